Source: an optimization exercise on an open RTL-to-GDS flow (aim: small area, a short achievable clock period and few clock cycles). Production flows keep margins and buffers that such runs may drop.
Only simulation tests tie the RTL to the original design; equivalence was not proved.
Runs are listed by start time; runs that overlapped did not see each other's results, and the first one shown may already differ from the original design.
Some runs may be left out. An edit can pass the tests and still lose a function that they never use.
Power figures rest on the tool's default switching activity, not on a simulated workload.

$ cat run.sh
#!/bin/bash
# synth_recipe.tcl (not shown) runs the flow's synth.tcl, then flattens the netlist and writes it again
# the make line also repeats each setting of config.mk as NAME=value (left out here)
make -C /OpenROAD-flow-scripts/flow DESIGN_CONFIG=/design/flow/config.mk WORK_HOME=/design/flow/orfs CLKGATE_MAP_FILE= SYNTH_SCRIPT=/design/flow/synth_recipe.tcl finish
$ cat constraint.sdc
create_clock -name core_clock -period 10.0 [get_ports {clk}]
set_input_delay 2.0000 -clock core_clock [delete_from_list [all_inputs] [get_ports {clk}]]
set_output_delay 2.0000 -clock core_clock [all_outputs]
set_load 0.01 [all_outputs]
$ cat config.mk
export PLATFORM = sky130hd
export DESIGN_NAME = CHIP
export DESIGN_NICKNAME = CHIP
export VERILOG_FILES = /design/flow/design.v
export SDC_FILE = /design/flow/constraint.sdc
export NUM_CORES = 8
export LEC_CHECK = 0
export CAP_MARGIN = 20
export CORE_MARGIN = 2
export CORE_UTILIZATION = 40
export PLACE_DENSITY = 0.6
export SLEW_MARGIN = 20
$ cat design.v
module CHIP(
    clk,
    rst_n,
    mem_wen_D,
    mem_addr_D,
    mem_wdata_D,
    mem_rdata_D,
    mem_addr_I,
    mem_rdata_I);
    input         clk, rst_n ;
    output        mem_wen_D  ;
    output [31:0] mem_addr_D ;
    output [31:0] mem_wdata_D;
    input  [31:0] mem_rdata_D;
    output [31:0] mem_addr_I ;
    input  [31:0] mem_rdata_I;
    reg    [31:0] PC          ;              
    reg    [31:0] PC_nxt      ;              
    wire          regWrite    ;              
    wire   [ 4:0] rs1, rs2, rd;              
    wire   [31:0] rs1_data    ;              
    wire   [31:0] rs2_data    ;              
    wire   [31:0] rd_data     ;              
    reg   [1:0]state, state_nxt;
    reg   [2:0]  itype, itype_nxt;  
    reg   [2:0]  func, func_nxt; 
    reg   [31:0] imm           ;
    reg   [31:0] alu_out       ;
    reg   [31:0] alu_out_nxt   ;
    reg   check_branch         ;
    reg   [31:0] write_rd      ;
    reg   [31:0] write_rd_nxt  ;
    reg   write, write_nxt     ;
    reg   ctrl, ctrl_nxt       ;  
    reg   [14:0] addr_I        ;
    reg   [14:0] addr_I_nxt    ;
    wire  valid                ;  
    wire  ready                ;  
    wire  [63:0] out           ;  
    parameter ID = 2'b00;
    parameter EX = 2'b01;
    parameter MW = 2'b10;   
    parameter R = 3'b000;
    parameter I = 3'b001;
    parameter S = 3'b010;
    parameter B = 3'b011;
    parameter U = 3'b100;
    parameter J = 3'b101;
    reg_file reg0(                           
        .clk(clk),                           
        .rst_n(rst_n),                       
        .wen(regWrite),                      
        .a1(rs1),                            
        .a2(rs2),                            
        .aw(rd),                             
        .d(rd_data),                         
        .q1(rs1_data),                       
        .q2(rs2_data));                      
    mulDiv mul0(
        .clk(clk),
        .rst_n(rst_n),
        .valid(valid),
        .ready(ready),
        .mode(1'b0),
        .in_A(rs1_data),
        .in_B(rs2_data),
        .out(out));
    assign  mem_wen_D  = ctrl;
    assign  mem_addr_D = alu_out;
    assign  mem_wdata_D = rs2_data;
    assign  mem_addr_I = PC;
    assign  regWrite = write;   
    assign  rs1 = addr_I[9:5];
    assign  rs2 = addr_I[14:10];
    assign  rd  = addr_I[4:0];
    assign  rd_data = (write && rd != 0) ? write_rd : 0;
    assign  valid = (itype == R && func == 3'b010 && state == EX) ? 1'b1 : 1'b0; 
    always @(*) begin
        case(state)
            ID : begin
                state_nxt = EX;
            end
            EX : begin
                state_nxt = ((itype == I && func == 3'b001)||(itype == S && func == 3'b000)) ? MW : ((itype == R && func == 3'b010 && !ready) ? EX : ID);
            end
            MW : begin
                state_nxt = ID;
            end
            default : state_nxt = ID;
        endcase
    end
    always @(*) begin   
        case(state)
            EX: begin
                case(itype)
                    R:begin
                        imm[31:0] = {32{1'b0}};
                    end
                    I:begin
                        imm[11:0]  = mem_rdata_I[31:20];
                        imm[31:12] = {20{imm[11]}};
                    end
                    S:begin
                        imm[11:5]  = mem_rdata_I[31:25];
                        imm[4:0]   = mem_rdata_I[11:7];
                        imm[31:12] = {20{imm[11]}};
                    end
                    B:begin
                        imm[12] = mem_rdata_I[31];
                        imm[11] = mem_rdata_I[7];
                        imm[10:5]  = mem_rdata_I[30:25];
                        imm[4:1]   = mem_rdata_I[11:8];
                        imm[0]  = 1'b0;
                        imm[31:13] = {19{imm[12]}};
                    end
                    U:begin
                        imm[31:12] = mem_rdata_I[31:12];
                        imm[11:0]  = {12{1'b0}};
                    end
                    J:begin
                        imm[20] = mem_rdata_I[31];
                        imm[19:12] =  mem_rdata_I[19:12];
                        imm[11] = mem_rdata_I[20];
                        imm[10:1]  = mem_rdata_I[30:21];
                        imm[0]  = 1'b0;
                        imm[31:21] = {11{imm[20]}};
                    end
                    default : imm = 0;
                endcase
            end
            default : imm = 0; 
        endcase
    end
    always @(*) begin  
        case(state)
            ID:begin
                case(mem_rdata_I[6:0])
                    7'b0110111:begin
                        itype_nxt = U;    
                        addr_I_nxt[4:0] = mem_rdata_I[11:7];
                        addr_I_nxt[9:5] = 5'b0;
                        addr_I_nxt[14:10] = 5'b0;
                        func_nxt = 3'b000;    
                    end
                    7'b0010111:begin
                        itype_nxt = U;    
                        addr_I_nxt[4:0] = mem_rdata_I[11:7];
                        addr_I_nxt[9:5] = 5'b0;
                        addr_I_nxt[14:10] = 5'b0;
                        func_nxt = 3'b001;    
                    end
                    7'b1101111:begin
                        itype_nxt = J;    
                        addr_I_nxt[4:0] = mem_rdata_I[11:7];
                        addr_I_nxt[9:5] = 5'b0;
                        addr_I_nxt[14:10] = 5'b0;
                        func_nxt = 3'b000;    
                    end
                    7'b1100111:begin
                        itype_nxt = I;    
                        addr_I_nxt[4:0] = mem_rdata_I[11:7];
                        addr_I_nxt[9:5] = mem_rdata_I[19:15];
                        addr_I_nxt[14:10] = 5'b0;
                        func_nxt = 3'b000;    
                    end
                    7'b1100011:begin
                        itype_nxt = B;    
                        addr_I_nxt[4:0] = 5'b0;
                        addr_I_nxt[9:5] = mem_rdata_I[19:15];
                        addr_I_nxt[14:10] = mem_rdata_I[24:20];
                        case(mem_rdata_I[14:12])
                            3'b000:begin
                                func_nxt = 3'b000;    
                            end
                            3'b001:begin
                                func_nxt = 3'b001;    
                            end
                            3'b100:begin
                                func_nxt = 3'b010;    
                            end
                            3'b101:begin
                                func_nxt = 3'b011;    
                            end
                        default : func_nxt = func;
                        endcase
                    end
                    7'b0000011:begin
                        itype_nxt = I;    
                        addr_I_nxt[4:0] = mem_rdata_I[11:7];
                        addr_I_nxt[9:5] = mem_rdata_I[19:15];
                        addr_I_nxt[14:10] = 5'b0;
                        func_nxt = 3'b001;    
                    end
                    7'b0100011:begin
                        itype_nxt = S;    
                        addr_I_nxt[4:0] = 5'b0;
                        addr_I_nxt[9:5] = mem_rdata_I[19:15];
                        addr_I_nxt[14:10] = mem_rdata_I[24:20];
                        func_nxt = 3'b000;    
                    end
                    7'b0010011:begin
                        itype_nxt = I;    
                        addr_I_nxt[4:0] = mem_rdata_I[11:7];
                        addr_I_nxt[9:5] = mem_rdata_I[19:15];
                        addr_I_nxt[14:10] = 5'b0;
                        case(mem_rdata_I[14:12])
                            3'b000:begin
                                func_nxt = 3'b010;    
                            end
                            3'b010:begin
                                func_nxt = 3'b011;    
                            end
                            3'b001:begin
                                func_nxt = 3'b100;    
                            end
                            3'b101:begin
                                func_nxt = 3'b101;    
                            end
                            default : func_nxt = func;
                        endcase
                    end
                    7'b0110011:begin
                        itype_nxt = R;    
                        addr_I_nxt[4:0] = mem_rdata_I[11:7];
                        addr_I_nxt[9:5] = mem_rdata_I[19:15];
                        addr_I_nxt[14:10] = mem_rdata_I[24:20];
                        case(mem_rdata_I[31:25])
                            7'b0000000:begin
                                func_nxt = 3'b000;    
                            end
                            7'b0100000:begin
                                func_nxt = 3'b001;    
                            end
                            7'b0000001:begin
                                func_nxt = 3'b010;    
                            end
                            default:begin
                                func_nxt = func;
                            end
                        endcase
                    end
                    default: begin
                        itype_nxt = itype;
                        func_nxt = func;
                        addr_I_nxt = addr_I;
                    end
                endcase
            end
            default: begin
                itype_nxt = itype;
                func_nxt = func;
                addr_I_nxt = addr_I;
            end
        endcase
    end
    always @(*) begin   
        check_branch = 1'b0;
        case(state)
            EX: begin
                case(itype)
                    R:begin         
                        case(func)
                            3'b000:begin     
                                alu_out_nxt = 0;
                                write_rd_nxt = rs1_data + rs2_data;
                                ctrl_nxt = 0;
                                PC_nxt = PC + 4;
                                write_nxt = 1;
                            end
                            3'b001:begin     
                                alu_out_nxt = 0;
                                write_rd_nxt = rs1_data - rs2_data;
                                ctrl_nxt = 0;
                                PC_nxt = PC + 4;
                                write_nxt = 1;
                            end
                            3'b010:begin     
                                if(ready) begin
                                    alu_out_nxt = alu_out;
                                    write_rd_nxt = out[31:0];
                                    ctrl_nxt = 0;
                                    PC_nxt = PC + 4;
                                    write_nxt = 1;
                                end
                                else begin
                                    alu_out_nxt = 0;
                                    write_rd_nxt = write_rd;
                                    ctrl_nxt = 0;
                                    PC_nxt = PC;
                                    write_nxt = 0;
                                end
                            end
                            default:begin
                                alu_out_nxt = alu_out;
                                write_rd_nxt = write_rd;
                                ctrl_nxt = 0;
                                PC_nxt = PC;
                                write_nxt = write;
                            end
                        endcase
                    end
                    I:begin         
                        case(func)
                            3'b000:begin     
                                alu_out_nxt = 0;
                                write_rd_nxt = PC + 4;
                                ctrl_nxt = 0;
                                PC_nxt = rs1_data + imm;
                                write_nxt = 1;
                            end
                            3'b001:begin     
                                alu_out_nxt = rs1_data + imm;
                                write_rd_nxt = write_rd;
                                ctrl_nxt = 0;
                                PC_nxt = PC;
                                write_nxt = 0;
                            end
                            3'b010:begin     
                                alu_out_nxt = 0;
                                write_rd_nxt = rs1_data + imm;
                                ctrl_nxt = 0;
                                PC_nxt = PC + 4;
                                write_nxt = 1;
                            end
                            3'b011:begin     
                                alu_out_nxt = 0;
                                write_rd_nxt = ($signed(rs1_data)<$signed(imm)) ? 1'b1 : 1'b0;
                                ctrl_nxt = 0;
                                PC_nxt = PC + 4;
                                write_nxt = 1;
                            end
                            3'b100:begin     
                                alu_out_nxt = 0;
                                write_rd_nxt = rs1_data <<< imm[4:0];
                                ctrl_nxt = 0;
                                PC_nxt = PC + 4;
                                write_nxt = 1;
                            end
                            3'b101:begin     
                                alu_out_nxt = 0;
                                write_rd_nxt = rs1_data >>> imm[4:0];
                                ctrl_nxt = 0;
                                PC_nxt = PC + 4;
                                write_nxt = 1;
                            end
                            default:begin
                                alu_out_nxt = alu_out;
                                write_rd_nxt = write_rd;
                                ctrl_nxt = 0;
                                PC_nxt = PC;
                                write_nxt = write;
                            end
                        endcase
                    end
                    S:begin         
                        case(func)
                            3'b000:begin     
                                alu_out_nxt = rs1_data + imm;
                                write_rd_nxt = 0;
                                ctrl_nxt = 1;
                                PC_nxt = PC;
                                write_nxt = 0;
                            end
                            default:begin
                                alu_out_nxt = alu_out;
                                write_rd_nxt = write_rd;
                                ctrl_nxt = 0;
                                PC_nxt = PC;
                                write_nxt = write;
                            end
                        endcase
                    end
                    B:begin         
                        case(func)
                            3'b000:begin     
                                check_branch = (rs1_data==rs2_data) ? 1'b1 : 1'b0;
                                alu_out_nxt = 0;
                                write_rd_nxt = 0;
                                ctrl_nxt = 0;
                                PC_nxt = (check_branch) ? (PC+imm) : (PC+4);
                                write_nxt = 0;
                            end
                            3'b001:begin     
                                check_branch = (rs1_data!=rs2_data) ? 1'b1 : 1'b0;
                                alu_out_nxt = 0;
                                write_rd_nxt = 0;
                                ctrl_nxt = 0;
                                PC_nxt = (check_branch) ? (PC+imm) : (PC+4);
                                write_nxt = 0;
                            end
                            3'b010:begin     
                                check_branch = ($signed(rs1_data)<$signed(rs2_data)) ? 1'b1 : 1'b0;
                                alu_out_nxt = 0;
                                write_rd_nxt = 0;
                                ctrl_nxt = 0;
                                PC_nxt = (check_branch) ? (PC+imm) : (PC+4);
                                write_nxt = 0;
                            end
                            3'b011:begin     
                                check_branch = ($signed(rs1_data)>=$signed(rs2_data)) ? 1'b1 : 1'b0;
                                alu_out_nxt = 0;
                                write_rd_nxt = 0;
                                ctrl_nxt = 0;
                                PC_nxt = (check_branch) ? (PC+imm) : (PC+4);
                                write_nxt = 0;
                            end
                            default:begin
                                alu_out_nxt = alu_out;
                                write_rd_nxt = write_rd;
                                ctrl_nxt = 0;
                                PC_nxt = PC;
                                write_nxt = write;
                            end
                        endcase
                    end
                    U:begin         
                        case(func)
                            3'b000:begin     
                                alu_out_nxt = 0;
                                write_rd_nxt = imm;
                                ctrl_nxt = 0;
                                PC_nxt = PC + 4;
                                write_nxt = 1;
                            end
                            3'b001:begin     
                                alu_out_nxt = 0;
                                write_rd_nxt = PC + imm;
                                ctrl_nxt = 0;
                                PC_nxt = PC + 4;
                                write_nxt = 1;
                            end
                            default:begin
                                alu_out_nxt = alu_out;
                                write_rd_nxt = write_rd;
                                ctrl_nxt = 0;
                                PC_nxt = PC;
                                write_nxt = write;
                            end
                        endcase
                    end
                    J:begin         
                        case(func)
                            3'b000:begin     
                                alu_out_nxt = 0;
                                write_rd_nxt = PC + 4;
                                ctrl_nxt = 0;
                                PC_nxt = PC + imm;
                                write_nxt = 1;
                            end
                            default:begin
                                alu_out_nxt = alu_out;
                                write_rd_nxt = write_rd;
                                ctrl_nxt = 0;
                                PC_nxt = PC;
                                write_nxt = write;
                            end
                        endcase
                    end
                    default:begin
                        alu_out_nxt = alu_out;
                        write_rd_nxt = write_rd;
                        ctrl_nxt = 0;
                        PC_nxt = PC;
                        write_nxt = write;
                    end
                endcase
            end
            MW: begin
                write_rd_nxt = (itype == I && func == 3'b001) ? mem_rdata_D : write_rd;
                ctrl_nxt = ctrl;
                alu_out_nxt = alu_out;
                PC_nxt = PC + 4;
                write_nxt = (itype == I && func == 3'b001) ? 1 : 0;
            end
            default:begin
                alu_out_nxt = alu_out;
                write_rd_nxt = write_rd;
                ctrl_nxt = 0;
                PC_nxt = PC;
                write_nxt = 0;
            end
        endcase
    end
    always @(posedge clk or negedge rst_n) begin
        if (!rst_n) begin
            PC <= 32'h00010000;  
            state <= ID;
            itype <= R;    
            func <= 3'b000;    
            write_rd <= 0;
            alu_out <= 0;
            write <= 0;
            ctrl <= 0;
            addr_I <= 0;
        end
        else begin
            PC <= PC_nxt;
            state <= state_nxt;
            itype <= itype_nxt;
            func <= func_nxt;
            write_rd <= write_rd_nxt;
            alu_out <= alu_out_nxt;
            write <= write_nxt;
            ctrl <= ctrl_nxt;
            addr_I <= addr_I_nxt;
        end 
    end
endmodule
module reg_file(clk, rst_n, wen, a1, a2, aw, d, q1, q2);
    parameter BITS = 32;
    parameter word_depth = 32;
    parameter addr_width = 5;  
    input clk, rst_n, wen;  
    input [BITS-1:0] d;
    input [addr_width-1:0] a1, a2, aw;
    output [BITS-1:0] q1, q2;
    reg [BITS-1:0] mem [0:word_depth-1];
    reg [BITS-1:0] mem_nxt [0:word_depth-1];
    integer i;
    assign q1 = mem[a1];
    assign q2 = mem[a2];
    always @(*) begin
        for (i=0; i<word_depth; i=i+1)
            mem_nxt[i] = (wen && (aw == i)) ? d : mem[i];
    end
    always @(posedge clk or negedge rst_n) begin
        if (!rst_n) begin
            mem[0] <= 0;
            for (i=1; i<word_depth; i=i+1) begin
                case(i)
                    32'd2: mem[i] <= 32'hbffffff0;
                    32'd3: mem[i] <= 32'h10008000;
                    default: mem[i] <= 32'h0;
                endcase
            end
        end
        else begin
            mem[0] <= 0;
            for (i=1; i<word_depth; i=i+1)
                mem[i] <= mem_nxt[i];
        end       
    end
endmodule
module mulDiv(clk, rst_n, valid, ready, mode, in_A, in_B, out);
    input         clk, rst_n;
    input         valid, mode;  
    output        ready;
    input  [31:0] in_A, in_B;
    output [63:0] out;
    parameter IDLE = 2'b00;
    parameter MUL  = 2'b01;
    parameter DIV  = 2'b10;
    parameter OUT  = 2'b11;
    reg  [ 1:0] state, state_nxt;
    reg  [ 4:0] counter, counter_nxt;
    reg  [63:0] shreg, shreg_nxt;
    reg  [31:0] alu_in, alu_in_nxt;
    reg  [32:0] alu_out;
    assign  ready = (state==OUT);
    assign  out = shreg;
    always @(*) begin
        case(state)
            IDLE: begin
                if (valid)
                    state_nxt = (mode==1) ? DIV : MUL;
                else
                    state_nxt = IDLE;
            end
            MUL : state_nxt = (counter==5'b11111) ? OUT : MUL;
            DIV : state_nxt = (counter==5'b11111) ? OUT : DIV;
            OUT : state_nxt = IDLE;       
        endcase
    end
    always @(*) begin
        case(state)
            MUL : counter_nxt = counter + 1'b1;
            DIV : counter_nxt = counter + 1'b1;
            default : counter_nxt = 0;
        endcase
    end
    always @(*) begin
        case(state)
            IDLE: begin
                if (valid) alu_in_nxt = in_B;
                else       alu_in_nxt = 0;
            end
            OUT : alu_in_nxt = 0;
            default: alu_in_nxt = alu_in;
        endcase
    end
    always @(*) begin
        case(state)
            MUL: begin 
                if (shreg[0]==1'b1) alu_out = shreg[63:32] + alu_in;
                else                alu_out = shreg[63:32];
            end
            DIV:begin
                if (shreg[62:31] >= alu_in) alu_out = shreg[62:31] - alu_in;
                else                        alu_out = shreg[62:31];
            end
            default: alu_out = 0;
        endcase
    end
    always @( *) begin
        case(state)
            IDLE: begin
                if (valid)begin
                    shreg_nxt[63:32] = 32'b0;
                    shreg_nxt[31:0] = in_A[31:0];
                end                  
                else
                    shreg_nxt = 0;
            end
            MUL: begin
                shreg_nxt[63:31] = alu_out[32:0];
                shreg_nxt[30:0] = shreg[31:1];
            end
            DIV: begin
                if (shreg[62:31] >= alu_in)begin
                    shreg_nxt[63:32] = alu_out[31:0];
                    shreg_nxt[31:1] = shreg[30:0];
                    shreg_nxt[0] = 1;
                end 
                else begin
                    shreg_nxt[63:32] = alu_out[31:0];
                    shreg_nxt[31:1] = shreg[30:0];
                    shreg_nxt[0] = 0;
                end                        
            end
            default: shreg_nxt = shreg;
        endcase
    end
    always @(posedge clk or negedge rst_n) begin
        if (!rst_n) begin
            state <= IDLE;
            counter <= 0;
            shreg <= 0;
            alu_in <= 0;
        end
        else begin
            state <= state_nxt;
            counter <= counter_nxt;
            shreg <= shreg_nxt;
            alu_in <= alu_in_nxt;
        end
    end
endmodule
==> results of run 1 <==
final timing paths:
path                       slack (ns)  depth (start not counted)                    endpoint
hold reg to reg                  0.46                          1   mul0.counter[0]$_DFF_PN0_
max in group asynchronous        6.60                          3       addr_I[8]$_DFFE_PN0P_
setup / recovery                 0.77                         16    write_rd[29]$_DFFE_PN0P_
min in group asynchronous        1.07                          1  mul0.shreg[61]$_DFFE_PN0P_
hold / removal                   0.46                          1   mul0.counter[0]$_DFF_PN0_
setup reg to reg                 0.77                         16    write_rd[29]$_DFFE_PN0P_
where the power goes:
group	leakage (uW)	total [uW]	switching, uW	internal, uW
Clock	0.00236	5530	2400	3120
Sequential	0.0167	6530	964	5560
Combinational	0.0203	10500	7670	2830
Total	0.0394	22500	11000	11500
cells by family after synthesis:
group / synth area share [%]
simple gates: 16.8
mux: 9.39
xor+xnor: 1.58
flops: 39.0
buf+inv: 4.59
fa+ha+maj: 3.93
compound gates: 24.7
routing by layer:
layer,track usage [%],routed length (um)
met3,18.8,64700
met1,52.8,161000
met5,0.757,609
met2,61.8,180000
met4,34.7,46100
flip-flops by register name, indices dropped and copies added, names as in the netlist, named ones only:
| name | flops |
|---|---|
| mul0.alu_in | 32 |
| mul0.state | 1 |
| func | 3 |
| mul0.shreg | 64 |
| itype | 3 |
| addr_I | 15 |
| reg0.mem | 992 |
| mul0.counter | 5 |
| state | 2 |
| write | 1 |
| PC | 32 |
| write_rd | 32 |
| alu_out | 32 |
| ctrl | 1 |
metrics by stage:
stage	power, uW	util (%)	std cells	instance area (um^2)	setup WS [ns]
floorplan	11600	-	8630	78200	3.62
global placement	16400	42.8	10900	83300	0.924
detailed placement	16400	42.8	10900	83300	1.20
CTS	21900	45.3	11200	88200	1.15
global route	22900	45.4	11200	88300	0.717
finish	22500	45.4	11200	88400	0.769
cells in the mapped netlist, types with 35 or more instances:
cell / n
o221ai_1: 41
or3_1: 36
clkbuf_1: 582
a211oi_1: 57
nor2_1: 430
o211ai_1: 55
nand3_1: 262
o22ai_1: 50
a21oi_1: 395
nor2b_1: 47
a22oi_1: 451
o31ai_1: 36
mux2_2: 537
nor3_1: 95
o21ai_0: 814
nand4_1: 124
a2111oi_0: 95
ha_1: 236
nand2b_1: 52
and3_1: 393
a221o_1: 42
xnor2_1: 100
dfrtp_1: 1186
o21bai_1: 40
inv_1: 194
nand2_1: 940
a221oi_1: 179
a22o_1: 201
and4_1: 47
a21o_1: 53
buf_1: 43
mux2i_1: 107
xor2_1: 41
buf_2: 60
or4_1: 35
area by class of cell:
cell class / count / area [um^2] / area share, %
antenna: 23 / 57.6 / 0.0651
inverter: 201 / 754 / 0.854
sequential: 1216 / 30500 / 34.5
multi-input combinational: 6505 / 44800 / 50.7
clock buffer: 208 / 4130 / 4.68
tap: 2542 / 3180 / 3.60
clock inverter: 52 / 743 / 0.841
timing repair buffer: 472 / 4220 / 4.78
==> metrics.yaml, run 1 <==
status: "complete, no violations"
layout.cells.most_common: "dfrtp_1"
fin_crit_sh_pct: 92.3
core-area_um2: 195000
drv_slew: 0
cpMaxStageDelayCell: "nor4_2"
slowest_delay_ns: 0.96
yosysSeqAreaShare_pct: 39.0
routed_wl_um: 452000
routed-via-count: 82300
final_hold_viol_count: 0
p_leak_uw: 0.0394
crit_start: "addr_I[9]$_DFFE_PN0P_"
final_cell_mix: "dfrtp_1 (1,181), nand2_1 (925), o21ai_0 (813), mux2_2 (537), a22oi_1 (451)"
crit_top_cell: "nor2_1"
tns_ns: 0
grt_pass1_vias: 77000
critPathTopFamily: "simple AND/OR/NAND/NOR gates"
yosys_warnings: 5
pwr_density_cell_nw_per_um2: 255
synth_cells: 8630
cts-resized-gates: 0
fmax_ghz: 0.108
clk_pin_slew_worst_paths_ns: 0.06
portBuffers: 162
path_max_fanout: 26
hp-start: "mul0.counter[0]$_DFF_PN0_"
rsz0062_at_grt: "false"
grt_pass1_wl_um: 622000
worstPathRequired_ns: 10.70
synth-main-ff-cell: "dfrtp_1"
max_slew_margin_pct: 6.29
clock_latency_ns: 0.86
r2r-start: "addr_I[9]$_DFFE_PN0P_"
antenna_found_initial: 39
rows: 162
drt-vias-per-instance: 7.34
critPathCaptureType: "flop"
syn_nets: 8938
async_flop_share_pct: 100
setup.worst_path.class: "reg -> reg"
postCtsSetupBuffers: 0
critPathBufInv: 0
antenna_left: 0
dp_hpwl_um: 305000
ir_drop_uv: 241
clock_tree.root_cell: "clkbuf_16"
drive_above_1_share_pct: 15.3
synth_edf_count: 0
nNetsFinal: 8847
fillers: 18700
setup_viol: 0
synth_area_um2: 78200
holdBufCountCts: 0
gp_congestion: 1.08
clockBufferDepth: 3
cts.sinks: 1216
drt_iter0_drc: 14600
worstMarginPinSlew_ns: 1.41
yosysTopAreaCell: "dfrtp_1"
cts_tree: "yes"
fin_worst_skew_ns: 0.0854
fin_crit_ns: 9.23
holdWs_ns: 0.459
worstSetupStartpointType: "flop"
crit_arrival_ns: 9.93
die_w_um: 446
synth.area.top_cells: "dfrtp_1 (38%), mux2_2 (7.7%), o21ai_0 (5.2%), nand2_1 (4.5%), a22oi_1 (4.3%)"
drc: 0
synth.avg_cell_area_um2: 9.06
area_delta_synth_final_pct: 13.1
drv_cap: 0
numCtsBuffers: 143
initial_core_util_pct: 40.2
ys_types: 120
h-tree-depth: 4
grt_max_degree: 176
hold_class: "reg -> reg"
path_cells: "nand2b_1 > nor2_1 > a2111o_1 > nor4_2 > nand2_1 > ha_1 > or3_1 > or4_1 > nor3_1 > a221o_1 > a2111oi_0 > a311oi_1 > nor2_1 > a2111oi_1 > o21ai_0 > and3_1"
grt.total_usage_pct: 44.1
die_h_um: 446
drtPass1Iterations: 14
io_pins: 163
overflow: 0
wire_per_inst_um: 40.3
dieArea_um2: 199000
synth_top_area_share_pct: 38.0
ys_seq_elements: 1216
Testbench counts, summed over its fixed seeds: cycles 63,243.
==> run 2: changes to the inputs <==
==> design.v (replaced) <==
module CHIP(
    clk,
    rst_n,
    mem_wen_D,
    mem_addr_D,
    mem_wdata_D,
    mem_rdata_D,
    mem_addr_I,
    mem_rdata_I);
    input         clk, rst_n ;
    output        mem_wen_D  ;
    output [31:0] mem_addr_D ;
    output [31:0] mem_wdata_D;
    input  [31:0] mem_rdata_D;
    output [31:0] mem_addr_I ;
    input  [31:0] mem_rdata_I;
    genvar gi;
    integer i;
    reg  [31:0] pc;              
    reg  [31:0] ea, eb;          
    reg  [31:0] ec;              
    reg  [ 4:0] e_rd;
    reg         e_we, e_ld, e_st, e_br, e_pred, e_jalr, e_mul;
    reg         e_sub, e_slt, e_sll, e_srl, e_selc;
    reg  [ 1:0] e_bf;            
    reg  [ 2:0] mcnt;            
    reg  [31:0] acc_s, acc_c;    
    reg  [31:0] m_res, m_sd;
    reg  [ 4:0] m_rd;
    reg         m_we, m_ld, m_st;
    reg  [31:0] rf [1:31];
    reg  [31:1] vld;
    wire [31:0] m_wb = m_ld ? mem_rdata_D : m_res;
    assign mem_wen_D   = m_st;
    assign mem_addr_D  = m_res;
    assign mem_wdata_D = m_sd;
    assign mem_addr_I  = pc;
    generate
        for (gi = 1; gi < 32; gi = gi + 1) begin : g_rf
            always @(posedge clk) begin
                if (m_we && m_rd == gi) rf[gi] <= m_wb;
            end
            always @(posedge clk or negedge rst_n) begin
                if (!rst_n) vld[gi] <= 1'b0;
                else if (m_we && m_rd == gi) vld[gi] <= 1'b1;
            end
        end
    endgenerate
    wire [31:0] ebx  = e_sub ? ~eb : eb;
    wire [31:0] sum  = ea + ebx + {31'd0, e_sub};
    wire        lt   = (ea[31] ^ eb[31]) ? ea[31] : sum[31];
    wire        eq   = (ea == eb);
    reg         taken;
    always @(*) begin
        case (e_bf)
            2'b00: taken = eq;
            2'b01: taken = ~eq;
            2'b10: taken = lt;
            default: taken = ~lt;
        endcase
    end
    wire        redir_br = e_br & (taken ^ e_pred);
    wire        redir    = redir_br | e_jalr;
    wire [31:0] redir_pc = e_jalr ? sum : ec;
    wire [31:0] ear, shr, shr_r;
    generate
        for (gi = 0; gi < 32; gi = gi + 1) begin : g_rev
            assign ear[gi]   = ea[31-gi];
            assign shr_r[gi] = shr[31-gi];
        end
    endgenerate
    assign shr = (e_sll ? ear : ea) >> eb[4:0];
    wire [7:0]  dig    = eb[31:24];
    wire        mfirst = (mcnt == 3'd0);
    wire        mcpa   = mcnt[2];
    reg  [31:0] row [0:9];
    always @(*) begin
        for (i = 0; i < 8; i = i + 1)
            row[i] = dig[i] ? (ea << i) : 32'd0;
        row[8] = mfirst ? 32'd0 : {acc_s[23:0], 8'd0};
        row[9] = mfirst ? 32'd0 : {acc_c[23:0], 8'd0};
    end
    function [63:0] csa;         
        input [31:0] x, y, z;
        begin
            csa[31:0]  = x ^ y ^ z;
            csa[63:32] = {((x[30:0] & y[30:0]) | (x[30:0] & z[30:0]) | (y[30:0] & z[30:0])), 1'b0};
        end
    endfunction
    wire [63:0] l1a = csa(row[0], row[1], row[2]);
    wire [63:0] l1b = csa(row[3], row[4], row[5]);
    wire [63:0] l1c = csa(row[6], row[7], row[8]);
    wire [63:0] l2a = csa(l1a[31:0], l1a[63:32], l1b[31:0]);
    wire [63:0] l2b = csa(l1b[63:32], l1c[31:0], l1c[63:32]);
    wire [63:0] l3a = csa(l2a[31:0], l2a[63:32], l2b[31:0]);
    wire [63:0] l4a = csa(l3a[31:0], l3a[63:32], l2b[63:32]);
    wire [63:0] l5a = csa(l4a[31:0], l4a[63:32], row[9]);
    wire [31:0] mprod = acc_s + acc_c;
    wire        mbusy = e_mul & ~mcpa;       
    reg  [31:0] e_res;
    always @(*) begin
        if (e_selc)      e_res = ec;
        else if (e_slt)  e_res = {31'd0, lt};
        else if (e_sll)  e_res = shr_r;
        else if (e_srl)  e_res = shr;
        else if (e_mul)  e_res = mprod;
        else             e_res = sum;
    end
    wire [31:0] ins = mem_rdata_I;
    wire [4:0]  op  = ins[6:2];
    wire [2:0]  f3  = ins[14:12];
    wire [4:0]  rs1 = ins[19:15];
    wire [4:0]  rs2 = ins[24:20];
    wire [4:0]  rd  = ins[11:7];
    wire is_lui   = (op == 5'b01101);
    wire is_auipc = (op == 5'b00101);
    wire is_jal   = (op == 5'b11011);
    wire is_jalr  = (op == 5'b11001);
    wire is_br    = (op == 5'b11000);
    wire is_ld    = (op == 5'b00000);
    wire is_st    = (op == 5'b01000);
    wire is_opi   = (op == 5'b00100);
    wire is_op    = (op == 5'b01100);
    wire is_mul   = is_op & ins[25];
    wire is_sub   = is_op & ins[30];
    wire is_slti  = is_opi & (f3 == 3'b010);
    wire is_slli  = is_opi & (f3 == 3'b001);
    wire is_srli  = is_opi & (f3 == 3'b101);
    wire use1 = ~(is_lui | is_auipc | is_jal);
    wire use2 = is_op | is_br | is_st;
    wire [31:0] imm_i = {{20{ins[31]}}, ins[31:20]};
    wire [31:0] imm_s = {{20{ins[31]}}, ins[31:25], ins[11:7]};
    wire [31:0] imm_b = {{19{ins[31]}}, ins[31], ins[7], ins[30:25], ins[11:8], 1'b0};
    wire [31:0] imm_u = {ins[31:12], 12'd0};
    wire [31:0] imm_j = {{11{ins[31]}}, ins[31], ins[19:12], ins[20], ins[30:21], 1'b0};
    wire efw  = e_we & ~e_ld;
    wire e1   = efw  && (e_rd == rs1) && use1;
    wire e2   = efw  && (e_rd == rs2);
    wire m1   = m_we && (m_rd == rs1) && use1 && !e1;
    wire m2   = m_we && (m_rd == rs2) && !e2;
    wire f1   = e1 | m1 | ~use1;
    wire f2   = e2 | m2;
    reg  [31:0] rv1, rv2;
    always @(*) begin
        rv1 = (e1 ? e_res : 32'd0) | (m1 ? m_wb : 32'd0);
        rv2 = (e2 ? e_res : 32'd0) | (m2 ? m_wb : 32'd0);
        for (i = 1; i < 32; i = i + 1) begin
            rv1 = rv1 | (((rs1 == i) && vld[i] && !f1) ? rf[i] : 32'd0);
            rv2 = rv2 | (((rs2 == i) && vld[i] && !f2) ? rf[i] : 32'd0);
        end
        rv1 = rv1 | (((rs1 == 5'd2) && !vld[2] && !f1) ? 32'hBFFFFFF0 : 32'd0)
                  | (((rs1 == 5'd3) && !vld[3] && !f1) ? 32'h10008000 : 32'd0);
        rv2 = rv2 | (((rs2 == 5'd2) && !vld[2] && !f2) ? 32'hBFFFFFF0 : 32'd0)
                  | (((rs2 == 5'd3) && !vld[3] && !f2) ? 32'h10008000 : 32'd0);
    end
    wire luse = e_ld && e_we && ((use1 && e_rd == rs1) || (use2 && e_rd == rs2));
    wire [31:0] pc4  = pc + 32'd4;
    wire [31:0] tgt  = pc + (is_jal ? imm_j : is_br ? imm_b : imm_u);
    wire        pred = is_jal | (is_br & ins[31]);
    wire [31:0] npc  = pred ? tgt : pc4;
    wire [31:0] alt  = ((is_br & ~ins[31]) | is_auipc) ? tgt : pc4;
    wire [31:0] ea_n = rv1;
    wire [31:0] eb_n = (is_op | is_br) ? rv2 : is_st ? imm_s : is_lui ? imm_u : imm_i;
    wire [31:0] ec_n = is_st ? rv2 : alt;
    wire hold_d = mbusy | luse;      
    always @(posedge clk or negedge rst_n) begin
        if (!rst_n) begin
            pc <= 32'h00010000;
        end else if (redir) begin
            pc <= redir_pc;
        end else if (!hold_d) begin
            pc <= npc;
        end
    end
    always @(posedge clk or negedge rst_n) begin
        if (!rst_n) begin
            e_we <= 1'b0; e_ld <= 1'b0; e_st <= 1'b0; e_br <= 1'b0;
            e_jalr <= 1'b0; e_mul <= 1'b0; mcnt <= 3'd0;
            e_rd <= 5'd0; e_pred <= 1'b0; e_sub <= 1'b0; e_slt <= 1'b0;
            e_sll <= 1'b0; e_srl <= 1'b0; e_selc <= 1'b0; e_bf <= 2'b00;
        end else if (mbusy) begin
            mcnt <= mcnt + 3'd1;
        end else if (redir | luse) begin
            e_we <= 1'b0; e_ld <= 1'b0; e_st <= 1'b0; e_br <= 1'b0;
            e_jalr <= 1'b0; e_mul <= 1'b0; mcnt <= 3'd0;
            e_selc <= 1'b0; e_slt <= 1'b0; e_sll <= 1'b0; e_srl <= 1'b0;
        end else begin
            e_we   <= (rd != 5'd0) & ~(is_br | is_st);
            e_ld   <= is_ld;
            e_st   <= is_st;
            e_br   <= is_br;
            e_jalr <= is_jalr;
            e_mul  <= is_mul;
            mcnt   <= 3'd0;
            e_rd   <= rd;
            e_pred <= ins[31];
            e_sub  <= is_sub | is_slti | is_br;
            e_slt  <= is_slti;
            e_sll  <= is_slli;
            e_srl  <= is_srli;
            e_selc <= is_jal | is_jalr | is_auipc;
            e_bf   <= {f3[2], f3[0]};
        end
    end
    always @(posedge clk) begin
        if (mbusy) begin
            eb    <= {eb[23:0], 8'd0};
            acc_s <= l5a[31:0];
            acc_c <= l5a[63:32];
        end else begin
            ea <= ea_n;
            eb <= eb_n;
            ec <= ec_n;
        end
    end
    always @(posedge clk or negedge rst_n) begin
        if (!rst_n) begin
            m_we <= 1'b0; m_ld <= 1'b0; m_st <= 1'b0; m_rd <= 5'd0;
        end else begin
            m_we <= e_we & ~mbusy;
            m_ld <= e_ld;
            m_st <= e_st;
            m_rd <= e_rd;
        end
    end
    always @(posedge clk) begin
        m_res <= e_res;
        m_sd  <= ec;
    end
endmodule
--- a/config.mk
+++ b/config.mk
@@ -10,3 +10,4 @@
 export CORE_UTILIZATION = 40
 export PLACE_DENSITY = 0.6
+export SETUP_SLACK_MARGIN = 5
 export SLEW_MARGIN = 20
==> run 2 against run 1 <==
The layout now fails its checks (max-capacitance violations, max-slew violations). Cell count is 21% lower. Critical path depth is 4 lower. Area after synthesis is 8.4% lower. Final area is 3.4% lower. Sequential share of layout area is 9.7 points higher. Clock power is 2% higher. Core utilization is 2.5 points higher. Worst hold slack worse by 0.071 ns. Non-clock buffer count is 111 higher. Critical endpoint is now ec[7]$_DFFE_PN_. Wire length is 7.1% lower. Combinational power is 75% higher. Fmax is 73% higher. Critical path type is now in -> reg.
==> metrics.yaml, run 2 <==
status: "complete, but fails checks"
violations: "max-capacitance violations, max-slew violations"
synth_edf_count: 1114  # +1,114
portBuffers: 160  # -1.2%
fin_crit_ns: 5.33  # -3.90 ns
holdWs_ns: 0.388  # -0.0709 ns
h-tree-depth: 4  # unchanged
synth_top_area_share_pct: 46.7  # +8.8 points
rows: 155  # -4.3%
fin_worst_skew_ns: 0.0864  # +0.00105 ns
syn_nets: 6461  # -28%
ir_drop_uv: 252  # +4.6%
p_leak_uw: 0.0303  # -23%
pwr-share-clk_pct: 16.8  # -7.7 points
rsz0062_at_grt: "true"
clk_pin_slew_worst_paths_ns: 0.06  # about the same
routed-via-count: 68200  # -17%
synth_cells: 6084  # -30%
dp_hpwl_um: 259000  # -15%
path_max_fanout: 9  # -65%
gp_congestion: 1.05  # -3.0%
grt.total_usage_pct: 44.4  # +0.27 points
worstPathRequired_ns: 10.70  # about the same
clockBufferDepth: 3  # unchanged
layout.cells.most_common: "edfxtp_1"
final_cell_mix: "edfxtp_1 (1,114), nand2_1 (458), a22oi_1 (403), buf_4 (311), a21oi_1 (226)"
setup_viol: 0  # unchanged
yosys_warnings: 3  # -2
netlist_top_cells_count: "edfxtp_1 (1,114), nand2_1 (461), a22oi_1 (406)"
critPathTopFamily: "simple AND/OR/NAND/NOR gates"
async_flop_share_pct: 7.14  # -93 points
regMostFlops: "rf"
synth_xor_area_share_pct: 2.29  # +0.71 points
switching_share_pct: 47.3  # -1.6 points
drive_above_1_share_pct: 16.6  # +1.3 points
initial_core_util_pct: 40.2  # about the same
pwr-share-seq_pct: 28.4  # -0.5 points
drtPass1Iterations: 13  # -1
ys_types: 109  # -9.2%
wire_per_inst_um: 47.2  # +17%
dieArea_um2: 182000  # -8.3%
fin_crit_sh_pct: 53.3  # -39 points
synth_top_family_by_area: "compound AO/OA/AOI/OAI gates"
clock_latency_ns: 0.86  # about the same
crit_top_cell: "buf_12"
antenna_found_initial: 60  # +54%
cts.sinks: 1303  # +7.2%
ys_seq_elements: 1303  # +7.2%
setup.worst_path.class: "in -> reg"
largest_register_ffs: 992  # unchanged
synth_area_um2: 71600  # -8.4%
fillers: 16100  # -14%
cts_tree: "yes"
worstSetupStartpointType: "primary input"
holdBufCountCts: 0  # unchanged
numCtsBuffers: 142  # -0.70%
clock_tree.root_cell: "clkbuf_16"
grt_max_degree: 73  # -59%
drc: 0  # unchanged
muxShareOfSynthArea_pct: 3.24  # -6.2 points
overflow: 0  # unchanged
routed_wl_um: 420000  # -7.1%
drv_cap: 1  # +1
critPathCaptureType: "flop"
yosysMostFrequentCell: "edfxtp_1"
internal-power_uw: 17700  # +54%
synth.avg_cell_area_um2: 11.8  # +30%
drv_slew: 12  # +12
cpMaxStageDelayCell: "or3b_2"
path_cells: "clkbuf_4 > buf_12 > buf_12 > or3b_2 > or4_1 > nand2_1 > a221oi_1 > a21oi_1 > a31oi_1 > o21ai_0 > a211o_1 > a21o_1"
yosysTopAreaCell: "edfxtp_1"
core-area_um2: 178000  # -8.4%
nNetsFinal: 6740  # -24%
synthAdderAreaFrac_pct: 7.52  # +3.6 points
drt-vias-per-instance: 7.68  # +4.7%
synth_compound_area_share_pct: 18.9  # -5.8 points
fin_util_pct: 47.9  # +2.5 points
pwr_density_cell_nw_per_um2: 393  # +54%
fmax_ghz: 0.188  # +73%
p_comb_share_pct: 54.9  # +8.4 points
antenna_left: 0  # unchanged
hold_class: "reg -> reg"
critPathBufInv: 3  # +3
area_delta_synth_final_pct: 19.3
tns_ns: 0  # unchanged
drt_iter0_drc: 16900  # +15%
grt_pass1_vias: 62100  # -19%
yosysSeqAreaShare_pct: 52.7  # +14 points
synth_simple_gate_area_share_pct: 11.6  # -5.2 points
crit_arrival_ns: 6.03  # -3.90 ns
p_switching_uw: 15900  # +44%
synth.area.top_cells: "edfxtp_1 (47%), fa_1 (5.6%), a22oi_1 (4.3%), dfrtp_1 (3.2%), dfxtp_1 (2.7%)"
grt_pass1_wl_um: 547000  # -12%
synth-main-ff-cell: "edfxtp_1"
max_slew_margin_pct: -0.620  # -6.9 points
die_w_um: 427  # -4.3%
worstMarginPinSlew_ns: 1.51  # +0.104 ns
io_pins: 163  # unchanged
die_h_um: 427  # -4.3%
slowest_delay_ns: 0.74  # -0.22 ns
final_hold_viol_count: 0  # unchanged
==> run 2: cell count changes in the layout (fill, tap and decap cells not counted), sizes merged, moves of 116 or more <==
cell | before | now
a21oi | 399 | 233
and2 | 22 | 220
and3 | 395 | 44
dfrtp | 1186 | 92
edfxtp | 0 | 1114
fa | 6 | 199
ha | 236 | 112
mux2 | 537 | 55
nand2 | 941 | 462
nand3 | 262 | 146
nor2 | 441 | 270
o21ai | 833 | 202
==> run 2: power by group through the flow <==
| stage | Combinational, uW | Sequential [uW] | Clock [uW] |
|---|---|---|---|
| 6_report | 18400 | 9530 | 5630 |
| 5_1_grt | 19500 | 9500 | 5800 |
| 4_1_cts | 17700 | 9430 | 5590 |
| 3_5_place_dp | 17000 | 9530 | 0 |
| 3_3_place_gp | 16800 | 9520 | 0 |
| 2_1_floorplan | 9970 | 8780 | 0 |
==> run 2: cell families (layout without fill, tap and decap cells) <==
family | Yosys count | in the layout
compound gates | 1813 | 1813
xor+xnor | 187 | 187
fa+ha+maj | 311 | 311
buf+inv | 680 | 1076
flops | 1303 | 1303
mux | 161 | 161
other cells | 0 | 50
simple gates | 1629 | 1632
==> run 2: cell type report <==
class                      instances  area (um^2)  area share, %
sequential                      1303        37700           44.2
antenna                           50          125          0.147
clock buffer                     182         3850           4.51
tap                             2355         2950           3.45
clock inverter                    82         1070           1.26
multi-input combinational       4104        33000           38.6
inverter                         229          861           1.01
timing repair buffer             583         5870           6.88
==> run 2: worst paths after layout <==
path | to | startpoint | depth (start not counted) | slack, ns
setup / recovery | ec[7]$_DFFE_PN_ | mem_rdata_I[24] | 12 | 4.67
hold / removal | m_st$_DFF_PN0_ | e_st$_DFFE_PN0N_ | 0 | 0.39
max in group asynchronous | e_sll$_DFFE_PN0N_ | rst_n | 2 | 7.30
hold reg to reg | m_st$_DFF_PN0_ | e_st$_DFFE_PN0N_ | 0 | 0.39
min in group asynchronous | pc[18]$_DFFE_PN0P_ | rst_n | 1 | 1.27
setup reg to reg | ea[13]$_DFFE_PN_ | e_sub$_DFFE_PN0P_ | 14 | 4.76
==> run 2: per-layer routing <==
metal  global-route usage (%)  up-vias  share of wire, %
li1                         -    24400                 -
met1                     51.2    33500                33
met2                     60.8     7622                39
met3                     23.5     2608                17
met4                     34.9       68                11
met5                     4.37        -              0.29
==> run 2: timing repair <==
action,4_1_cts,5_1_grt
gates resized for setup,275,133
setup endpoints to repair,151,127
endpoints found under the hold margin,0,0
pin swaps,50,43
buffers inserted,90,47
cloned,8,6
==> run 2: per-stage QoR <==
step                worst slack, ns  cells  area [um^2]  power (uW)
detailed placement             2.28   8422        77300       26600
CTS                            4.94   8784        84300       32700
global route                   4.95   8856        85300       34800
finish                         4.67   8888        85400       33600
global placement               2.30   8421        77300       26400
floorplan                      4.85   6084        71800       18700
==> run 2: worst reg2reg max path, stage by stage, from the launching register on <==
cell	delay, ns
dfrtp_2	0.44
buf_12	0.26
xor2_1	0.31
ha_1	0.32
a21o_1	0.21
a2111o_1	0.45
o32ai_4	0.46
o2bb2ai_2	0.22
xor2_2	0.22
nor2_1	0.13
a21oi_1	0.09
o21ai_0	0.26
buf_4	0.25
nand2_1	0.20
o211ai_1	1.02
Testbench counts for the RTL of run 2, summed over its fixed seeds: cycles 23,660.
==> run 3: changes to the inputs <==
==> design.v (replaced) <==
module CHIP(
    clk,
    rst_n,
    mem_wen_D,
    mem_addr_D,
    mem_wdata_D,
    mem_rdata_D,
    mem_addr_I,
    mem_rdata_I);
    input         clk, rst_n ;
    output        mem_wen_D  ;
    output [31:0] mem_addr_D ;
    output [31:0] mem_wdata_D;
    input  [31:0] mem_rdata_D;
    output [31:0] mem_addr_I ;
    input  [31:0] mem_rdata_I;
    genvar gi;
    integer i;
    reg  [31:0] pc;              
    reg  [31:0] ea, eb;          
    reg  [31:0] ec;              
    reg  [ 4:0] e_rd;
    reg         e_we, e_ld, e_st, e_br, e_pred, e_jalr, e_mul;
    reg         e_kill;          
    wire        E_WE = e_we & ~e_kill, E_LD = e_ld & ~e_kill, E_ST = e_st & ~e_kill;
    wire        E_BR = e_br & ~e_kill, E_JALR = e_jalr & ~e_kill, E_MUL = e_mul & ~e_kill;
    reg         e_sub, e_slt, e_sll, e_srl, e_selc;
    reg  [ 1:0] e_bf;            
    reg         fa, fb, fc;      
    reg  [31:0] m_res, m_sd;
    reg  [31:0] m_x;             
    reg         m_mul;
    reg  [ 4:0] m_rd;
    reg         m_we, m_ld, m_st;
    reg  [31:0] rf [1:31];
    reg  [31:1] vld;
    wire [31:0] m_prod = m_res + m_sd + m_x;
    wire [31:0] m_wb = m_ld ? mem_rdata_D : m_mul ? m_prod : m_res;
    assign mem_wen_D   = m_st;
    assign mem_addr_D  = m_res;
    assign mem_wdata_D = m_sd;
    assign mem_addr_I  = pc;
    generate
        for (gi = 1; gi < 32; gi = gi + 1) begin : g_rf
            always @(posedge clk) begin
                if (m_we && m_rd == gi) rf[gi] <= m_wb;
            end
            always @(posedge clk or negedge rst_n) begin
                if (!rst_n) vld[gi] <= 1'b0;
                else if (m_we && m_rd == gi) vld[gi] <= 1'b1;
            end
        end
    endgenerate
    wire [31:0] A    = fa ? mem_rdata_D : ea;
    wire [31:0] B    = fb ? mem_rdata_D : eb;
    wire [31:0] C    = fc ? mem_rdata_D : ec;
    wire [31:0] ebx  = e_sub ? ~B : B;
    wire [31:0] sum  = A + ebx + {31'd0, e_sub};
    wire        lt   = (A[31] ^ B[31]) ? A[31] : sum[31];
    wire        eq   = (A == B);
    reg         taken;
    always @(*) begin
        case (e_bf)
            2'b00: taken = eq;
            2'b01: taken = ~eq;
            2'b10: taken = lt;
            default: taken = ~lt;
        endcase
    end
    wire        redir_br = E_BR & (taken ^ e_pred);
    wire        redir    = redir_br | E_JALR;
    wire [31:0] redir_pc = e_jalr ? sum : C;
    wire [31:0] ear, shr, shr_r;
    generate
        for (gi = 0; gi < 32; gi = gi + 1) begin : g_rev
            assign ear[gi]   = A[31-gi];
            assign shr_r[gi] = shr[31-gi];
        end
    endgenerate
    assign shr = (e_sll ? ear : A) >> B[4:0];
    reg  [31:0] row [0:16];
    reg  [2:0]  bd;
    reg         b1, b2, bn;
    always @(*) begin
        row[16] = 32'd0;                     
        for (i = 0; i < 16; i = i + 1) begin
            bd = {eb[2*i+1], eb[2*i], (i == 0) ? 1'b0 : eb[2*i-1]};
            b1 = bd[1] ^ bd[0];                                  
            b2 = (bd == 3'b011) | (bd == 3'b100);                
            bn = bd[2] & ~(bd[1] & bd[0]);                       
            row[i] = ((({32{b1}} & ea) | ({32{b2}} & {ea[30:0], 1'b0})) ^ {32{bn}}) << (2*i);
            row[16][2*i] = bn;
        end
    end
    function [63:0] csa;         
        input [31:0] x, y, z;
        begin
            csa[31:0]  = x ^ y ^ z;
            csa[63:32] = {((x[30:0] & y[30:0]) | (x[30:0] & z[30:0]) | (y[30:0] & z[30:0])), 1'b0};
        end
    endfunction
    wire [63:0] t1a = csa(row[0],  row[1],  row[2]);
    wire [63:0] t1b = csa(row[3],  row[4],  row[5]);
    wire [63:0] t1c = csa(row[6],  row[7],  row[8]);
    wire [63:0] t1d = csa(row[9],  row[10], row[11]);
    wire [63:0] t1e = csa(row[12], row[13], row[14]);
    wire [63:0] t2a = csa(t1a[31:0], t1a[63:32], t1b[31:0]);
    wire [63:0] t2b = csa(t1b[63:32], t1c[31:0], t1c[63:32]);
    wire [63:0] t2c = csa(t1d[31:0], t1d[63:32], t1e[31:0]);
    wire [63:0] t2d = csa(t1e[63:32], row[15], row[16]);
    wire [63:0] t3a = csa(t2a[31:0], t2a[63:32], t2b[31:0]);
    wire [63:0] t3b = csa(t2b[63:32], t2c[31:0], t2c[63:32]);
    wire [63:0] t4a = csa(t3a[31:0], t3a[63:32], t3b[31:0]);
    wire [63:0] t4b = csa(t3b[63:32], t2d[31:0], t2d[63:32]);
    wire [63:0] t5a = csa(t4a[31:0], t4a[63:32], t4b[31:0]);
    reg  [31:0] e_res;
    always @(*) begin
        if (e_selc)      e_res = C;
        else if (e_slt)  e_res = {31'd0, lt};
        else if (e_sll)  e_res = shr_r;
        else if (e_srl)  e_res = shr;
        else             e_res = sum;
    end
    wire [31:0] ins = mem_rdata_I;
    wire [4:0]  op  = ins[6:2];
    wire [2:0]  f3  = ins[14:12];
    wire [4:0]  rs1 = ins[19:15];
    wire [4:0]  rs2 = ins[24:20];
    wire [4:0]  rd  = ins[11:7];
    wire is_lui   = (op == 5'b01101);
    wire is_auipc = (op == 5'b00101);
    wire is_jal   = (op == 5'b11011);
    wire is_jalr  = (op == 5'b11001);
    wire is_br    = (op == 5'b11000);
    wire is_ld    = (op == 5'b00000);
    wire is_st    = (op == 5'b01000);
    wire is_opi   = (op == 5'b00100);
    wire is_op    = (op == 5'b01100);
    wire is_mul   = is_op & ins[25];
    wire is_sub   = is_op & ins[30];
    wire is_slti  = is_opi & (f3 == 3'b010);
    wire is_slli  = is_opi & (f3 == 3'b001);
    wire is_srli  = is_opi & (f3 == 3'b101);
    wire use1 = ~(is_lui | is_auipc | is_jal);
    wire use2 = is_op | is_br | is_st;
    wire [31:0] imm_i = {{20{ins[31]}}, ins[31:20]};
    wire [31:0] imm_s = {{20{ins[31]}}, ins[31:25], ins[11:7]};
    wire [31:0] imm_b = {{19{ins[31]}}, ins[31], ins[7], ins[30:25], ins[11:8], 1'b0};
    wire [31:0] imm_u = {ins[31:12], 12'd0};
    wire [31:0] imm_j = {{11{ins[31]}}, ins[31], ins[19:12], ins[20], ins[30:21], 1'b0};
    wire efw  = E_WE & ~E_LD & ~E_MUL;
    wire e1   = efw  && (e_rd == rs1) && use1;
    wire e2   = efw  && (e_rd == rs2);
    wire m1   = m_we && (m_rd == rs1) && use1 && !e1;
    wire m2   = m_we && (m_rd == rs2) && !e2;
    wire f1   = e1 | m1 | ~use1;
    wire f2   = e2 | m2;
    reg  [31:0] rv1, rv2;
    always @(*) begin
        rv1 = (e1 ? e_res : 32'd0) | (m1 ? m_wb : 32'd0);
        rv2 = (e2 ? e_res : 32'd0) | (m2 ? m_wb : 32'd0);
        for (i = 1; i < 32; i = i + 1) begin
            rv1 = rv1 | (((rs1 == i) && vld[i] && !f1) ? rf[i] : 32'd0);
            rv2 = rv2 | (((rs2 == i) && vld[i] && !f2) ? rf[i] : 32'd0);
        end
        rv1 = rv1 | (((rs1 == 5'd2) && !vld[2] && !f1) ? 32'hBFFFFFF0 : 32'd0)
                  | (((rs1 == 5'd3) && !vld[3] && !f1) ? 32'h10008000 : 32'd0);
        rv2 = rv2 | (((rs2 == 5'd2) && !vld[2] && !f2) ? 32'hBFFFFFF0 : 32'd0)
                  | (((rs2 == 5'd3) && !vld[3] && !f2) ? 32'h10008000 : 32'd0);
    end
    wire eld  = E_LD & E_WE;
    wire fa_n = eld && use1 && (e_rd == rs1);
    wire fb_n = eld && (is_op | is_br) && (e_rd == rs2);
    wire lmul = eld && is_mul && ((e_rd == rs1) || (e_rd == rs2));
    wire fc_n = eld && is_st && (e_rd == rs2);
    wire luse = (E_MUL && E_WE && ((use1 && e_rd == rs1) || (use2 && e_rd == rs2))) || lmul;
    wire [31:0] pc4  = pc + 32'd4;
    wire [31:0] tgt  = pc + (is_jal ? imm_j : is_br ? imm_b : imm_u);
    wire        pred = is_jal | (is_br & ins[31]);
    wire [31:0] npc  = pred ? tgt : pc4;
    wire [31:0] alt  = ((is_br & ~ins[31]) | is_auipc) ? tgt : pc4;
    wire [31:0] ea_n = rv1;
    wire [31:0] eb_n = (is_op | is_br) ? rv2 : is_st ? imm_s : is_lui ? imm_u : imm_i;
    wire [31:0] ec_n = is_st ? rv2 : alt;
    wire hold_d = luse;              
    always @(posedge clk or negedge rst_n) begin
        if (!rst_n) begin
            pc <= 32'h00010000;
        end else if (redir) begin
            pc <= redir_pc;
        end else if (!hold_d) begin
            pc <= npc;
        end
    end
    always @(posedge clk or negedge rst_n) begin
        if (!rst_n) e_kill <= 1'b1;
        else        e_kill <= redir | luse;
    end
    always @(posedge clk) begin
        e_we   <= (rd != 5'd0) & ~(is_br | is_st);
        e_ld   <= is_ld;
        e_st   <= is_st;
        e_br   <= is_br;
        e_jalr <= is_jalr;
        e_mul  <= is_mul;
        e_rd   <= rd;
        e_pred <= ins[31];
        e_sub  <= is_sub | is_slti | is_br;
        e_slt  <= is_slti;
        e_sll  <= is_slli;
        e_srl  <= is_srli;
        e_selc <= is_jal | is_jalr | is_auipc;
        e_bf   <= {f3[2], f3[0]};
    end
    always @(posedge clk or negedge rst_n) begin
        if (!rst_n) begin
            fa <= 1'b0; fb <= 1'b0; fc <= 1'b0;
        end else begin
            fa <= fa_n; fb <= fb_n; fc <= fc_n;
        end
    end
    always @(posedge clk) begin
        ea <= ea_n;
        eb <= eb_n;
        ec <= ec_n;
    end
    always @(posedge clk or negedge rst_n) begin
        if (!rst_n) begin
            m_we <= 1'b0; m_ld <= 1'b0; m_st <= 1'b0; m_mul <= 1'b0; m_rd <= 5'd0;
        end else begin
            m_we  <= E_WE;
            m_ld  <= E_LD;
            m_st  <= E_ST;
            m_mul <= E_MUL;
            m_rd  <= e_rd;
        end
    end
    always @(posedge clk) begin
        m_res <= e_mul ? t5a[31:0] : e_res;
        m_sd  <= e_mul ? t5a[63:32] : C;
        m_x   <= t4b[63:32];
    end
endmodule
--- a/config.mk
+++ b/config.mk
@@ -6,8 +6,8 @@
 export NUM_CORES = 8
 export LEC_CHECK = 0
-export CAP_MARGIN = 20
+export CAP_MARGIN = 30
 export CORE_MARGIN = 2
-export CORE_UTILIZATION = 40
-export PLACE_DENSITY = 0.6
+export CORE_UTILIZATION = 50
+export PLACE_DENSITY = 0.7
 export SETUP_SLACK_MARGIN = 5
-export SLEW_MARGIN = 20
+export SLEW_MARGIN = 30
==> run 3 against run 2 <==
The run now finishes clean. Wire length grew 8.3%. Sequential power shrank 22%. Core utilization rose by 13 points. Cell count grew 9.0%. First-iteration DRC count grew 12%. Area after synthesis up 8.8%. Clock skew fell by 0.016 ns. Die area down 13%. Worst hold slack better by 0.0079 ns. Critical path depth increased by 1. Global-route usage grew 11 points. Sequential share of layout area shrank 6.3 points.
==> metrics.yaml, run 3 <==
status: "complete, no violations"
core-area_um2: 154000  # -13%
cpMaxStageDelayCell: "nand3_1"
drc: 0  # unchanged
rrSetupSlack_ns: 4.91  # +0.15 ns
max_slew_margin_pct: 15.9  # +16 points
synth-main-ff-cell: "edfxtp_1"
reg2reg_to: "m_res[31]$_DFF_P_"
p_leak_uw: 0.0334  # +10%
crit_start: "mem_rdata_I[16]"
h-tree-depth: 4  # unchanged
drt-vias-per-instance: 8.12  # +5.8%
grt_pass1_vias: 70800  # +14%
antenna_left: 0  # unchanged
die_h_um: 399  # -6.7%
final_cell_mix: "edfxtp_1 (992), a22oi_1 (548), buf_4 (459), nand2_1 (418), a21oi_1 (339)"
initial_core_util_pct: 50.4  # +10 points
netlist_top_cells_count: "edfxtp_1 (992), a22oi_1 (567), clkbuf_1 (429), nand2_1 (429), a21oi_1 (374)"
drv_cap: 0  # -1
synth_cells: 7179  # +18%
worstSetupStartpointType: "primary input"
regMostFlops: "rf"
final.setup.worst_slack_ns: 4.64  # -0.0325 ns
r2r-start: "eb[10]$_DFF_P_"
fin_crit_sh_pct: 53.6  # +0.33 points
ys_types: 106  # -2.8%
fmax_ghz: 0.186  # -0.61%
yosys_warnings: 3  # unchanged
rows: 144  # -7.1%
cts.sinks: 1255  # -3.7%
async_flop_share_pct: 6.06  # -1.1 points
crit_arrival_ns: 6.06  # +0.03 ns
syn_nets: 7644  # +18%
area_delta_synth_final_pct: 20.7
layout.cells.most_common: "edfxtp_1"
dieArea_um2: 159000  # -13%
synth_edf_count: 992  # -11%
yosysMostFrequentCell: "edfxtp_1"
yosysTopAreaCell: "edfxtp_1"
tns_ns: 0  # unchanged
synth_area_um2: 77900  # +8.8%
worstPathRequired_ns: 10.69  # about the same
die_w_um: 399  # -6.7%
holdWs_ns: 0.396  # +0.00786 ns
fin_util_pct: 60.9  # +13 points
path_cells: "clkbuf_4 > xor2_1 > nor4_2 > and3_4 > buf_4 > nor3_1 > nand3_1 > o211ai_1 > a221oi_1 > nand4_1 > nor2_1 > nand4_1 > a221o_1"
cts_tree: "yes"
clk_pin_slew_worst_paths_ns: 0.07  # about the same
fillers: 12500  # -22%
hold_class: "reg -> reg"
clock_latency_ns: 0.85  # about the same
dp_hpwl_um: 286000  # +11%
routed-via-count: 78700  # +15%
drv_slew: 0  # -12
final_hold_viol_count: 0  # unchanged
ys_seq_elements: 1255  # -3.7%
yosysSeqAreaShare_pct: 45.5  # -7.2 points
drtPass1Iterations: 17  # +4
drive_above_1_share_pct: 21.9  # +5.3 points
worstMarginPinSlew_ns: 1.23  # -0.282 ns
clock_tree.root_cell: "clkbuf_16"
reg2regPathDepth: 19  # +5
portBuffers: 160  # unchanged
grt_pass1_wl_um: 596000  # +9.1%
endpoint: "ea[16]$_DFF_P_"
critPathCaptureType: "flop"
grt.total_usage_pct: 55.0  # +11 points
numCtsBuffers: 137  # -3.5%
crit_top_cell: "nand4_1"
synth_top_area_share_pct: 38.3  # -8.5 points
nNetsFinal: 7956  # +18%
fin_worst_skew_ns: 0.0701  # -0.0163 ns
grt_max_degree: 66  # -9.6%
slowest_delay_ns: 0.71  # -0.03 ns
path_max_fanout: 12  # +3
largest_register_ffs: 992  # unchanged
routed_wl_um: 455000  # +8.3%
wire_per_inst_um: 46.9  # -0.67%
overflow: 0  # unchanged
clockBufferDepth: 3  # unchanged
holdBufCountCts: 0  # unchanged
synth.area.top_cells: "edfxtp_1 (38%), a22oi_1 (5.5%), fa_1 (5.2%), dfxtp_1 (4.8%), xnor2_1 (3.7%)"
stdcell_area_um2: 94000  # +10%
synth.avg_cell_area_um2: 10.8  # -7.8%
pre_cts_ws_ns: 2.36  # +0.0833 ns
fin_crit_ns: 5.36  # +0.0325 ns
antenna_found_initial: 49  # -18%
ir_drop_uv: 659  # +160%
gp_congestion: 1.08  # +3.5%
drt_iter0_drc: 18900  # +12%
pwr_density_cell_nw_per_um2: 313  # -20%
hp-start: "e_rd[3]$_DFF_P_"
setup_viol: 0  # unchanged
dpl_cell_area_um2: 83100  # +7.5%
io_pins: 163  # unchanged
setup.worst_path.class: "in -> reg"
rsz0062_at_grt: "true"
==> run 3: changes by cell type in the layout (fill, tap and decap cells not counted), moves of 38 or more <==
cell | before | now
a21oi_1 | 226 | 339
a221oi_1 | 195 | 252
a22o_1 | 163 | 201
a22oi_1 | 403 | 548
and2_1 | 214 | 46
buf_4 | 311 | 459
dfxtp_1 | 89 | 152
edfxtp_1 | 1114 | 992
inv_1 | 224 | 321
mux2_2 | 47 | 111
mux2i_1 | 57 | 109
nand2_1 | 458 | 418
xnor2_1 | 100 | 309
xor2_1 | 76 | 121
==> run 3: power by group <==
part	switching (uW)	total, uW	internal [uW]
sequential	694	7420	6730
combinational	10500	16700	6120
clock	2370	5330	2960
==> run 3: kinds of logic after synthesis <==
family | Yosys count | synth area share [%]
DFF | 1255 | 45.5
adders and majority gates | 399 | 8.35
AOI/OAI and AO/OA | 2325 | 22.0
muxes | 295 | 4.52
xor gates and xnor gates | 455 | 5.13
buffers and inverters | 953 | 4.93
and+or+nand+nor | 1497 | 9.60
==> run 3: per-layer routing <==
metal  track usage [%]  part of all wire [%]  vias up  wire (um)
met2              74.8                    39     9197     175000
met1              62.4                    31    37700     142000
met5              3.72                  0.29        -       1330
met4              47.0                    12       61      55600
met3              29.7                    18     3224      80700
li1                  -                     -    28500          -
==> run 3: stage by stage <==
step	std cells	total power [uW]
finish	9688	29400
global route	9651	30300
CTS	9455	28000
detailed placement	9072	22400
global placement	9065	22300
floorplan	7179	16000
==> run 3: layout make-up <==
class | instances | area [um^2] | share of cell area (%)
Sequential cell | 1255 | 35500 | 37.8
Antenna cell | 42 | 105 | 0.112
Clock buffer | 174 | 3670 | 3.91
Inverter | 332 | 1270 | 1.35
Multi-Input combinational cell | 4981 | 42200 | 44.9
Timing Repair inverter | 1 | 5.00 | 0.00532
Clock inverter | 76 | 922 | 0.981
Tap cell | 2044 | 2560 | 2.72
Timing Repair Buffer | 783 | 7680 | 8.17
==> run 3: worst min-delay path by stage <==
stage               cells after the start           endpoint  slack, ns
floorplan                               0  m_rd[0]$_DFF_PN0_       0.37
global placement                        0  m_rd[1]$_DFF_PN0_       0.38
detailed placement                      0  m_rd[1]$_DFF_PN0_       0.38
CTS                                     0  m_rd[4]$_DFF_PN0_       0.39
global route                            0  m_rd[3]$_DFF_PN0_       0.40
finish                                  0  m_rd[3]$_DFF_PN0_       0.40
==> run 3: timing repair <==
action / in CTS / in global routing
endpoints found under the hold margin: 0 / 0
endpoints found under the setup margin: 247 / 193
gates cloned: 14 / 11
resized for setup: 557 / 385
setup buffers: 119 / 175
pin swaps: 71 / 98
==> run 3: critical path, delay by kind of cell <==
| kind | cells | cell delay [ns] |
|---|---|---|
| buffers and inverters | 2 | 0.38 |
| and+or+nand+nor | 7 | 2.12 |
| xor gates and xnor gates | 1 | 0.22 |
| AOI/OAI and AO/OA | 3 | 1.29 |
Testbench counts for the RTL of run 3, summed over its fixed seeds: cycles 20,907.
==> run 4: changes to the inputs <==
--- a/config.mk
+++ b/config.mk
@@ -8,6 +8,6 @@
 export CAP_MARGIN = 30
 export CORE_MARGIN = 2
-export CORE_UTILIZATION = 50
-export PLACE_DENSITY = 0.7
+export CORE_UTILIZATION = 40
+export PLACE_DENSITY = 0.6
 export SETUP_SLACK_MARGIN = 5
 export SLEW_MARGIN = 30
==> run 4 against run 3 <==
Still clean. Clock power down 2%. Cell count up 4.4%. Power up 3.2%. Combinational power up 7%. Clock-buffer cell count down 5. Wire length up 1.2%. Fmax up 3.1%. Die area up 25%.
==> metrics.yaml, run 4 <==
status: "complete, no violations"
routed-via-count: 76400  # -3.0%
overflow: 0  # unchanged
nNetsFinal: 7904  # -0.65%
clock_latency_ns: 0.83  # -0.02 ns
cts.sinks: 1255  # unchanged
ys_seq_elements: 1255  # unchanged
final_cell_mix: "edfxtp_1 (992), a22oi_1 (551), nand2_1 (419), buf_4 (408), a21oi_1 (335)"
setup.worst_path.class: "in -> reg"
h-tree-depth: 4  # unchanged
wire_per_inst_um: 45.5  # -3.0%
rsz0062_at_grt: "true"
async_flop_share_pct: 6.06  # unchanged
synth-main-ff-cell: "edfxtp_1"
drive_above_1_share_pct: 21.5  # -0.44 points
ir_drop_uv: 669  # +1.6%
ys_types: 106  # unchanged
synth.area.top_cells: "edfxtp_1 (38%), a22oi_1 (5.5%), fa_1 (5.2%), dfxtp_1 (4.8%), xnor2_1 (3.7%)"
drt_iter0_drc: 16300  # -13%
drv_slew: 0  # unchanged
setup_viol: 0  # unchanged
final_hold_viol_count: 0  # unchanged
drt-vias-per-instance: 7.55  # -7.0%
largest_register_ffs: 992  # unchanged
drc: 0  # unchanged
multi_input_area_um2: 42100  # -0.24%
syn_nets: 7644  # unchanged
max_slew_margin_pct: 21.5  # +5.6 points
pwr_density_cell_nw_per_um2: 323  # +3.2%
fin_worst_skew_ns: 0.0566  # -0.0135 ns
antenna_found_initial: 35  # -29%
area_delta_synth_final_pct: 20.7  # about the same
grt.total_usage_pct: 44.2  # -11 points
worstPathRequired_ns: 10.64  # -0.05 ns
synth_top_area_share_pct: 38.3  # unchanged
path_max_fanout: 8  # -4
grt_max_degree: 66  # unchanged
yosysTopAreaCell: "edfxtp_1"
p_total_uw: 30400  # +3.2%
grt_pass1_vias: 70200  # -0.82%
numCtsBuffers: 136  # -0.73%
fillers: 17300  # +38%
core-area_um2: 193000  # +25%
crit_arrival_ns: 5.84  # -0.22 ns
synth_edf_count: 992  # unchanged
clock_tree.root_cell: "clkbuf_16"
worstMarginPinSlew_ns: 1.18  # -0.0491 ns
tns_ns: 0  # unchanged
cts_tree: "yes"
seq_area_um2: 35500  # about the same
fin_util_pct: 48.7  # -12 points
io_pins: 163  # unchanged
netlist_top_cells_count: "edfxtp_1 (992), a22oi_1 (567), clkbuf_1 (429), nand2_1 (429), a21oi_1 (374)"
die_w_um: 445  # +12%
layout.cells.most_common: "edfxtp_1"
clockBufferDepth: 3  # unchanged
synth_area_um2: 77900  # unchanged
fmax_ghz: 0.192  # +3.1%
yosysSeqAreaShare_pct: 45.5  # unchanged
worstSetupStartpointType: "primary input"
drtPass1Iterations: 17  # unchanged
fin_crit_ns: 5.20  # -0.159 ns
antenna_left: 0  # unchanged
gp_congestion: 1.07  # -1.4%
dp_hpwl_um: 290000  # +1.6%
clk_pin_slew_worst_paths_ns: 0.06  # about the same
rows: 161  # +12%
reg2regPathDepth: 19  # unchanged
grt_pass1_wl_um: 602000  # +0.88%
routed_wl_um: 460000  # +1.2%
p_leak_uw: 0.0330  # -1.1%
regMostFlops: "rf"
yosys_warnings: 3  # unchanged
synth.avg_cell_area_um2: 10.8  # unchanged
synth_cells: 7179  # unchanged
hold_depth: 0  # unchanged
initial_core_util_pct: 40.3  # -10 points
dieArea_um2: 198000  # +25%
fin_crit_sh_pct: 52.0  # -1.6 points
critPathCaptureType: "flop"
yosysMostFrequentCell: "edfxtp_1"
portBuffers: 160  # unchanged
hold_class: "reg -> reg"
drv_cap: 0  # unchanged
die_h_um: 445  # +12%
==> run 4: cell families after synthesis <==
kind of cell,Yosys count,synth area share [%]
mux,295,4.52
compound gates,2325,22.0
flops,1255,45.5
buf+inv,953,4.93
simple gates,1497,9.60
fa+ha+maj,399,8.35
xor+xnor,455,5.13
==> run 4: layer usage <==
metal / wire length [um] / global-route usage [%] / up-vias
li1: - / - / 28400
met4: 52400 / 36.5 / 33
met1: 150000 / 50.9 / 37200
met5: 951 / 1.17 / -
met3: 74700 / 20.9 / 2715
met2: 182000 / 61.9 / 8027
==> run 4: worst max-delay path, cell delays in order <==
cell and delay [ns]:
clkdlybuf4s15_2 0.39, mux2i_2 0.32, xnor2_1 0.12, ha_2 0.48, nand2_1 0.13, nor4_4 0.34
nor2_1 0.20, o221ai_4 0.33, a31oi_2 0.18, xnor2_2 0.32, o221a_2 0.38, a22oi_1 0.17
o21ai_1 0.46
==> run 4: area by class of cell <==
type                    instances  share of cell area [%]
clock buffers                 169                    3.91
multi-input cells            4977                    44.8
repair buffers                737                    7.77
inverters                     332                    1.36
well taps                    2526                    3.36
flip-flops and latches       1255                    37.8
clock inverters                77                   0.856
diodes                         37                  0.0985
==> run 4: metrics by stage <==
step           cells  hold WS, ns  area [um^2]  worst slack (ns)
6_report       10100        0.396        94000              4.80
5_1_grt        10100        0.410        93900              4.80
3_5_place_dp    9541        0.380        83500              2.37
4_1_cts         9938        0.394        91400              4.91
2_1_floorplan   7179        0.370        78300              4.67
3_3_place_gp    9537        0.382        83400              2.30
==> run 4: what timing repair did <==
item                       4_1_cts  5_1_grt
gates cloned                     8       13
buffers inserted               143      120
gates resized for setup        609      313
hold buffers                     0        0
pin swaps                       73      110
setup endpoints to repair      210      182
==> run 4: worst paths after layout <==
kind | from | to | slack, ns
setup reg to reg | eb[7]$_DFF_P_ | m_res[31]$_DFF_P_ | 4.89
max in group asynchronous | rst_n | fa$_DFF_PN0_ | 7.56
min in group asynchronous | rst_n | pc[15]$_DFFE_PN0P_ | 1.06
hold reg to reg | e_rd[3]$_DFF_P_ | m_rd[3]$_DFF_PN0_ | 0.40
hold / removal | e_rd[3]$_DFF_P_ | m_rd[3]$_DFF_PN0_ | 0.40
setup / recovery | mem_rdata_D[13] | m_res[27]$_DFF_P_ | 4.80
==> run 4: power by group <==
group / internal [uW] / switching, uW / total [uW]
logic: 6300 / 11500 / 17800
clock network: 2850 / 2350 / 5200
registers: 6730 / 672 / 7400
==> run 5: changes to the inputs <==
--- a/design.v
+++ b/design.v
@@ -29,5 +29,5 @@
     reg         fa, fb, fc;      
     reg  [31:0] m_res, m_sd;
-    reg  [31:0] m_x;             
+    reg  [31:0] m_x, m_y;        
     reg         m_mul;
     reg  [ 4:0] m_rd;
@@ -35,5 +35,5 @@
     reg  [31:0] rf [1:31];
     reg  [31:1] vld;
-    wire [31:0] m_prod = m_res + m_sd + m_x;
+    wire [31:0] m_prod = m_res + m_sd + m_x + m_y;
     wire [31:0] m_wb = m_ld ? mem_rdata_D : m_mul ? m_prod : m_res;
     assign mem_wen_D   = m_st;
@@ -113,5 +113,4 @@
     wire [63:0] t4a = csa(t3a[31:0], t3a[63:32], t3b[31:0]);
     wire [63:0] t4b = csa(t3b[63:32], t2d[31:0], t2d[63:32]);
-    wire [63:0] t5a = csa(t4a[31:0], t4a[63:32], t4b[31:0]);
     reg  [31:0] e_res;
     always @(*) begin
@@ -237,7 +236,8 @@
     end
     always @(posedge clk) begin
-        m_res <= e_mul ? t5a[31:0] : e_res;
-        m_sd  <= e_mul ? t5a[63:32] : C;
-        m_x   <= t4b[63:32];
+        m_res <= e_mul ? t4a[31:0] : e_res;
+        m_sd  <= e_mul ? t4a[63:32] : C;
+        m_x   <= t4b[31:0];
+        m_y   <= t4b[63:32];
     end
 endmodule
==> run 5 against run 4 <==
Still clean. Non-clock buffer count down 179. Synthesized cell count down 2.8%. Fmax down 0.73%. Sequential share of layout area up 1.9 points. Global-route usage down 2.9 points. Clock skew down 0.0011 ns. Critical path type unchanged.
==> metrics.yaml, run 5 <==
status: "complete, no violations"
yosysMostFrequentCell: "edfxtp_1"
drtPass1Iterations: 13  # -4
r2r-start: "m_res[21]$_DFF_P_"
final_cell_mix: "edfxtp_1 (992), a22oi_1 (528), nand2_1 (384), inv_1 (354), a21oi_1 (324)"
wire_per_inst_um: 43.1  # -5.4%
clockBufferDepth: 3  # unchanged
drc: 0  # unchanged
fin_worst_skew_ns: 0.0555  # -0.00108 ns
cts.sinks: 1278  # +1.8%
clock_latency_ns: 0.85  # +0.02 ns
p_switching_uw: 12300  # -15%
tns_ns: 0  # unchanged
routed_wl_um: 420000  # -8.6%
internal-power_uw: 15200  # -4.5%
synth_cells: 6977  # -2.8%
initial_core_util_pct: 40.1  # -0.23 points
antenna_left: 0  # unchanged
core-area_um2: 192000  # -0.52%
critPathBufInv: 3  # +2
synth_edf_count: 992  # unchanged
pwr-share-seq_pct: 27.8  # +3.4 points
yosysSeqAreaShare_pct: 46.6  # +1.1 points
clock_tree.root_cell: "clkbuf_16"
h-tree-depth: 4  # unchanged
cpMaxStageDelayCell: "nor4bb_1"
worstPathRequired_ns: 10.75  # +0.11 ns
synth.area.top_cells: "edfxtp_1 (39%), dfxtp_1 (5.5%), fa_1 (5.3%), a22oi_1 (5.2%), xnor2_1 (3.7%)"
io_pins: 163  # unchanged
max_slew_margin_pct: 21.6  # +0.10 points
fillers: 17300  # -0.16%
layout.cells.most_common: "edfxtp_1"
rsz0062_at_grt: "true"
rrSetupSlack_ns: 5.00  # +0.11 ns
grt.total_usage_pct: 41.3  # -2.9 points
setup_viol: 0  # unchanged
path_cells: "buf_2 > and4b_1 > o21ai_1 > o31ai_4 > buf_4 > nor4bb_1 > and3_4 > buf_4 > a22o_1 > a221oi_1 > nand4_1 > or3_1 > a221o_1"
holdBufCountCts: 0  # unchanged
final.setup.worst_slack_ns: 4.76  # -0.0381 ns
ys_seq_elements: 1278  # +1.8%
drt-vias-per-instance: 7.45  # -1.3%
die_w_um: 443  # -0.54%
largest_register_ffs: 992  # unchanged
final_hold_viol_count: 0  # unchanged
regMostFlops: "rf"
synth-main-ff-cell: "edfxtp_1"
syn_nets: 7443  # -2.6%
area_delta_synth_final_pct: 17.7
gp_congestion: 1.05  # -1.5%
multi_input_area_um2: 40300  # -4.4%
overflow: 0  # unchanged
drive_above_1_share_pct: 18.1  # -3.4 points
ir_drop_uv: 243  # -64%
crit_arrival_ns: 5.99  # +0.15 ns
p_comb_share_pct: 53.4  # -5.1 points
worstSetupStartpointType: "primary input"
reg2regPathDepth: 17  # -2
fin_crit_ns: 5.24  # +0.0381 ns
fmax_ghz: 0.191  # -0.73%
pre_cts_ws_ns: 2.21  # -0.160 ns
crit_top_cell: "buf_4"
pwr_density_cell_nw_per_um2: 303  # -6.1%
async_flop_share_pct: 5.95  # -0.11 points
critPathTopFamily: "simple AND/OR/NAND/NOR gates"
hold_class: "reg -> reg"
setup.worst_path.class: "in -> reg"
grt_pass1_wl_um: 563000  # -6.5%
p_leak_uw: 0.0325  # -1.7%
grt_max_degree: 84  # +27%
fin_crit_sh_pct: 52.4  # +0.38 points
dpl_cell_area_um2: 82500  # -1.2%
seq_area_um2: 36000  # +1.2%
netlist_top_cells_count: "edfxtp_1 (992), a22oi_1 (533), clkbuf_1 (431)"
pwr-share-clk_pct: 18.8  # +1.7 points
rows: 161  # unchanged
dp_hpwl_um: 261000  # -10%
grt_pass1_vias: 67900  # -3.4%
portBuffers: 160  # unchanged
switching_share_pct: 44.8  # -2.9 points
clk_pin_slew_worst_paths_ns: 0.06  # about the same
hold_depth: 0  # unchanged
worstMarginPinSlew_ns: 1.18  # -0.00156 ns
hp-start: "e_rd[2]$_DFF_P_"
reg2reg_to: "eb[27]$_DFF_P_"
yosysTopAreaCell: "edfxtp_1"
synth.avg_cell_area_um2: 11.0  # +1.8%
synth_area_um2: 77000  # -1.1%
path_max_fanout: 17  # +9
drv_slew: 0  # unchanged
critPathCaptureType: "flop"
holdWs_ns: 0.394  # -0.00160 ns
yosys_warnings: 3  # unchanged
min_to: "m_rd[2]$_DFF_PN0_"
die_h_um: 443  # -0.54%
drv_cap: 0  # unchanged
dieArea_um2: 196000  # -1.1%
synth_top_area_share_pct: 38.7  # +0.42 points
routed-via-count: 72800  # -4.7%
ys_types: 97  # -8.5%
antenna_found_initial: 48  # +37%
drt_iter0_drc: 16000  # -2.3%
cts_tree: "yes"
nNetsFinal: 7567  # -4.3%
fin_util_pct: 47.2  # -1.5 points
stdcell_area_um2: 90600  # -3.6%
slowest_delay_ns: 0.80  # +0.32 ns
numCtsBuffers: 138  # +1.5%
-- run 5: cell count changes after synthesis, moves of 26 or more --
cell,previous run,this run
o21ai_0,215,182
nor2_1,297,259
a211oi_1,75,48
a22o_1,205,249
a21oi_1,374,348
a22oi_1,567,533
nand2_1,429,388
mux2i_1,142,184
inv_1,328,360
-- run 5: power groups by stage --
| stage | Combinational [uW] | Clock (uW) | Sequential (uW) |
|---|---|---|---|
| 6_report | 14700 | 5160 | 7640 |
| 5_1_grt | 15500 | 5350 | 7650 |
| 4_1_cts | 13600 | 5130 | 7610 |
| 3_5_place_dp | 13100 | 0 | 7700 |
| 3_3_place_gp | 13000 | 0 | 7700 |
| 2_1_floorplan | 7760 | 0 | 7440 |
-- run 5: area by class of cell --
class	instances	area share, %
Tap cell	2526	3.49
Antenna cell	26	0.0718
Multi-Input combinational cell	4757	44.4
Sequential cell	1278	39.7
Inverter	367	1.55
Clock buffer	171	4.06
Clock inverter	82	0.826
Timing Repair Buffer	558	5.86
Timing Repair inverter	1	0.00828
-- run 5: worst register-to-register path, cell delays in order (launching register included) --
cell and delay, ns:
dfxtp_2 0.38, inv_1 0.07, fa_1 0.53, inv_1 0.05
fa_1 0.36, ha_1 0.41, a21oi_2 0.21, o221ai_1 0.13
a21o_1 0.19, a221o_1 0.39, a21oi_4 0.29, mux2i_4 0.34
nand4_1 0.68, nand4_1 0.32, buf_6 0.17, o21bai_1 0.12
o21ai_0 0.12, o21ai_1 0.17
-- run 5: metal layers --
metal,track usage [%],vias up,routed length (um)
li1,-,27300,-
met1,47.5,35000,135000
met3,18.0,2585,66600
met4,34.8,58,46900
met2,58.8,7769,171000
met5,1.93,-,1010
-- run 5: through the flow --
stage / power [uW] / instances
2_1_floorplan: 15200 / 6977
3_3_place_gp: 20700 / 9332
3_5_place_dp: 20800 / 9336
4_1_cts: 26400 / 9669
5_1_grt: 28500 / 9742
6_report: 27500 / 9766
-- run 5: timing repair --
item / CTS / global route
pin swaps: 53 / 61
buffers inserted: 70 / 63
gates cloned: 10 / 4
endpoints found under the setup margin: 471 / 296
gates resized for setup: 472 / 246
-- run 5: kinds of logic (layout without fill, tap and decap cells) --
kind of cell | after synthesis | count (layout) | synth area share (%)
AO/OA/AOI/OAI | 2213 | 2215 | 21.2
XOR/XNOR | 434 | 434 | 4.95
adder cells (fa/ha/maj) | 400 | 400 | 8.49
buffers and inverters | 951 | 1179 | 4.79
flip-flops | 1278 | 1278 | 46.6
multiplexers | 321 | 322 | 4.90
other | 0 | 26 | 0
AND/OR/NAND/NOR | 1380 | 1386 | 9.08
-- run 5: worst max-delay path by stage --
stage	start	end	cells after the start
2_1_floorplan	mem_rdata_I[6]	ec[30]$_DFF_P_	20
3_3_place_gp	mem_rdata_I[22]	eb[17]$_DFF_P_	14
3_5_place_dp	mem_rdata_I[23]	eb[11]$_DFF_P_	13
4_1_cts	mem_rdata_D[26]	ec[4]$_DFF_P_	12
5_1_grt	m_res[21]$_DFF_P_	ec[27]$_DFF_P_	17
6_report	mem_rdata_I[3]	ea[12]$_DFF_P_	13
Testbench counts for the RTL of run 5, summed over its fixed seeds: cycles 20,907.
==> run 6: changes to the inputs <==
==> flow/run.sh (new file) <==
#!/bin/bash
# Standard layout (standard.sh), except that the port buffers are buf_4 cells
# instead of the delay cells that buffer_ports picks by default.
set -euo pipefail
bash standard.sh "BUFFER_PORTS_ARGS=-buffer_cell sky130_fd_sc_hd__buf_4" finish > standard.log 2>&1
==> standard.sh (new file) <==
#!/bin/bash
# synth_recipe.tcl (not shown) runs the flow's synth.tcl, then flattens the netlist and writes it again
# the make line also repeats each setting of config.mk as NAME=value (left out here)
make -C /OpenROAD-flow-scripts/flow DESIGN_CONFIG=/design/flow/config.mk WORK_HOME=/design/flow/orfs CLKGATE_MAP_FILE= SYNTH_SCRIPT=/design/flow/synth_recipe.tcl "${@:-finish}"
removed: run.sh
==> run 6 against run 5 <==
Largest power group unchanged. Sequential share of layout area up 0.41 points. Combinational power about the same. Critical path depth down 1. Clock skew down 0.0035 ns. Die area unchanged. Largest cell class unchanged. Clock-buffer cell count up 6. Sequential power about the same. Worst hold slack worse by 0.00061 ns. Area after synthesis unchanged. Register-to-register slack worse by 0.02 ns. First-iteration DRC count down 6.9%. Setup slack about the same.
==> metrics.yaml, run 6 <==
status: "complete, no violations"
grt_pass1_wl_um: 554000  # -1.5%
synth_cells: 6977  # unchanged
grt.total_usage_pct: 40.6  # -0.70 points
overflow: 0  # unchanged
antenna_left: 0  # unchanged
ys_seq_elements: 1278  # unchanged
crit_arrival_ns: 6.00  # about the same
ys_types: 97  # unchanged
setup.worst_path.class: "in -> reg"
synth.area.top_cells: "edfxtp_1 (39%), dfxtp_1 (5.5%), fa_1 (5.3%), a22oi_1 (5.2%), xnor2_1 (3.7%)"
final_cell_mix: "edfxtp_1 (992), a22oi_1 (529), buf_4 (419), nand2_1 (383), inv_1 (357)"
die_w_um: 443  # unchanged
rsz0062_at_grt: "true"
portBuffers: 160  # unchanged
drc: 0  # unchanged
hold_class: "reg -> reg"
synth_top_area_share_pct: 38.7  # unchanged
layoutNonFillerInstCount: 9723  # -0.44%
drive_above_1_share_pct: 18.4  # +0.38 points
dieArea_um2: 196000  # unchanged
die_h_um: 443  # unchanged
drv_cap: 0  # unchanged
regMostFlops: "rf"
clock_tree.root_cell: "clkbuf_16"
synthAdderAreaFrac_pct: 8.49  # unchanged
synth_compound_area_share_pct: 21.2  # unchanged
pwr_density_cell_nw_per_um2: 307  # +1.1%
drtPass1Iterations: 14  # +1
worstSetupStartpointType: "primary input"
cts_tree: "yes"
drt-vias-per-instance: 7.46  # +0.16%
hp-start: "e_rd[0]$_DFF_P_"
path_max_fanout: 19  # +2
fin_worst_skew_ns: 0.0520  # -0.00355 ns
h-tree-depth: 4  # unchanged
clockBufferDepth: 3  # unchanged
drv_slew: 0  # unchanged
numCtsBuffers: 141  # +2.2%
max_slew_margin_pct: 20.3  # -1.3 points
worstPathRequired_ns: 10.76  # about the same
clk_pin_slew_worst_paths_ns: 0.06  # about the same
synth.avg_cell_area_um2: 11.0  # unchanged
grt_pass1_vias: 67300  # -0.88%
ir_drop_uv: 248  # +2.2%
critPathCaptureType: "flop"
synth_xor_area_share_pct: 4.95  # unchanged
yosysMostFrequentCell: "edfxtp_1"
setup_viol: 0  # unchanged
fin_crit_ns: 5.24  # +0.000210 ns
area_delta_synth_final_pct: 16.5
netlist_top_cells_count: "edfxtp_1 (992), a22oi_1 (533), clkbuf_1 (431)"
initial_core_util_pct: 40.1  # unchanged
clock_latency_ns: 0.83  # -0.02 ns
dp_hpwl_um: 257000  # -1.7%
layout.cells.most_common: "edfxtp_1"
rows: 161  # unchanged
synth_top_family_by_area: "compound AO/OA/AOI/OAI gates"
antenna_found_initial: 42  # -13%
nNetsFinal: 7521  # -0.61%
drt_iter0_drc: 14800  # -6.9%
syn_nets: 7443  # unchanged
fmax_ghz: 0.191  # about the same
routed_wl_um: 416000  # -1.1%
placedCellCount: 9322  # -0.15%
grt_max_degree: 64  # -24%
gp_congestion: 1.05  # about the same
yosys_warnings: 3  # unchanged
yosysSeqAreaShare_pct: 46.6  # unchanged
async_flop_share_pct: 5.95  # unchanged
yosysTopAreaCell: "edfxtp_1"
cts.sinks: 1278  # unchanged
muxShareOfSynthArea_pct: 4.90  # unchanged
io_pins: 163  # unchanged
crit_start: "mem_rdata_I[3]"
final_hold_viol_count: 0  # unchanged
largest_register_ffs: 992  # unchanged
wire_per_inst_um: 42.8  # -0.64%
worstMarginPinSlew_ns: 1.20  # +0.0188 ns
synth_simple_gate_area_share_pct: 9.08  # unchanged
core-area_um2: 192000  # unchanged
fin_crit_sh_pct: 52.4  # about the same
p_leak_uw: 0.0324  # -0.30%
synth_edf_count: 992  # unchanged
r2r-start: "fb$_DFF_PN0_"
tns_ns: 0  # unchanged
routed-via-count: 72600  # -0.29%
synth-main-ff-cell: "edfxtp_1"
synth_area_um2: 77000  # unchanged
-- run 6: final cells by class --
class                      count  area (um^2)
tap                         2526         3160
antenna                       35         87.6
inverter                     367         1390
clock inverter                73          796
timing repair buffer         511         4580
multi-input combinational   4756        40000
clock buffer                 177         3780
sequential                  1278        36000
fill                       17400       102000
-- run 6: stage by stage --
step           hold WS [ns]  setup slack (ns)  power [uW]  instance area (um^2)  utilization, %
2_1_floorplan         0.368              4.79       15200                 77500               -
3_3_place_gp          0.382              2.69       20700                 81900            42.7
3_5_place_dp          0.382              2.61       20800                 81900            42.7
4_1_cts               0.394              4.93       26500                 87800            45.7
5_1_grt               0.404              4.85       28500                 89600            46.7
6_report              0.394              4.76       27500                 89700            46.7
-- run 6: path summary, 6_finish.rpt --
| path | end | slack (ns) | cells past startpoint |
|---|---|---|---|
| max | ea[21]$_DFF_P_ | 4.76 | 12 |
| min | m_rd[0]$_DFF_PN0_ | 0.39 | 0 |
| max reg2reg | m_res[23]$_DFF_P_ | 4.98 | 15 |
| min reg2reg | m_rd[0]$_DFF_PN0_ | 0.39 | 0 |
| max in group asynchronous | fa$_DFF_PN0_ | 7.68 | 2 |
| min in group asynchronous | vld[1]$_DFFE_PN0P_ | 1.03 | 1 |
-- run 6: repair_timing --
action / 4_1_cts / 5_1_grt
pin swaps: 26 / 80
hold buffers: 0 / 0
setup buffers: 26 / 71
endpoints found under the setup margin: 366 / 259
cloned: 6 / 11
gates resized for setup: 201 / 258
-- run 6: routing by layer --
layer  track usage, %  vias up  part of all wire, %
li1                 -    27200                    -
met5             2.03        -                 0.21
met2             56.7     7500                   40
met4             34.3       38                   11
met1             46.7    35300                   33
met3             19.1     2566                   16
-- run 6: kinds of logic (layout without fill, tap and decap cells) --
kind of cell / after synthesis / in the layout
AO/OA/AOI/OAI: 2213 / 2213
XOR/XNOR: 434 / 434
adder cells (fa/ha/maj): 400 / 400
buffers and inverters: 951 / 1128
flip-flops: 1278 / 1278
multiplexers: 321 / 326
other: 0 / 35
AND/OR/NAND/NOR: 1380 / 1383
-- run 6: report_power, final --
group / switching [uW] / internal [uW]
combinational: 9350 / 5240
clock: 2310 / 3010
sequential: 671 / 6930
total: 12300 / 15200
-- run 6: critical path: stages --
cell and delay [ns]:
buf_4 0.18, and4b_1 0.22, o21ai_1 0.24, o31ai_4 0.11
buf_4 0.18, nor4bb_1 0.58, and3_2 1.10, buf_4 0.53
a221oi_1 0.18, nand4_1 0.12, or3_1 0.30, a221o_1 0.22
==> run 7: changes to the inputs <==
--- a/design.v
+++ b/design.v
@@ -25,5 +25,5 @@
     wire        E_WE = e_we & ~e_kill, E_LD = e_ld & ~e_kill, E_ST = e_st & ~e_kill;
     wire        E_BR = e_br & ~e_kill, E_JALR = e_jalr & ~e_kill, E_MUL = e_mul & ~e_kill;
-    reg         e_sub, e_slt, e_sll, e_srl, e_selc;
+    reg         e_sub, e_slt, e_sll, e_srl, e_selc, e_selb;
     reg  [ 1:0] e_bf;            
     reg         fa, fb, fc;      
@@ -116,4 +116,5 @@
     always @(*) begin
         if (e_selc)      e_res = C;
+        else if (e_selb) e_res = B;
         else if (e_slt)  e_res = {31'd0, lt};
         else if (e_sll)  e_res = shr_r;
@@ -149,9 +150,9 @@
     wire [31:0] imm_j = {{11{ins[31]}}, ins[31], ins[19:12], ins[20], ins[30:21], 1'b0};
     wire efw  = E_WE & ~E_LD & ~E_MUL;
-    wire e1   = efw  && (e_rd == rs1) && use1;
+    wire e1   = efw  && (e_rd == rs1);
     wire e2   = efw  && (e_rd == rs2);
-    wire m1   = m_we && (m_rd == rs1) && use1 && !e1;
+    wire m1   = m_we && (m_rd == rs1) && !e1;
     wire m2   = m_we && (m_rd == rs2) && !e2;
-    wire f1   = e1 | m1 | ~use1;
+    wire f1   = e1 | m1;
     wire f2   = e2 | m2;
     reg  [31:0] rv1, rv2;
@@ -169,5 +170,5 @@
     end
     wire eld  = E_LD & E_WE;
-    wire fa_n = eld && use1 && (e_rd == rs1);
+    wire fa_n = eld && (e_rd == rs1);
     wire fb_n = eld && (is_op | is_br) && (e_rd == rs2);
     wire lmul = eld && is_mul && ((e_rd == rs1) || (e_rd == rs2));
@@ -210,4 +211,5 @@
         e_srl  <= is_srli;
         e_selc <= is_jal | is_jalr | is_auipc;
+        e_selb <= is_lui;
         e_bf   <= {f3[2], f3[0]};
     end
==> run.sh (new file) <==
#!/bin/bash
# synth_recipe.tcl (not shown) runs the flow's synth.tcl, then flattens the netlist and writes it again
# the make line also repeats each setting of config.mk as NAME=value (left out here)
make -C /OpenROAD-flow-scripts/flow DESIGN_CONFIG=/design/flow/config.mk WORK_HOME=/design/flow/orfs CLKGATE_MAP_FILE= SYNTH_SCRIPT=/design/flow/synth_recipe.tcl finish
removed: flow/run.sh
removed: standard.sh
==> run 7 against run 6 <==
Power is 6.9% higher. Critical path depth is 6 higher. Largest cell class unchanged. Register-to-register slack worse by 0.20 ns. Cell count is 3.4% higher. Clock-buffer cell count is 3 higher. Via count is 3.0% higher. Fmax is 2.0% lower. Largest power group unchanged.
==> metrics.yaml, run 7 <==
die_h_um: 444  # +0.23%
drt-vias-per-instance: 7.43  # -0.48%
portBuffers: 160  # unchanged
fin_util_pct: 48.5  # +1.8 points
synth.area.top_cells: "edfxtp_1 (38%), a22oi_1 (5.6%), dfxtp_1 (5.5%), fa_1 (5.3%), xnor2_1 (3.8%)"
io_pins: 163  # unchanged
ir_drop_uv: 390  # +57%
synth_edf_count: 992  # unchanged
fillers: 17300  # -1.1%
synth-main-ff-cell: "edfxtp_1"
crit_arrival_ns: 6.06  # +0.06 ns
tns_ns: 0  # unchanged
path_max_fanout: 6  # -13
drc: 0  # unchanged
clock_latency_ns: 0.84  # about the same
synth_cells: 7138  # +2.3%
status: "complete, no violations"
fin_crit_sh_pct: 53.5  # +1.1 points
routed_wl_um: 450000  # +8.2%
final_cell_mix: "edfxtp_1 (992), a22oi_1 (568), buf_4 (436), nand2_1 (404), inv_1 (350)"
area_delta_synth_final_pct: 20.6
grt_pass1_vias: 69100  # +2.7%
yosysMostFrequentCell: "edfxtp_1"
critPathCaptureType: "flop"
max_slew_margin_pct: 18.3  # -2.0 points
yosysSeqAreaShare_pct: 46.4  # -0.19 points
initial_core_util_pct: 40.2  # +0.10 points
worstPathRequired_ns: 10.71  # -0.05 ns
ys_types: 95  # -2.1%
wire_per_inst_um: 44.7  # +4.6%
cts.sinks: 1279  # +0.078%
layout.cells.most_common: "edfxtp_1"
drv_slew: 0  # unchanged
rows: 161  # unchanged
grt_pass1_wl_um: 592000  # +6.9%
drv_cap: 0  # unchanged
dp_hpwl_um: 290000  # +13%
drtPass1Iterations: 14  # unchanged
pwr_density_cell_nw_per_um2: 315  # +2.8%
clk_pin_slew_worst_paths_ns: 0.07  # about the same
dieArea_um2: 197000  # +0.47%
overflow: 0  # unchanged
fin_crit_ns: 5.35  # +0.109 ns
largest_register_ffs: 992  # unchanged
antenna_left: 0  # unchanged
clockBufferDepth: 3  # unchanged
p_leak_uw: 0.0335  # +3.5%
drt_iter0_drc: 15500  # +4.4%
gp_congestion: 1.07  # +1.9%
holdBufCountCts: 0  # unchanged
numCtsBuffers: 142  # +0.71%
drive_above_1_share_pct: 20.8  # +2.4 points
fin_worst_skew_ns: 0.0773  # +0.0253 ns
setup.worst_path.class: "in -> reg"
die_w_um: 444  # +0.23%
async_flop_share_pct: 5.94  # about the same
grt_max_degree: 66  # +3.1%
synth_area_um2: 77400  # +0.47%
clock_tree.root_cell: "clkbuf_16"
h-tree-depth: 4  # unchanged
final_hold_viol_count: 0  # unchanged
worstMarginPinSlew_ns: 1.22  # +0.0223 ns
setup_viol: 0  # unchanged
rsz0062_at_grt: "true"
grt.total_usage_pct: 43.9  # +3.2 points
synth_top_area_share_pct: 38.5  # -0.18 points
yosys_warnings: 3  # unchanged
fmax_ghz: 0.187  # -2.0%
ys_seq_elements: 1279  # +0.078%
yosysTopAreaCell: "edfxtp_1"
synth.avg_cell_area_um2: 10.8  # -1.8%
core-area_um2: 192000  # +0.21%
cts_tree: "yes"
nNetsFinal: 7852  # +4.4%
worstSetupStartpointType: "primary input"
hold_class: "reg -> reg"
syn_nets: 7604  # +2.2%
routed-via-count: 74700  # +3.0%
antenna_found_initial: 39  # -7.1%
netlist_top_cells_count: "edfxtp_1 (992), a22oi_1 (574), clkbuf_1 (470)"
regMostFlops: "rf"
run 7: cell count changes after synthesis, moves of 39 or more:
cell,before,now
a221oi_1,292,209
nor2_1,259,317
a22o_1,249,171
a22oi_1,533,574
mux2i_1,184,134
clkbuf_1,431,470
run 7: stage by stage:
step / setup WS, ns / instance area (um^2) / hold WS (ns) / instances / total power, uW
6_report: 4.65 / 93300 / 0.398 / 10100 / 29400
4_1_cts: 4.67 / 91000 / 0.396 / 9918 / 28100
5_1_grt: 4.64 / 93200 / 0.409 / 10000 / 30200
3_5_place_dp: 1.75 / 83000 / 0.381 / 9523 / 22100
3_3_place_gp: 1.74 / 82900 / 0.389 / 9521 / 22000
2_1_floorplan: 4.51 / 77800 / 0.353 / 7138 / 15200
run 7: power breakdown:
part	switching, uW	leakage, uW	internal (uW)
clock network	2390	0.00227	3020
logic	10500	0.0196	5830
registers	656	0.0116	6990
total	13600	0.0335	15800
run 7: cell type report:
class	instances	area, um^2	share of cell area [%]
Antenna cell	31	77.6	0.0831
Clock buffer	180	3770	4.04
Clock inverter	79	960	1.03
Inverter	364	1400	1.50
Multi-Input combinational cell	4891	41400	44.3
Sequential cell	1279	35900	38.5
Tap cell	2526	3160	3.39
Timing Repair Buffer	707	6630	7.11
Timing Repair inverter	1	5.00	0.00536
run 7: metal layers:
layer	GRT usage, %	vias up	share of wire [%]
met3	17.9	2449	15
met2	62.4	7963	40
met4	36.0	30	11
li1	-	28000	-
met5	0.0488	-	0.064
met1	51.7	36300	33
run 7: path summary, 6_finish.rpt:
check / start / endpoint / slack, ns / cells after the start
max in group asynchronous: rst_n / m_mul$_DFF_PN0_ / 7.71 / 2
min reg2reg: e_rd[1]$_DFF_P_ / m_rd[1]$_DFF_PN0_ / 0.40 / 0
max reg2reg: fa$_DFF_PN0_ / pc[17]$_DFFE_PN0P_ / 4.78 / 17
min in group asynchronous: rst_n / vld[5]$_DFFE_PN0P_ / 1.12 / 1
max: mem_rdata_D[13] / eb[27]$_DFF_P_ / 4.65 / 18
min: e_rd[1]$_DFF_P_ / m_rd[1]$_DFF_PN0_ / 0.40 / 0
run 7: logic make-up (layout without fill, tap and decap cells):
group                      Yosys count  after routing  synth area share (%)
other                                0             31                     0
adders and majority gates          400            400                  8.45
and+or+nand+nor                   1540           1540                  9.87
muxes                              299            300                  4.64
DFF                               1279           1279                  46.4
xor gates and xnor gates           441            441                  4.99
AOI/OAI and AO/OA                 2210           2210                  20.7
buffers and inverters              969           1331                  4.92
run 7: timing repair:
item	in CTS	in global routing
pin swaps	89	87
buffers inserted	133	100
hold endpoints to repair	0	0
cloned	3	4
gates resized for setup	598	294
endpoints found under the setup margin	244	179
run 7: worst max-delay path: stages:
cell and delay [ns]:
buf_6 0.10, buf_12 0.14, mux2i_4 0.27, xnor2_2 0.12, ha_4 0.34, nor2b_4 0.16
buf_6 0.13, nand2b_4 0.04, or4_4 0.43, o311ai_4 0.08, o31a_1 0.35, a21oi_4 0.11
o311a_4 0.37, a21oi_2 0.17, o221ai_1 0.13, buf_4 0.25, a221o_2 0.50, a221o_1 0.32
Testbench counts for the RTL of run 7, summed over its fixed seeds: cycles 20,907.
==> run 8: changes to the inputs <==
==> flow/run.sh (new file) <==
#!/bin/bash
# Standard layout (standard.sh), except that the port buffers are buf_4 cells
# instead of the delay cells that buffer_ports picks by default.
set -euo pipefail
bash standard.sh "BUFFER_PORTS_ARGS=-buffer_cell sky130_fd_sc_hd__buf_4" finish > standard.log 2>&1
==> standard.sh (new file) <==
#!/bin/bash
# synth_recipe.tcl (not shown) runs the flow's synth.tcl, then flattens the netlist and writes it again
# the make line also repeats each setting of config.mk as NAME=value (left out here)
make -C /OpenROAD-flow-scripts/flow DESIGN_CONFIG=/design/flow/config.mk WORK_HOME=/design/flow/orfs CLKGATE_MAP_FILE= SYNTH_SCRIPT=/design/flow/synth_recipe.tcl "${@:-finish}"
removed: run.sh
==> run 8 against run 7 <==
Still clean on timing, DRC and antenna. Sequential share of layout area grew 0.69 points. Die area stayed put. Synthesized cell count stayed put. Area after synthesis unchanged. Clock-buffer cell count shrank 18. Non-clock buffer count shrank 76. Clock skew down 0.0080 ns. Largest cell class unchanged. Highest routed layer unchanged.
==> metrics.yaml, run 8 <==
status: "complete, no violations"
die_h_um: 444  # unchanged
path_max_fanout: 6  # unchanged
antenna_left: 0  # unchanged
setup_viol: 0  # unchanged
clk_pin_slew_worst_paths_ns: 0.06  # about the same
grt_pass1_wl_um: 578000  # -2.3%
worstMarginPinSlew_ns: 1.17  # -0.0490 ns
synth_cells: 7138  # unchanged
pwr_density_cell_nw_per_um2: 315  # +0.11%
reg2regPathDepth: 20  # +3
syn_nets: 7604  # unchanged
slowest_delay_ns: 0.39  # -0.11 ns
clock_latency_ns: 0.86  # +0.02 ns
dp_hpwl_um: 277000  # -4.5%
drv_slew: 0  # unchanged
fin_util_pct: 47.7  # -0.84 points
nNetsFinal: 7769  # -1.1%
cts.sinks: 1279  # unchanged
crit_top_cell: "buf_6"
yosysTopAreaCell: "edfxtp_1"
async_flop_share_pct: 5.94  # unchanged
synth_area_um2: 77400  # unchanged
fin_worst_skew_ns: 0.0693  # -0.00799 ns
fillers: 17400  # +0.56%
wire_per_inst_um: 44.0  # -1.7%
h-tree-depth: 4  # unchanged
largest_register_ffs: 992  # unchanged
clockBufferDepth: 3  # unchanged
grt_pass1_vias: 68500  # -0.79%
worstPathRequired_ns: 10.70  # about the same
path_cells: "buf_12 > mux2i_4 > xnor2_1 > ha_2 > and4_4 > buf_4 > a211oi_4 > o21ai_2 > o31a_1 > buf_6 > buf_6 > a211oi_4 > a211oi_4 > buf_12 > mux2i_4 > o31ai_4 > buf_6 > buf_6 > o211ai_1 > a21boi_2"
ir_drop_uv: 502  # +29%
routed_wl_um: 439000  # -2.5%
fin_crit_sh_pct: 53.0  # -0.46 points
grt_max_degree: 64  # -3.0%
area_delta_synth_final_pct: 18.5
hold_depth: 0  # unchanged
critPathCaptureType: "flop"
core-area_um2: 192000  # unchanged
ys_seq_elements: 1279  # unchanged
numCtsBuffers: 137  # -3.5%
gp_congestion: 1.12  # +4.2%
grt.total_usage_pct: 42.5  # -1.3 points
min_to: "m_rd[0]$_DFF_PN0_"
cts_tree: "yes"
p_leak_uw: 0.0330  # -1.4%
routed-via-count: 75100  # +0.54%
portBuffers: 160  # unchanged
io_pins: 163  # unchanged
holdBufCountCts: 0  # unchanged
rrSetupSlack_ns: 4.72  # -0.06 ns
cpMaxStageDelayCell: "o31a_1"
antenna_found_initial: 55  # +41%
dieArea_um2: 197000  # unchanged
yosysSeqAreaShare_pct: 46.4  # unchanged
drc: 0  # unchanged
max_slew_margin_pct: 22.1  # +3.8 points
rsz0062_at_grt: "true"
netlist_top_cells_count: "edfxtp_1 (992), a22oi_1 (574), clkbuf_1 (470)"
drive_above_1_share_pct: 20.8  # about the same
synth_edf_count: 992  # unchanged
synth-main-ff-cell: "edfxtp_1"
crit_cells: 20  # +2
hold_class: "reg -> reg"
setup.worst_path.class: "in -> reg"
fin_crit_ns: 5.30  # -0.0463 ns
critPathTopFamily: "compound AO/OA/AOI/OAI gates"
initial_core_util_pct: 40.2  # unchanged
final_cell_mix: "edfxtp_1 (992), a22oi_1 (569), buf_4 (521), nand2_1 (407), inv_1 (353)"
rows: 161  # unchanged
tns_ns: 0  # unchanged
drtPass1Iterations: 13  # -1
ys_types: 95  # unchanged
reg2reg_to: "pc[29]$_DFFE_PN0P_"
hp-start: "e_rd[0]$_DFF_P_"
layout.cells.most_common: "edfxtp_1"
holdWs_ns: 0.384  # -0.0133 ns
drt_iter0_drc: 16600  # +7.4%
yosys_warnings: 3  # unchanged
critPathBufInv: 7  # +3
die_w_um: 444  # unchanged
worstSetupStartpointType: "primary input"
r2r-start: "fb$_DFF_PN0_"
final_hold_viol_count: 0  # unchanged
synth.area.top_cells: "edfxtp_1 (38%), a22oi_1 (5.6%), dfxtp_1 (5.5%), fa_1 (5.3%), xnor2_1 (3.8%)"
yosysMostFrequentCell: "edfxtp_1"
crit_arrival_ns: 6.01  # -0.05 ns
drv_cap: 0  # unchanged
clock_tree.root_cell: "clkbuf_16"
overflow: 0  # unchanged
synth.avg_cell_area_um2: 10.8  # unchanged
drt-vias-per-instance: 7.53  # +1.3%
synth_top_area_share_pct: 38.5  # unchanged
fmax_ghz: 0.189  # +0.87%
regMostFlops: "rf"
[run 8: cell families after synthesis]
| logic type | Yosys count | share of synthesized area [%] |
|---|---|---|
| buffers and inverters | 969 | 4.92 |
| AO/OA/AOI/OAI | 2210 | 20.7 |
| adder cells (fa/ha/maj) | 400 | 8.45 |
| XOR/XNOR | 441 | 4.99 |
| flip-flops | 1279 | 46.4 |
| multiplexers | 299 | 4.64 |
| AND/OR/NAND/NOR | 1540 | 9.87 |
[run 8: how the worst max path moves through the flow]
stage                          to  slack, ns            start
2_1_floorplan  pc[28]$_DFFE_PN0P_       4.51   mem_rdata_I[6]
3_3_place_gp       eb[28]$_DFF_P_       2.56  mem_rdata_I[24]
5_1_grt         pc[4]$_DFFE_PN0P_       4.70   mem_rdata_D[9]
4_1_cts            eb[27]$_DFF_P_       4.80  mem_rdata_D[11]
6_report       pc[29]$_DFFE_PN0P_       4.70   mem_rdata_D[9]
3_5_place_dp       eb[21]$_DFF_P_       2.83  mem_rdata_I[24]
[run 8: cell type report]
cell class | instances | area, um^2 | share of cell area, %
multi-input cells | 4890 | 40800 | 44.5
flip-flops and latches | 1279 | 36000 | 39.2
repair buffers | 631 | 5770 | 6.29
clock buffers | 162 | 3570 | 3.90
well taps | 2526 | 3160 | 3.45
inverters | 364 | 1390 | 1.51
clock inverters | 86 | 958 | 1.05
diodes | 43 | 108 | 0.117
[run 8: report_power, final]
group | internal (uW) | switching (uW) | total (uW)
Clock | 2830 | 2410 | 5240
Sequential | 6990 | 641 | 7630
Combinational | 5670 | 10400 | 16100
Total | 15500 | 13400 | 28900
[run 8: repair_timing]
item,CTS,global route
setup endpoints to repair,237,208
cloned,0,10
resized for setup,305,295
pin swaps,68,100
setup buffers,60,106
[run 8: per-layer routing]
| metal | global-route usage, % | routed length, um | part of all wire, % | vias to the layer above |
|---|---|---|---|---|
| met3 | 20.2 | 75400 | 17 | 2579 |
| met4 | 34.1 | 47000 | 11 | 60 |
| li1 | - | - | - | 27800 |
| met1 | 50.0 | 143000 | 33 | 36400 |
| met5 | 1.20 | 1140 | 0.26 | - |
| met2 | 58.9 | 172000 | 39 | 8263 |
[run 8: metrics by stage]
stage	instances	total power (uW)	setup WS (ns)	area [um^2]
detailed placement	9508	21500	2.83	82500
floorplan	7138	15200	4.51	77800
global route	9945	29700	4.70	91600
CTS	9816	27100	4.80	88900
global placement	9503	21300	2.56	82400
finish	9981	28900	4.70	91700

==> re-timing with driven ports <==
The results above use ideal ports. As a check the final layouts listed here were re-extracted and re-timed, cells and wires unchanged.
Step 1 sets driving cells, clkbuf_16 on the clock port and buf_2 on the other inputs (assumed; they add their load-dependent delay and slew).
Step 2, shift: input delay + t, output delay - t, t = (earliest + latest rising clock arrival at the registers) / 2. This alone moves slack from input paths to output paths.
Three values: ideal, step 1, step 2; two values: the first two.
run | t, ns | slack for setup (ns) | worst hold slack (ns)
run 1 | 0.908 | 0.769 / 0.769 / 0.769 | 0.459 / 0.459 / 0.459
run 2 | 0.920 | 4.670 / 4.743 / 3.822 | 0.388 / 0.388 / 0.388
run 3 | 0.904 | 4.638 / 4.696 / 3.792 | 0.396 / 0.396 / 0.396
run 4 | 0.891 | 4.797 / 4.854 / 3.963 | 0.396 / 0.396 / 0.396
run 5 | 0.897 | 4.759 / 4.816 / 3.918 | 0.394 / 0.394 / 0.394
run 6 | 0.883 | 4.759 / 4.778 / 3.896 | 0.394 / 0.394 / 0.394
run 7 | 0.890 | 4.650 / 4.703 / 3.813 | 0.398 / 0.398 / 0.398
run 8 | 0.911 | 4.697 / 4.723 / 3.823 | 0.384 / 0.384 / 0.384
The setup slack of run 8, which loses most, moves by +0.026 ns with the drivers and by -0.874 ns with both steps.
